From an optimization exercise on the open Yosys and OpenROAD flow, aimed at small area; shortcuts taken in it are not production practice. In this exercise RTL edits were held to simulation tests only and were not proved equivalent to the original. Runs are listed by start time; runs that overlapped did not see each other's results, and the first one shown may already differ from the original design. The series may have gaps, and a smaller design here may also do less where the tests do not look. Power is estimated from default activity; no workload was simulated.

--- design/flow/design.v ---
`timescale 1ns / 1ps
module Controller (
    input [6:0] Opcode, 
    output reg ALUSrc, MemtoReg, RegWrite, MemRead, MemWrite,
    output reg [1:0] ALUOp
);
    always @ (*) begin      
        case (Opcode) 
            7'b0110011: begin        
                ALUSrc = 1'b0;
                MemtoReg = 1'b0;
                RegWrite = 1'b1;
                MemRead = 1'b0;
                MemWrite = 1'b0;
                ALUOp = 2'b10;
            end
            7'b0010011: begin        
                ALUSrc = 1'b1;
                MemtoReg = 1'b0;
                RegWrite = 1'b1;
                MemRead = 1'b0;
                MemWrite = 1'b0;
                ALUOp = 2'b10;
            end
            7'b0000011: begin        
                ALUSrc = 1'b1;
                MemtoReg = 1'b1;
                RegWrite = 1'b1;
                MemRead = 1'b1;
                MemWrite = 1'b0;
                ALUOp = 2'b00;
            end
            7'b0100011: begin        
                ALUSrc = 1'b1;
                MemtoReg = 1'b0;
                RegWrite = 1'b0;
                MemRead = 1'b0;
                MemWrite = 1'b1;
                ALUOp = 2'b01;
            end
            default: begin           
                ALUSrc = 1'b0;
                MemtoReg = 1'b0;
                RegWrite = 1'b0;
                MemRead = 1'b0;
                MemWrite = 1'b0;
                ALUOp = 2'b00;
            end
        endcase    
    end
endmodule    
`timescale 1ns / 1ps
module ALUController (
    input [1:0] ALUOp,
    input [6:0] Funct7,
    input [2:0] Funct3,
    output reg [3:0] Operation
);
    always @(*) begin
        case (ALUOp)
            2'b00: begin                                                                 
                case (Funct3)
                    3'b000: Operation = 4'b0010;                                         
                    3'b010: Operation = 4'b0010;                                         
                    3'b100: Operation = 4'b1100;                                         
                    3'b110: Operation = 4'b0001;                                         
                    3'b111: Operation = 4'b0000;                                         
                    default: Operation = 4'b0000;
                endcase
            end
            2'b01: Operation = 4'b0010;                                                  
            2'b10: begin                                                                 
                case (Funct3)
                    3'b000: Operation = (Funct7 == 7'b0100000) ? 4'b0110 : 4'b0010;      
                    3'b010: Operation = 4'b0111;                                         
                    3'b100: Operation = 4'b1100;                                         
                    3'b110: Operation = 4'b0001;                                         
                    3'b111: Operation = 4'b0000;                                         
                    default: Operation = 4'b0000;
                endcase
            end
            default: Operation = 4'b0000;
        endcase
    end
endmodule            
`timescale 1ns / 1ps
module alu_32(
    input wire [31:0] A_in, B_in,
    input wire [3:0] ALU_Sel,
    output reg [31:0] ALU_Out,
    output reg Carry_Out, Overflow,
    output wire Zero 
);
    reg [32:0] Temp;
    assign Zero = (ALU_Out == 32'h00000000);
    always @ (*)
    begin        
        ALU_Out = 32'b0;
        Temp = 33'b0;
        Carry_Out = 1'b0;
        Overflow = 1'b0;
        case(ALU_Sel)
            4'b0000:     
                begin
                    ALU_Out = A_in & B_in;
                end            
            4'b0001:     
                begin
                    ALU_Out = A_in | B_in;
                end
            4'b0010:     
                begin
                    ALU_Out = $signed(A_in) + $signed(B_in);
                    Temp = A_in + B_in;
                    Carry_Out = Temp[32];
                    Overflow = (~A_in[31] & ~B_in[31] & ALU_Out[31]) | (A_in[31] & B_in[31] & ~ALU_Out[31]);
                end
            4'b0110:     
                begin
                    ALU_Out = $signed(A_in) - $signed(B_in);
                    Overflow = (~A_in[31] & B_in[31] & ALU_Out[31]) | (A_in[31] & ~B_in[31] & ~ALU_Out[31]);
                end
            4'b0111:     
                begin
                    ALU_Out = ($signed(A_in) < $signed(B_in)) ? 32'h00000001 : 32'h00000000;
                end
            4'b1100:     
                begin
                    ALU_Out = ~(A_in | B_in);
                end
            4'b1111:     
                begin
                    ALU_Out = (A_in == B_in) ? 32'h00000001 : 32'h00000000;
                end
            default:     
                begin
                    ALU_Out = $signed(A_in) + $signed(B_in);
                    Temp = A_in + B_in;
                    Carry_Out = Temp[32];
                    Overflow = (~A_in[31] & ~B_in[31] & ALU_Out[31]) | (A_in[31] & B_in[31] & ~ALU_Out[31]);
                end
        endcase
    end
endmodule    
`timescale 1ns / 1ps
module RegFile(
    input clk, reset, rg_wrt_en,
    input [4:0] rg_rd_addr1, rg_rd_addr2, rg_wrt_addr,
    input [31:0] rg_wrt_data,
    output wire [31:0] rg_rd_data1, rg_rd_data2 
    );
    reg [31:0] register_file [31:0];
    integer i;
    always @ (posedge reset or posedge clk) begin
        if (reset) begin
            for (i = 0; i < 32; i = i + 1) begin
                register_file[i] <= 32'h00000000;
            end
        end
        else if (rg_wrt_en) begin
            register_file[rg_wrt_addr] <= rg_wrt_data;
        end
    end
    assign rg_rd_data1 = register_file[rg_rd_addr1];
    assign rg_rd_data2 = register_file[rg_rd_addr2];
endmodule  
`timescale 1ns / 1ps
module FlipFlop(input clk, reset, input [7:0] d, output reg [7:0] q);
    always @ (posedge clk)
        begin
            if (reset)
                q <= 8'b0000000;
            else 
                q <= d;
        end
endmodule    
`timescale 1ns / 1ps
module ImmGen(InstCode, ImmOut);
input [31:0] InstCode;
output reg [31:0] ImmOut;
always @ (InstCode)
    begin
        case (InstCode[6:0])
            7'b0000011:
                ImmOut = {InstCode[31] ? {20{1'b1}} : 20'b0, InstCode[31:20]};
            7'b0010011:
                ImmOut = {InstCode[31] ? {20{1'b1}} : 20'b0, InstCode[31:20]};
            7'b0100011:
                ImmOut = {InstCode[31] ? {20{1'b1}} : 20'b0, InstCode[31:25], InstCode[11:7]};
            7'b0010111:
                ImmOut = {InstCode[31:12], 12'b0};
            default:
                ImmOut = {32'b0};
        endcase
    end
endmodule
`timescale 1ns / 1ps
module MUX21 (
    input  S,
    input [31:0] D1, D2,
    output [31:0] Y
);
    assign Y = S ? D2 : D1;
endmodule 
`timescale 1ns / 1ps
module data_path #(
    parameter PC_W = 8,        
    parameter INS_W = 32,      
    parameter RF_ADDRESS = 5,  
    parameter DATA_W = 32,     
    parameter DM_ADDRESS = 9,  
    parameter ALU_CC_W = 4     
)(
    input                  clk ,         
    input                  reset,        
    input                  reg_write,    
    input                  mem2reg,      
    input                  alu_src,      
    input                  mem_write,    
    input                  mem_read,     
    input  [ALU_CC_W-1:0]  alu_cc,       
    output          [6:0]  opcode,       
    output          [6:0]  funct7,       
    output          [2:0]  funct3,       
    output   [DATA_W-1:0]  alu_result,   
    output     [PC_W-1:0]  pc_out,       
    input     [INS_W-1:0]  instruction,  
    output   [DATA_W-1:0]  dm_wdata,     
    input    [DATA_W-1:0]  dm_rdata      
);
    wire carry_out, overflow, zero;
    wire [RF_ADDRESS-1:0] rd_rg_wrt_wire, rd_rg_addr_wire1, rd_rg_addr_wire2;        
    wire [PC_W-1:0] pc, pc_plus4;                                                    
    wire [DATA_W-1:0] reg1, reg2, ext_imm, src_b;                                    
    wire [DATA_W-1:0] datamem_read, writeback_data;                                  
    assign opcode = instruction[6:0];
    assign funct3 = instruction[14:12];
    assign funct7 = instruction[31:25];
    assign rd_rg_wrt_wire = instruction[11:7];
    assign rd_rg_addr_wire1 = instruction[19:15];
    assign rd_rg_addr_wire2 = instruction[24:20];
    assign pc_plus4 = pc + 4;         
    FlipFlop PC_Reg (
        .clk(clk),           
        .reset(reset),       
        .d(pc_plus4),         
        .q(pc)               
    );    
    assign pc_out = pc;
    RegFile reg_file (
        .clk(clk),                               
        .reset(reset),                           
        .rg_wrt_en(reg_write),                   
        .rg_rd_addr1(rd_rg_addr_wire1),          
        .rg_rd_addr2(rd_rg_addr_wire2),          
        .rg_wrt_addr(rd_rg_wrt_wire),            
        .rg_wrt_data(writeback_data),            
        .rg_rd_data1(reg1),                      
        .rg_rd_data2(reg2)                       
    );
    ImmGen imm_gen (
        .InstCode(instruction),          
        .ImmOut(ext_imm)                  
    );
    MUX21 alu_src_mux (
        .S(alu_src),                 
        .D1(reg2),                   
        .D2(ext_imm),                 
        .Y(src_b)                     
    );
    alu_32 alu (
        .A_in(reg1),                 
        .B_in(src_b),                 
        .ALU_Sel(alu_cc),            
        .ALU_Out(alu_result),        
        .Carry_Out(carry_out),       
        .Overflow(overflow),         
        .Zero(zero)                  
    );
    assign dm_wdata = reg2;
    assign datamem_read = dm_rdata;
    MUX21 mem2reg_mux (
        .S(mem2reg),                         
        .D1(alu_result),                     
        .D2(datamem_read),                   
        .Y(writeback_data)                   
    );
endmodule
`timescale 1ns / 1ps
module processor (
    input clk, reset,
    output [31:0] Result,        
    output [7:0] pc,             
    input [31:0] instruction,    
    output mem_read,             
    output mem_write,            
    output [31:0] mem_wdata,     
    input [31:0] mem_rdata       
);
    wire alu_src, mem2reg, reg_write;       
    wire [6:0] funct7, opcode;                                   
    wire [2:0] funct3;                                           
    wire [3:0] operation;                                        
    wire [1:0] alu_op;                                           
    wire [31:0] datapath_result;                                 
    assign Result = datapath_result;
    Controller controller (
        .Opcode(opcode),                     
        .ALUSrc(alu_src),                    
        .MemtoReg(mem2reg),                  
        .RegWrite(reg_write),                
        .MemRead(mem_read),                  
        .MemWrite(mem_write),                
        .ALUOp(alu_op)                       
    );
    ALUController alu_controller (
        .ALUOp(alu_op),              
        .Funct7(funct7),             
        .Funct3(funct3),             
        .Operation(operation)        
    );
    data_path datapath (
        .clk(clk),                           
        .reset(reset),                       
        .reg_write(reg_write),               
        .mem2reg(mem2reg),                   
        .alu_src(alu_src),                   
        .mem_write(mem_write),               
        .mem_read(mem_read),                 
        .alu_cc(operation),                  
        .opcode(opcode),                     
        .funct7(funct7),                     
        .funct3(funct3),                     
        .alu_result(datapath_result),        
        .pc_out(pc),                         
        .instruction(instruction),           
        .dm_wdata(mem_wdata),                
        .dm_rdata(mem_rdata)                 
    );
endmodule    
--- design/flow/run.sh ---
#!/bin/bash
# synth_recipe.tcl (not shown) runs the flow's synth.tcl, then flattens the netlist and writes it again
# the make line also repeats each setting of config.mk as NAME=value (left out here)
make -C /OpenROAD-flow-scripts/flow DESIGN_CONFIG=/design/flow/config.mk WORK_HOME=/design/flow/orfs CLKGATE_MAP_FILE= SYNTH_SCRIPT=/design/flow/synth_recipe.tcl finish
--- design/flow/config.mk ---
export PLATFORM = sky130hd
export DESIGN_NAME = processor
export DESIGN_NICKNAME = processor
export VERILOG_FILES = /design/flow/design.v
export SDC_FILE = /design/flow/constraint.sdc
export NUM_CORES = 4
export LEC_CHECK = 0
export CAP_MARGIN = 20
export CORE_MARGIN = 2
export CORE_UTILIZATION = 40
export SLEW_MARGIN = 20
--- design/flow/constraint.sdc ---
create_clock -name core_clock -period 14.0 [get_ports {clk}]
set_input_delay 2.8000 -clock core_clock [delete_from_list [all_inputs] [get_ports {clk}]]
set_output_delay 2.8000 -clock core_clock [all_outputs]
set_load 0.01 [all_outputs]
==> metrics.cfg, run 1 <==
[global_routing]
antenna_found_initial=15
grt_pass1_wl_mm=431.6
grt_max_degree=167
overflow=0
grt_pass1_vias=55030
grt_use_total_pct=41.51

[finish]
final_layout_size_suffix_gt1_share_pct=14.76
final_nets=6497
final_cell_mix=nand2_1 (1212), dfrtp_1 (1024), a22oi_1 (795)
instances_no_fill=8354
layout_commonest_cell=nand2_1
syn_to_final_growth_pct=14.97

[logic_synthesis]
synth.yosys.seq_area_share_pct=44.82
synthesis.yosys.warnings=7
avgSynthCellArea_um2=8.986
synth_flop_cell=dfrtp_1
synth_top_cell_by_area=dfrtp_1
synth_edf_count=0
synth_seq_cells=1030
async_reset_ff_share_pct=99.42
netlist_area_um2=57440
synthCells=6392
synthTopCellsByArea=dfrtp_1 (45%), a22oi_1 (10%), nand2_1 (8.1%), mux2_2 (5.8%), o21ai_0 (5.7%)
yosysTopAreaCellShare_pct=44.61
synth_cell_type_count=111

[route]
via_per_inst=6.991
drt_iter0_drc=10580
routed_wl_mm=310.9
ant_nets=0
drc=0
drtPass1Iterations=11
routed-via-count=58410
wl_per_cell_um=37.21

[clock_tree]
cts_root_buffer=clkbuf_16
cts_num_sinks=1030
cts_resized=0
cts_made_buffers=113
cts_tree=built
cts_hold_buf=0
path_clk_slew_ns=0.05
cts_setup_buffers=0
htree_num_levels=3
clock_path_buffers=3
insertion_delay_ns=0.78

[worst_setup_path]
path_cells=clkdlybuf4s50_1, nand3_1, nor2_4, a22oi_1, nand2_1, nor4_1, a21oi_1, nor2b_1, o21ai_0, o221ai_1, fa_1, a21oi_1, nor4b_1, and3_1, nor4_1, o211ai_1, o211ai_2, a211oi_1, nor2_1, a2111o_1, or2_2, clkdlybuf4s50_1
critical_path.top_delay_family=simple AND/OR/NAND/NOR gates
arrival_ns=10.86
critPathCaptureType=primary output
slowest_stage=nor2_4
path_class=in2out
critPathMaxFanout=18
required_ns=11.20
crit_path_start_kind=primary input
cp_slowest_stage_delay_ns=1.18
worst-path-buf-inv=2

[placed_design]
dp.cells=8119
io_buffers=137
gp_congestion=1.024
dp.final_hpwl_mm=195.9

[die]
core_um2=143100
start_util_pct=40.13
dieArea_um2=146600
rows=139
fp.dieW_um=382.9
pin_count=140
die_h_um=382.9

[timing]
fmax_mhz=73.22
slew_violations=0
finClkSkew_ns=0.07529
tns_ns=0
setup_viol=0
layout_min_cycle_time_ns=13.66
finalHoldViolations=0
rsz0062_at_grt=false
min_period_over_period_pct=97.56
holdWs_ns=0.4618
worstMarginPinSlew_ns=1.352
relSlewSlack_pct=8.630

[flow_run]
max_cap_violations=0

[pwr]
powerDensity_nw_per_um2=104.7
ir_drop_mv=0.1077
leakage_nw=30.26

[status]
outcome=timing/DRC/antenna clean

[min_path]
hp-class=reg2reg

==> cells by family after synthesis <==
kind of cell / after synthesis / share of synthesized area (%)
other: 1 / 0.006529
adder cells (fa/ha/maj): 90 / 1.987
multiplexers: 345 / 6.692
AO/OA/AOI/OAI: 2156 / 25.05
flip-flops: 1030 / 44.82
buffers and inverters: 665 / 4.679
XOR/XNOR: 46 / 0.7014
AND/OR/NAND/NOR: 2059 / 16.06
==> worst register-to-register path, cell delays in order, from the launching register on <==
cell and delay (ns):
dfrtp_1 0.42, a22o_1 0.21, a221oi_1 0.22, nand3_1 0.12
nor4_1 0.99, buf_4 0.25, nor2_1 0.15, a21oi_1 0.45
ha_1 0.32, buf_4 0.19, inv_1 0.21, a21oi_1 0.11
nor2_1 0.09, nor2_1 0.05, o21ai_1 0.39, nor2_1 0.08
nor3_1 0.22, nor3_1 0.07, nor2_1 0.15, a31oi_1 0.12
a221oi_1 0.31, a31o_2 0.23, buf_4 0.42, o21ai_0 0.23
==> worst paths after layout <==
path	start	endpoint	slack, ns	cells past startpoint
min reg2reg	datapath.PC_Reg.q[2]	datapath.PC_Reg.q[2]	0.46	1
max in group asynchronous	reset	datapath.reg_file.register_file[31][26]	8.13	5
max reg2reg	datapath.reg_file.register_file[12][24]	datapath.reg_file.register_file[13][31]	7.89	23
max	instruction[20]	Result[16]	0.34	22
min in group asynchronous	reset	datapath.reg_file.register_file[14][16]	2.75	2
min	datapath.PC_Reg.q[2]	datapath.PC_Reg.q[2]	0.46	1
==> report_power, final <==
group	switching, mW	internal, mW
Clock	1.35	1.90
Sequential	0.0316	3.01
Combinational	0.471	0.157
Total	1.85	5.07
==> flip-flops by register name, summed over array words and instances (netlist names) <==
| name | count |
|---|---|
| datapath.PC_Reg.q | 6 |
| datapath.reg_file.register_file | 1024 |
==> cells in the mapped netlist, types with 9 or more instances <==
cell	count
a2111oi_0	22
a211oi_1	13
a21o_1	15
a21oi_1	177
a221oi_1	50
a22o_1	34
a22oi_1	795
a31o_2	10
a31oi_1	11
and3_1	84
buf_1	34
buf_2	56
buf_6	9
clkbuf_1	446
clkbuf_2	10
dfrtp_1	1024
ha_1	88
inv_1	99
mux2_2	298
mux2i_1	45
nand2_1	1240
nand2b_1	27
nand3_1	128
nand3b_1	22
nand4_1	44
nor2_1	206
nor2b_1	32
nor3_1	68
nor4_1	90
nor4b_1	10
o2111ai_1	9
o211ai_1	15
o21a_1	36
o21ai_0	650
o21ai_1	75
o21ai_2	12
o21bai_1	28
o22ai_1	14
o31ai_1	72
or2_2	19
or3_1	13
or4_1	15
xnor2_1	9
xor2_1	37
==> final cells by class <==
type | instances | area [um2]
Tap cell | 1903 | 2381
Sequential cell | 1030 | 25740
Clock inverter | 49 | 728.2
Multi-Input combinational cell | 4698 | 29900
Fill cell | 13690 | 77100
Antenna cell | 13 | 32.53
Clock buffer | 163 | 3267
Inverter | 101 | 382.9
Timing Repair Buffer | 397 | 3601
==> layer usage <==
layer	vias to the layer above	wire length, um	GRT usage (%)
met1	28440	114900	52.92
met5	-	372	1.455
li1	23300	-	-
met3	1542	47930	18.11
met2	5093	123600	57.74
met4	28	24090	24.49
==> per-stage QoR <==
step	utilization, %	area [um2]	setup WS [ns]	total power, mW
floorplan	-	57450	-2.914	3.408
global placement	43.14	61750	0.9030	3.687
detailed placement	43.15	61760	0.7627	3.687
CTS	45.94	65750	0.7400	6.877
global route	46.11	66000	0.1841	7.053
finish	46.14	66030	0.3417	6.917
==> run 2: changes to the inputs <==
==> design/flow/design.v (replaced) <==
`timescale 1ns / 1ps
module Controller (
    input [6:0] Opcode,
    output RegWrite, MemRead, MemWrite
);
    wire r_type = (Opcode == 7'b0110011);
    wire i_type = (Opcode == 7'b0010011);
    assign MemRead  = (Opcode == 7'b0000011);
    assign MemWrite = (Opcode == 7'b0100011);
    assign RegWrite = r_type | i_type | MemRead;
endmodule
`timescale 1ns / 1ps
`timescale 1ns / 1ps
module alu_32 (
    input  wire [31:0] ins,
    input  wire [31:0] A_in, B_reg,
    output wire [31:0] ALU_Out
);
    wire [2:0] f3 = ins[14:12];
    wire st   = ins[5] & ~ins[4];           
    wire ri   = ins[4];                     
    wire [31:0] immI = {{20{ins[31]}}, ins[31:20]};
    wire [31:0] immS = {{20{ins[31]}}, ins[31:25], ins[11:7]};
    wire [31:0] B = (ins[5] & ins[4]) ? B_reg : (st ? immS : immI);
    wire slt   = ri & (f3 == 3'b010);
    wire sub   = slt | (ri & (f3 == 3'b000) & (ins[31:25] == 7'b0100000));
    wire arith = st | (f3 == 3'b000) | (f3 == 3'b010);
    wire [31:0] sum = A_in + (B ^ {32{sub}}) + {31'b0, sub};
    wire lt = (A_in[31] ^ B[31]) ? A_in[31] : sum[31];
    reg [31:0] logic_out;
    always @(*) begin
        case (f3)
            3'b100:  logic_out = ~(A_in | B);
            3'b110:  logic_out = A_in | B;
            default: logic_out = A_in & B;
        endcase
    end
    assign ALU_Out = arith ? (slt ? {31'b0, lt} : sum) : logic_out;
endmodule
`timescale 1ns / 1ps
module RegFile(
    input clk, reset, rg_wrt_en,
    input [4:0] rg_rd_addr1, rg_rd_addr2, rg_wrt_addr,
    input [31:0] rg_wrt_data,
    output wire [31:0] rg_rd_data1, rg_rd_data2
    );
    wire [31:0] we, hold, valid;
    wire [31:0] sel1, sel2;
    wire [1023:0] q;
    WriteDec wdec (
        .clk(clk), .reset(reset), .en(rg_wrt_en), .addr(rg_wrt_addr),
        .we(we), .hold(hold), .valid(valid)
    );
    ReadDec rdec1 (.addr(rg_rd_addr1), .valid(valid), .sel(sel1));
    ReadDec rdec2 (.addr(rg_rd_addr2), .valid(valid), .sel(sel2));
    genvar k, j;
    generate
        for (k = 0; k < 32; k = k + 1) begin : row
            for (j = 0; j < 32; j = j + 1) begin : b
                RegBit r (
                    .clk(clk), .we(we[k]), .hold(hold[k]),
                    .d(rg_wrt_data[j]), .q(q[32*k + j])
                );
            end
        end
    endgenerate
    ReadMux rmux1 (.sel(sel1), .q(q), .y(rg_rd_data1));
    ReadMux rmux2 (.sel(sel2), .q(q), .y(rg_rd_data2));
endmodule
module WriteDec (
    input clk, reset, en,
    input [4:0] addr,
    output [31:0] we, hold,
    output reg [31:0] valid
);
    genvar k;
    generate
        for (k = 0; k < 32; k = k + 1) begin : dec
            assign we[k]   = en & (addr == k);
            assign hold[k] = ~(en & (addr == k));
        end
    endgenerate
    always @ (posedge reset or posedge clk)
        if (reset) valid <= 32'h0;
        else       valid <= valid | we;
endmodule
module ReadDec (
    input [4:0] addr,
    input [31:0] valid,
    output [31:0] sel
);
    genvar k;
    generate
        for (k = 0; k < 32; k = k + 1) begin : dec
            assign sel[k] = valid[k] & (addr == k);
        end
    endgenerate
endmodule
module RegBit (
    input clk, we, hold, d,
    output reg q
);
    always @ (posedge clk)
        q <= (d & we) | (q & hold);
endmodule
module ReadMux (
    input [31:0] sel,
    input [1023:0] q,
    output [31:0] y
);
    genvar j;
    generate
        for (j = 0; j < 32; j = j + 1) begin : bs
            wire [31:0] col;
            genvar k;
            for (k = 0; k < 32; k = k + 1) begin : c
                assign col[k] = q[32*k + j];
            end
            ReadSlice s (.sel(sel), .d(col), .y(y[j]));
        end
    endgenerate
endmodule
module ReadSlice (
    input [31:0] sel,
    input [31:0] d,
    output y
);
    wire [10:0] n;
    wire [2:0] o;
    genvar g;
    generate
        for (g = 0; g < 10; g = g + 1) begin : grp
            AOI222 u (.a1(sel[3*g]), .a2(d[3*g]), .b1(sel[3*g+1]), .b2(d[3*g+1]),
                      .c1(sel[3*g+2]), .c2(d[3*g+2]), .y(n[g]));
        end
    endgenerate
    AOI22 u10 (.a1(sel[30]), .a2(d[30]), .b1(sel[31]), .b2(d[31]), .y(n[10]));
    NAND4 u11 (.a(n[0]), .b(n[1]), .c(n[2]), .d(n[3]), .y(o[0]));
    NAND4 u12 (.a(n[4]), .b(n[5]), .c(n[6]), .d(n[7]), .y(o[1]));
    NAND3 u13 (.a(n[8]), .b(n[9]), .c(n[10]), .y(o[2]));
    assign y = o[0] | o[1] | o[2];
endmodule
module AOI222 (input a1, a2, b1, b2, c1, c2, output y);
    assign y = ~((a1 & a2) | (b1 & b2) | (c1 & c2));
endmodule
module AOI22 (input a1, a2, b1, b2, output y);
    assign y = ~((a1 & a2) | (b1 & b2));
endmodule
module NAND4 (input a, b, c, d, output y);
    assign y = ~(a & b & c & d);
endmodule
module NAND3 (input a, b, c, output y);
    assign y = ~(a & b & c);
endmodule
`timescale 1ns / 1ps
module PCReg (input clk, reset, output [7:0] pc);
    reg [5:0] q;
    always @ (posedge clk)
        if (reset) q <= 6'd0;
        else       q <= q + 6'd1;
    assign pc = {q, 2'b00};
endmodule
`timescale 1ns / 1ps
`timescale 1ns / 1ps
module MUX21 (
    input  S,
    input [31:0] D1, D2,
    output [31:0] Y
);
    assign Y = S ? D2 : D1;
endmodule
`timescale 1ns / 1ps
`timescale 1ns / 1ps
module processor (
    input clk, reset,
    output [31:0] Result,        
    output [7:0] pc,             
    input [31:0] instruction,    
    output mem_read,             
    output mem_write,            
    output [31:0] mem_wdata,     
    input [31:0] mem_rdata       
);
    wire        reg_write;
    wire [31:0] reg1, reg2, wb_data;
    Controller controller (
        .Opcode(instruction[6:0]),
        .RegWrite(reg_write),
        .MemRead(mem_read),
        .MemWrite(mem_write)
    );
    PCReg pc_reg (
        .clk(clk),
        .reset(reset),
        .pc(pc)
    );
    RegFile reg_file (
        .clk(clk),
        .reset(reset),
        .rg_wrt_en(reg_write),
        .rg_rd_addr1(instruction[19:15]),
        .rg_rd_addr2(instruction[24:20]),
        .rg_wrt_addr(instruction[11:7]),
        .rg_wrt_data(wb_data),
        .rg_rd_data1(reg1),
        .rg_rd_data2(reg2)
    );
    alu_32 alu (
        .ins(instruction),
        .A_in(reg1),
        .B_reg(reg2),
        .ALU_Out(Result)
    );
    assign mem_wdata = reg2;
    MUX21 wb_mux (
        .S(instruction[4]),
        .D1(mem_rdata),
        .D2(Result),
        .Y(wb_data)
    );
endmodule
--- a/design/flow/config.mk
+++ b/design/flow/config.mk
@@ -11 +11,2 @@
 export SLEW_MARGIN = 20
+export SYNTH_HIERARCHICAL = 1
==> metrics.cfg, run 2 <==
[status]
outcome=timing/DRC/antenna clean

[worst_setup_path]
path_class=in2out
slowest_stage=o221ai_1
cp_slowest_stage_delay_ns=0.78
regToRegSetupSlack_ns=6.36
r2r-end=reg_file.row[7].b[31].r.q
critPathCaptureType=primary output
required_ns=11.20
rr_worst_depth=18
timing.rr.start=reg_file.wdec.valid[21]
worst-path-buf-inv=3
crit_path_start_kind=primary input
critical_path.top_delay_family=compound AO/OA/AOI/OAI gates
critPathMaxFanout=18
path_cells=clkdlybuf4s50_1, and3b_2, and3_1, buf_4, a222oi_1, nand4_1, or3_1, a21oi_1, xnor2_1, ha_1, a21oi_1, a21oi_1, a21oi_1, nand3_1, a31oi_1, o21a_1, xnor2_1, o221ai_1, clkdlybuf4s50_1
path_common_cell=a21oi_1
arrival_ns=10.39

[timing]
min_period_over_period_pct=94.24
worstMarginPinSlew_ns=1.291
layout_min_cycle_time_ns=13.19
finClkSkew_ns=0.05049
holdWs_ns=0.4668
relSlewSlack_pct=13.70
rsz0062_at_grt=false
setup_viol=0
slew_violations=0
finalHoldViolations=0
fmax_mhz=75.79
tns_ns=0

[finish]
final_layout_size_suffix_gt1_share_pct=12.06
final_cell_mix=dfxtp_1 (1030), a22o_1 (1025), a222oi_1 (640)
largestRegisters=reg_file.row.b.r.q: 1024 flops, reg_file.wdec.valid: 32 flops, pc_reg.q: 6 flops
nFillCells=10140
regMostFlops=reg_file.row.b.r.q
layout_commonest_cell=dfxtp_1
instances_no_fill=5784
final_nets=4294
largest_reg_flops=1024
syn_to_final_growth_pct=18.08

[pwr]
power.switching_mw=1.659
ir_drop_mv=0.1233
swShare_pct=24.90
seq_power_share_pct=47.0
p_int_mw=5.004
powerDensity_nw_per_um2=125.6
leakage_nw=19.72
p_clk_share_pct=46.8
power_frac_comb_pct=6.2

[placed_design]
dp.cells=5559
dp.final_hpwl_mm=133.5
io_buffers=137
gp_congestion=0.9977

[clock_tree]
cts_resized=0
cts_made_buffers=112
cts_hold_buf=0
cts_setup_buffers=0
clock_path_buffers=3
cts_root_buffer=clkbuf_16
cts_num_sinks=1062
htree_num_levels=3
path_clk_slew_ns=0.07
insertion_delay_ns=0.75
cts_tree=built

[logic_synthesis]
synthTopCellsByArea=dfxtp_1 (46%), a22o_1 (20%), a222oi_1 (14%), nand4_1 (1.9%), a22oi_2 (1.8%)
synth.yosys.seq_area_share_pct=47.68
synth_seq_cells=1062
yosysMostFrequentCell=dfxtp_1
avgSynthCellArea_um2=11.52
synthCells=3900
yosysTopAreaCellShare_pct=45.90
synthesis.yosys.warnings=10
synthTopCellsByCount=dfxtp_1 (1030), a22o_1 (1025), a222oi_1 (640)
synth_cell_type_count=82
synth_edf_count=0
synth_flop_cell=dfxtp_1
synth_top_cell_by_area=dfxtp_1
netlist_area_um2=44920
async_reset_ff_share_pct=3.013

[die]
core_um2=111000
die_h_um=339.1
fp.dieW_um=339.1
start_util_pct=40.48
pin_count=140
dieArea_um2=115000
rows=122

[min_path]
hp-class=reg2reg
min_from=reg_file.wdec.valid[25]
worstHoldPathCells=1
whs_endpoint=reg_file.wdec.valid[25]

[route]
routed_wl_mm=219.5
ant_nets=0
routed-via-count=44910
drt_iter0_drc=10070
via_per_inst=7.765
wl_per_cell_um=37.94
drc=0
drtPass1Iterations=14

[global_routing]
grt_pass1_wl_mm=307.2
overflow=0
grt_pass1_vias=41580
antenna_found_initial=27
grt_max_degree=38
grt_use_total_pct=36.14

[flow_run]
max_cap_violations=0

## run 2: worst max path at each step
stage / startpoint / to / slack (ns) / depth (start not counted)
2_1_floorplan: instruction[20] / Result[22] / 3.78 / 18
5_1_grt: instruction[21] / Result[0] / 0.82 / 19
3_3_place_gp: instruction[21] / Result[0] / 1.47 / 20
6_report: instruction[21] / Result[0] / 0.81 / 19
3_5_place_dp: instruction[21] / Result[0] / 1.41 / 20
4_1_cts: instruction[20] / Result[0] / 1.38 / 20
## run 2: Yosys stat by module (local to each module, per instance), a selection
| module | area, um2 | flip-flops and latches | times used |
|---|---|---|---|
| NAND3 | 5.005 | 0 | 64 |
| MUX21 | 544.3 | 0 | 1 |
| PCReg | 247.7 | 6 | 1 |
| AOI222 | 10.01 | 0 | 640 |
| Controller | 41.29 | 0 | 1 |
| WriteDec | 1608 | 32 | 1 |
| ReadSlice | 6.256 | 0 | 64 |
| AOI22 | 12.51 | 0 | 64 |
| RegBit | 28.78 | 1 | 1024 |
| ReadDec | 325.3 | 0 | 2 |
| NAND4 | 6.256 | 0 | 128 |
## run 2: routing by layer
| layer | global-route usage (%) | wire length [um] |
|---|---|---|
| met1 | 47.11 | 82310 |
| met2 | 48.99 | 85860 |
| met3 | 15.43 | 36190 |
| met4 | 21.56 | 14990 |
| met5 | 1.144 | 126 |
## run 2: kinds of logic (layout without fill, tap and decap cells)
group           Yosys count  after routing  synth area share, %
other cells               1             11             0.008347
compound gates         1995           1995                39.86
mux                      46             46                1.381
buf+inv                  80            466               0.8801
simple gates            610            610                7.818
xor+xnor                 71             71                1.384
flops                  1062           1062                47.68
fa+ha+maj                35             35               0.9915
## run 2: area by class of cell
class                   count  area (um2)  area share (%)
clock inverters            46       545.5           1.028
inverters                  13       48.80         0.09199
diodes                      9       22.52         0.04246
multi-input cells        2759       23470           44.24
clock buffers             162        3306           6.232
flip-flops and latches   1062       21420           40.38
well taps                1488        1862           3.510
repair buffers            245        2375           4.477
## run 2: per-stage QoR
| stage | setup WS (ns) | instance area [um2] | util [%] | power [mW] |
|---|---|---|---|---|
| 2_1_floorplan | 3.780 | 44930 | - | 3.405 |
| 3_3_place_gp | 1.466 | 48870 | 44.03 | 3.589 |
| 3_5_place_dp | 1.408 | 48970 | 44.12 | 3.593 |
| 4_1_cts | 1.380 | 52820 | 47.59 | 6.658 |
| 5_1_grt | 0.8241 | 53030 | 47.79 | 6.822 |
| 6_report | 0.8064 | 53040 | 47.80 | 6.662 |
## run 2: power by group through the flow
stage                     combinational [mW]  clock (mW)  sequential (mW)
after detailed placement               0.400           0             3.19
after floorplan                        0.224           0             3.18
after global placement                 0.395           0             3.19
final                                  0.416        3.11             3.13
after global routing                   0.431        3.26             3.14
after CTS                              0.401        3.13             3.13
==> run 3: changes to the inputs <==
--- a/design/flow/design.v
+++ b/design/flow/design.v
@@ -19,21 +19,298 @@
     wire [2:0] f3 = ins[14:12];
-    wire st   = ins[5] & ~ins[4];           
-    wire ri   = ins[4];                     
-    wire [31:0] immI = {{20{ins[31]}}, ins[31:20]};
-    wire [31:0] immS = {{20{ins[31]}}, ins[31:25], ins[11:7]};
-    wire [31:0] B = (ins[5] & ins[4]) ? B_reg : (st ? immS : immI);
-    wire slt   = ri & (f3 == 3'b010);
-    wire sub   = slt | (ri & (f3 == 3'b000) & (ins[31:25] == 7'b0100000));
-    wire arith = st | (f3 == 3'b000) | (f3 == 3'b010);
-    wire [31:0] sum = A_in + (B ^ {32{sub}}) + {31'b0, sub};
-    wire lt = (A_in[31] ^ B[31]) ? A_in[31] : sum[31];
-    reg [31:0] logic_out;
-    always @(*) begin
-        case (f3)
-            3'b100:  logic_out = ~(A_in | B);
-            3'b110:  logic_out = A_in | B;
-            default: logic_out = A_in & B;
-        endcase
-    end
-    assign ALU_Out = arith ? (slt ? {31'b0, lt} : sum) : logic_out;
+    wire st    = ins[5] & ~ins[4];          
+    wire ri    = ins[4];                    
+    wire selB  = ins[5] & ins[4];           
+    wire [11:0] imm = {ins[31:25], st ? ins[11:7] : ins[24:20]};
+    wire hi_k  = ~selB & ins[31];           
+    wire slt    = ri & (f3 == 3'b010);
+    wire sub    = slt | (ri & (f3 == 3'b000) & (ins[31:25] == 7'b0100000));
+    wire arith  = st | (f3 == 3'b000) | (f3 == 3'b010);
+    wire nor_m  = ~arith & (f3 == 3'b100);
+    wire or_m   = ~arith & (f3 == 3'b110);
+    wire and_m  = ~arith & ~nor_m & ~or_m;
+    wire k_g = or_m | and_m;
+    wire k_p = or_m;
+    wire k_n = nor_m;
+    wire add_m = arith & ~slt;
+    wire cinn = ~sub;
+    wire [31:0] op2n, b, p, g, gn, tn, sn, ln;
+    wire g0c;
+    genvar i;
+    generate
+        for (i = 0; i < 32; i = i + 1) begin : sl
+            if (i < 12) begin : lo
+                CellMux2i m (.a0(imm[i]), .a1(B_reg[i]), .s(selB), .y(op2n[i]));
+            end else begin : hi
+                CellA21oi m (.a1(selB), .a2(B_reg[i]), .b1(hi_k), .y(op2n[i]));
+            end
+            CellXnor2 x (.a(op2n[i]), .b(sub), .y(b[i]));
+            CellHa h (.a(A_in[i]), .b(b[i]), .s(p[i]), .c(g[i]));
+            CellNand2 gg (.a(A_in[i]), .b(b[i]), .y(gn[i]));
+            CellNor2 tt (.a(A_in[i]), .b(b[i]), .y(tn[i]));
+            CellA222oi l (.a1(g[i]), .a2(k_g), .b1(p[i]), .b2(k_p), .c1(tn[i]), .c2(k_n), .y(ln[i]));
+        end
+    endgenerate
+    CellO21ai c0 (.a1(tn[0]), .a2(cinn), .b1(gn[0]), .y(g0c));
+    wire i_g0c;
+    wire G_1_0;
+    wire G_3_2;
+    wire T_3_2;
+    wire G_5_4;
+    wire T_5_4;
+    wire G_7_6;
+    wire T_7_6;
+    wire G_9_8;
+    wire T_9_8;
+    wire G_11_10;
+    wire T_11_10;
+    wire G_13_12;
+    wire T_13_12;
+    wire G_15_14;
+    wire T_15_14;
+    wire G_17_16;
+    wire T_17_16;
+    wire G_19_18;
+    wire T_19_18;
+    wire G_21_20;
+    wire T_21_20;
+    wire G_23_22;
+    wire T_23_22;
+    wire G_25_24;
+    wire T_25_24;
+    wire G_27_26;
+    wire T_27_26;
+    wire G_29_28;
+    wire T_29_28;
+    wire G_31_30;
+    wire T_31_30;
+    wire G_3_0;
+    wire G_7_4;
+    wire T_7_4;
+    wire G_11_8;
+    wire T_11_8;
+    wire G_15_12;
+    wire T_15_12;
+    wire G_19_16;
+    wire T_19_16;
+    wire G_23_20;
+    wire T_23_20;
+    wire G_27_24;
+    wire T_27_24;
+    wire G_31_28;
+    wire T_31_28;
+    wire G_7_0;
+    wire G_15_8;
+    wire T_15_8;
+    wire G_23_16;
+    wire T_23_16;
+    wire G_31_24;
+    wire T_31_24;
+    wire G_15_0;
+    wire G_31_16;
+    wire T_31_16;
+    wire G_31_0;
+    wire i_G_15_0;
+    wire G_23_0;
+    wire i_G_7_0;
+    wire G_11_0;
+    wire G_19_0;
+    wire G_27_0;
+    wire i_G_3_0;
+    wire G_5_0;
+    wire G_9_0;
+    wire G_13_0;
+    wire G_17_0;
+    wire G_21_0;
+    wire i_G_23_0;
+    wire G_25_0;
+    wire G_29_0;
+    wire i_G_1_0;
+    wire G_2_0;
+    wire G_4_0;
+    wire G_6_0;
+    wire G_8_0;
+    wire G_10_0;
+    wire i_G_11_0;
+    wire G_12_0;
+    wire G_14_0;
+    wire G_16_0;
+    wire G_18_0;
+    wire i_G_19_0;
+    wire G_20_0;
+    wire G_22_0;
+    wire G_24_0;
+    wire G_26_0;
+    wire i_G_27_0;
+    wire G_28_0;
+    wire G_30_0;
+    CellInv u1 (.a(g0c), .y(i_g0c));
+    CellO21ai u2 (.a1(tn[1]), .a2(i_g0c), .b1(gn[1]), .y(G_1_0));
+    CellO21ai u3 (.a1(tn[3]), .a2(gn[2]), .b1(gn[3]), .y(G_3_2));
+    CellNor2 u4 (.a(tn[3]), .b(tn[2]), .y(T_3_2));
+    CellO21ai u5 (.a1(tn[5]), .a2(gn[4]), .b1(gn[5]), .y(G_5_4));
+    CellNor2 u6 (.a(tn[5]), .b(tn[4]), .y(T_5_4));
+    CellO21ai u7 (.a1(tn[7]), .a2(gn[6]), .b1(gn[7]), .y(G_7_6));
+    CellNor2 u8 (.a(tn[7]), .b(tn[6]), .y(T_7_6));
+    CellO21ai u9 (.a1(tn[9]), .a2(gn[8]), .b1(gn[9]), .y(G_9_8));
+    CellNor2 u10 (.a(tn[9]), .b(tn[8]), .y(T_9_8));
+    CellO21ai u11 (.a1(tn[11]), .a2(gn[10]), .b1(gn[11]), .y(G_11_10));
+    CellNor2 u12 (.a(tn[11]), .b(tn[10]), .y(T_11_10));
+    CellO21ai u13 (.a1(tn[13]), .a2(gn[12]), .b1(gn[13]), .y(G_13_12));
+    CellNor2 u14 (.a(tn[13]), .b(tn[12]), .y(T_13_12));
+    CellO21ai u15 (.a1(tn[15]), .a2(gn[14]), .b1(gn[15]), .y(G_15_14));
+    CellNor2 u16 (.a(tn[15]), .b(tn[14]), .y(T_15_14));
+    CellO21ai u17 (.a1(tn[17]), .a2(gn[16]), .b1(gn[17]), .y(G_17_16));
+    CellNor2 u18 (.a(tn[17]), .b(tn[16]), .y(T_17_16));
+    CellO21ai u19 (.a1(tn[19]), .a2(gn[18]), .b1(gn[19]), .y(G_19_18));
+    CellNor2 u20 (.a(tn[19]), .b(tn[18]), .y(T_19_18));
+    CellO21ai u21 (.a1(tn[21]), .a2(gn[20]), .b1(gn[21]), .y(G_21_20));
+    CellNor2 u22 (.a(tn[21]), .b(tn[20]), .y(T_21_20));
+    CellO21ai u23 (.a1(tn[23]), .a2(gn[22]), .b1(gn[23]), .y(G_23_22));
+    CellNor2 u24 (.a(tn[23]), .b(tn[22]), .y(T_23_22));
+    CellO21ai u25 (.a1(tn[25]), .a2(gn[24]), .b1(gn[25]), .y(G_25_24));
+    CellNor2 u26 (.a(tn[25]), .b(tn[24]), .y(T_25_24));
+    CellO21ai u27 (.a1(tn[27]), .a2(gn[26]), .b1(gn[27]), .y(G_27_26));
+    CellNor2 u28 (.a(tn[27]), .b(tn[26]), .y(T_27_26));
+    CellO21ai u29 (.a1(tn[29]), .a2(gn[28]), .b1(gn[29]), .y(G_29_28));
+    CellNor2 u30 (.a(tn[29]), .b(tn[28]), .y(T_29_28));
+    CellO21ai u31 (.a1(tn[31]), .a2(gn[30]), .b1(gn[31]), .y(G_31_30));
+    CellNor2 u32 (.a(tn[31]), .b(tn[30]), .y(T_31_30));
+    CellA21oi u33 (.a1(T_3_2), .a2(G_1_0), .b1(G_3_2), .y(G_3_0));
+    CellA21oi u34 (.a1(T_7_6), .a2(G_5_4), .b1(G_7_6), .y(G_7_4));
+    CellNand2 u35 (.a(T_7_6), .b(T_5_4), .y(T_7_4));
+    CellA21oi u36 (.a1(T_11_10), .a2(G_9_8), .b1(G_11_10), .y(G_11_8));
+    CellNand2 u37 (.a(T_11_10), .b(T_9_8), .y(T_11_8));
+    CellA21oi u38 (.a1(T_15_14), .a2(G_13_12), .b1(G_15_14), .y(G_15_12));
+    CellNand2 u39 (.a(T_15_14), .b(T_13_12), .y(T_15_12));
+    CellA21oi u40 (.a1(T_19_18), .a2(G_17_16), .b1(G_19_18), .y(G_19_16));
+    CellNand2 u41 (.a(T_19_18), .b(T_17_16), .y(T_19_16));
+    CellA21oi u42 (.a1(T_23_22), .a2(G_21_20), .b1(G_23_22), .y(G_23_20));
+    CellNand2 u43 (.a(T_23_22), .b(T_21_20), .y(T_23_20));
+    CellA21oi u44 (.a1(T_27_26), .a2(G_25_24), .b1(G_27_26), .y(G_27_24));
+    CellNand2 u45 (.a(T_27_26), .b(T_25_24), .y(T_27_24));
+    CellA21oi u46 (.a1(T_31_30), .a2(G_29_28), .b1(G_31_30), .y(G_31_28));
+    CellNand2 u47 (.a(T_31_30), .b(T_29_28), .y(T_31_28));
+    CellO21ai u48 (.a1(T_7_4), .a2(G_3_0), .b1(G_7_4), .y(G_7_0));
+    CellO21ai u49 (.a1(T_15_12), .a2(G_11_8), .b1(G_15_12), .y(G_15_8));
+    CellNor2 u50 (.a(T_15_12), .b(T_11_8), .y(T_15_8));
+    CellO21ai u51 (.a1(T_23_20), .a2(G_19_16), .b1(G_23_20), .y(G_23_16));
+    CellNor2 u52 (.a(T_23_20), .b(T_19_16), .y(T_23_16));
+    CellO21ai u53 (.a1(T_31_28), .a2(G_27_24), .b1(G_31_28), .y(G_31_24));
+    CellNor2 u54 (.a(T_31_28), .b(T_27_24), .y(T_31_24));
+    CellA21oi u55 (.a1(T_15_8), .a2(G_7_0), .b1(G_15_8), .y(G_15_0));
+    CellA21oi u56 (.a1(T_31_24), .a2(G_23_16), .b1(G_31_24), .y(G_31_16));
+    CellNand2 u57 (.a(T_31_24), .b(T_23_16), .y(T_31_16));
+    CellO21ai u58 (.a1(T_31_16), .a2(G_15_0), .b1(G_31_16), .y(G_31_0));
+    CellInv u59 (.a(G_15_0), .y(i_G_15_0));
+    CellA21oi u60 (.a1(T_23_16), .a2(i_G_15_0), .b1(G_23_16), .y(G_23_0));
+    CellInv u61 (.a(G_7_0), .y(i_G_7_0));
+    CellO21ai u62 (.a1(T_11_8), .a2(i_G_7_0), .b1(G_11_8), .y(G_11_0));
+    CellO21ai u63 (.a1(T_19_16), .a2(G_15_0), .b1(G_19_16), .y(G_19_0));
+    CellO21ai u64 (.a1(T_27_24), .a2(G_23_0), .b1(G_27_24), .y(G_27_0));
+    CellInv u65 (.a(G_3_0), .y(i_G_3_0));
+    CellA21oi u66 (.a1(T_5_4), .a2(i_G_3_0), .b1(G_5_4), .y(G_5_0));
+    CellA21oi u67 (.a1(T_9_8), .a2(G_7_0), .b1(G_9_8), .y(G_9_0));
+    CellA21oi u68 (.a1(T_13_12), .a2(G_11_0), .b1(G_13_12), .y(G_13_0));
+    CellA21oi u69 (.a1(T_17_16), .a2(i_G_15_0), .b1(G_17_16), .y(G_17_0));
+    CellA21oi u70 (.a1(T_21_20), .a2(G_19_0), .b1(G_21_20), .y(G_21_0));
+    CellInv u71 (.a(G_23_0), .y(i_G_23_0));
+    CellA21oi u72 (.a1(T_25_24), .a2(i_G_23_0), .b1(G_25_24), .y(G_25_0));
+    CellA21oi u73 (.a1(T_29_28), .a2(G_27_0), .b1(G_29_28), .y(G_29_0));
+    CellInv u74 (.a(G_1_0), .y(i_G_1_0));
+    CellO21ai u75 (.a1(tn[2]), .a2(i_G_1_0), .b1(gn[2]), .y(G_2_0));
+    CellO21ai u76 (.a1(tn[4]), .a2(G_3_0), .b1(gn[4]), .y(G_4_0));
+    CellO21ai u77 (.a1(tn[6]), .a2(G_5_0), .b1(gn[6]), .y(G_6_0));
+    CellO21ai u78 (.a1(tn[8]), .a2(i_G_7_0), .b1(gn[8]), .y(G_8_0));
+    CellO21ai u79 (.a1(tn[10]), .a2(G_9_0), .b1(gn[10]), .y(G_10_0));
+    CellInv u80 (.a(G_11_0), .y(i_G_11_0));
+    CellO21ai u81 (.a1(tn[12]), .a2(i_G_11_0), .b1(gn[12]), .y(G_12_0));
+    CellO21ai u82 (.a1(tn[14]), .a2(G_13_0), .b1(gn[14]), .y(G_14_0));
+    CellO21ai u83 (.a1(tn[16]), .a2(G_15_0), .b1(gn[16]), .y(G_16_0));
+    CellO21ai u84 (.a1(tn[18]), .a2(G_17_0), .b1(gn[18]), .y(G_18_0));
+    CellInv u85 (.a(G_19_0), .y(i_G_19_0));
+    CellO21ai u86 (.a1(tn[20]), .a2(i_G_19_0), .b1(gn[20]), .y(G_20_0));
+    CellO21ai u87 (.a1(tn[22]), .a2(G_21_0), .b1(gn[22]), .y(G_22_0));
+    CellO21ai u88 (.a1(tn[24]), .a2(G_23_0), .b1(gn[24]), .y(G_24_0));
+    CellO21ai u89 (.a1(tn[26]), .a2(G_25_0), .b1(gn[26]), .y(G_26_0));
+    CellInv u90 (.a(G_27_0), .y(i_G_27_0));
+    CellO21ai u91 (.a1(tn[28]), .a2(i_G_27_0), .b1(gn[28]), .y(G_28_0));
+    CellO21ai u92 (.a1(tn[30]), .a2(G_29_0), .b1(gn[30]), .y(G_30_0));
+    CellXnor2 s1 (.a(p[1]), .b(g0c), .y(sn[1]));
+    CellMux2i r1 (.a0(ln[1]), .a1(sn[1]), .s(add_m), .y(ALU_Out[1]));
+    CellXnor2 s2 (.a(p[2]), .b(G_1_0), .y(sn[2]));
+    CellMux2i r2 (.a0(ln[2]), .a1(sn[2]), .s(add_m), .y(ALU_Out[2]));
+    CellXnor2 s3 (.a(p[3]), .b(G_2_0), .y(sn[3]));
+    CellMux2i r3 (.a0(ln[3]), .a1(sn[3]), .s(add_m), .y(ALU_Out[3]));
+    CellXor2 s4 (.a(p[4]), .b(G_3_0), .y(sn[4]));
+    CellMux2i r4 (.a0(ln[4]), .a1(sn[4]), .s(add_m), .y(ALU_Out[4]));
+    CellXnor2 s5 (.a(p[5]), .b(G_4_0), .y(sn[5]));
+    CellMux2i r5 (.a0(ln[5]), .a1(sn[5]), .s(add_m), .y(ALU_Out[5]));
+    CellXor2 s6 (.a(p[6]), .b(G_5_0), .y(sn[6]));
+    CellMux2i r6 (.a0(ln[6]), .a1(sn[6]), .s(add_m), .y(ALU_Out[6]));
+    CellXnor2 s7 (.a(p[7]), .b(G_6_0), .y(sn[7]));
+    CellMux2i r7 (.a0(ln[7]), .a1(sn[7]), .s(add_m), .y(ALU_Out[7]));
+    CellXnor2 s8 (.a(p[8]), .b(G_7_0), .y(sn[8]));
+    CellMux2i r8 (.a0(ln[8]), .a1(sn[8]), .s(add_m), .y(ALU_Out[8]));
+    CellXnor2 s9 (.a(p[9]), .b(G_8_0), .y(sn[9]));
+    CellMux2i r9 (.a0(ln[9]), .a1(sn[9]), .s(add_m), .y(ALU_Out[9]));
+    CellXor2 s10 (.a(p[10]), .b(G_9_0), .y(sn[10]));
+    CellMux2i r10 (.a0(ln[10]), .a1(sn[10]), .s(add_m), .y(ALU_Out[10]));
+    CellXnor2 s11 (.a(p[11]), .b(G_10_0), .y(sn[11]));
+    CellMux2i r11 (.a0(ln[11]), .a1(sn[11]), .s(add_m), .y(ALU_Out[11]));
+    CellXnor2 s12 (.a(p[12]), .b(G_11_0), .y(sn[12]));
+    CellMux2i r12 (.a0(ln[12]), .a1(sn[12]), .s(add_m), .y(ALU_Out[12]));
+    CellXnor2 s13 (.a(p[13]), .b(G_12_0), .y(sn[13]));
+    CellMux2i r13 (.a0(ln[13]), .a1(sn[13]), .s(add_m), .y(ALU_Out[13]));
+    CellXor2 s14 (.a(p[14]), .b(G_13_0), .y(sn[14]));
+    CellMux2i r14 (.a0(ln[14]), .a1(sn[14]), .s(add_m), .y(ALU_Out[14]));
+    CellXnor2 s15 (.a(p[15]), .b(G_14_0), .y(sn[15]));
+    CellMux2i r15 (.a0(ln[15]), .a1(sn[15]), .s(add_m), .y(ALU_Out[15]));
+    CellXor2 s16 (.a(p[16]), .b(G_15_0), .y(sn[16]));
+    CellMux2i r16 (.a0(ln[16]), .a1(sn[16]), .s(add_m), .y(ALU_Out[16]));
+    CellXnor2 s17 (.a(p[17]), .b(G_16_0), .y(sn[17]));
+    CellMux2i r17 (.a0(ln[17]), .a1(sn[17]), .s(add_m), .y(ALU_Out[17]));
+    CellXor2 s18 (.a(p[18]), .b(G_17_0), .y(sn[18]));
+    CellMux2i r18 (.a0(ln[18]), .a1(sn[18]), .s(add_m), .y(ALU_Out[18]));
+    CellXnor2 s19 (.a(p[19]), .b(G_18_0), .y(sn[19]));
+    CellMux2i r19 (.a0(ln[19]), .a1(sn[19]), .s(add_m), .y(ALU_Out[19]));
+    CellXnor2 s20 (.a(p[20]), .b(G_19_0), .y(sn[20]));
+    CellMux2i r20 (.a0(ln[20]), .a1(sn[20]), .s(add_m), .y(ALU_Out[20]));
+    CellXnor2 s21 (.a(p[21]), .b(G_20_0), .y(sn[21]));
+    CellMux2i r21 (.a0(ln[21]), .a1(sn[21]), .s(add_m), .y(ALU_Out[21]));
+    CellXor2 s22 (.a(p[22]), .b(G_21_0), .y(sn[22]));
+    CellMux2i r22 (.a0(ln[22]), .a1(sn[22]), .s(add_m), .y(ALU_Out[22]));
+    CellXnor2 s23 (.a(p[23]), .b(G_22_0), .y(sn[23]));
+    CellMux2i r23 (.a0(ln[23]), .a1(sn[23]), .s(add_m), .y(ALU_Out[23]));
+    CellXor2 s24 (.a(p[24]), .b(G_23_0), .y(sn[24]));
+    CellMux2i r24 (.a0(ln[24]), .a1(sn[24]), .s(add_m), .y(ALU_Out[24]));
+    CellXnor2 s25 (.a(p[25]), .b(G_24_0), .y(sn[25]));
+    CellMux2i r25 (.a0(ln[25]), .a1(sn[25]), .s(add_m), .y(ALU_Out[25]));
+    CellXor2 s26 (.a(p[26]), .b(G_25_0), .y(sn[26]));
+    CellMux2i r26 (.a0(ln[26]), .a1(sn[26]), .s(add_m), .y(ALU_Out[26]));
+    CellXnor2 s27 (.a(p[27]), .b(G_26_0), .y(sn[27]));
+    CellMux2i r27 (.a0(ln[27]), .a1(sn[27]), .s(add_m), .y(ALU_Out[27]));
+    CellXnor2 s28 (.a(p[28]), .b(G_27_0), .y(sn[28]));
+    CellMux2i r28 (.a0(ln[28]), .a1(sn[28]), .s(add_m), .y(ALU_Out[28]));
+    CellXnor2 s29 (.a(p[29]), .b(G_28_0), .y(sn[29]));
+    CellMux2i r29 (.a0(ln[29]), .a1(sn[29]), .s(add_m), .y(ALU_Out[29]));
+    CellXor2 s30 (.a(p[30]), .b(G_29_0), .y(sn[30]));
+    CellMux2i r30 (.a0(ln[30]), .a1(sn[30]), .s(add_m), .y(ALU_Out[30]));
+    CellXnor2 s31 (.a(p[31]), .b(G_30_0), .y(sn[31]));
+    CellMux2i r31 (.a0(ln[31]), .a1(sn[31]), .s(add_m), .y(ALU_Out[31]));
+    wire c32 = G_31_0;
+    wire lt = p[31] ^ c32;
+    wire l0 = ~ln[0] | (lt & slt);
+    assign ALU_Out[0] = add_m ? (p[0] ^ sub) : l0;
+endmodule
+module CellInv (input a, output y);            assign y = ~a;                 endmodule
+module CellNand2 (input a, b, output y);       assign y = ~(a & b);           endmodule
+module CellNor2 (input a, b, output y);        assign y = ~(a | b);           endmodule
+module CellXor2 (input a, b, output y);        assign y = a ^ b;              endmodule
+module CellXnor2 (input a, b, output y);       assign y = ~(a ^ b);           endmodule
+module CellHa (input a, b, output s, c);       assign s = a ^ b; assign c = a & b; endmodule
+module CellMux2i (input a0, a1, s, output y);  assign y = ~(s ? a1 : a0);     endmodule
+module CellA21oi (input a1, a2, b1, output y); assign y = ~((a1 & a2) | b1);  endmodule
+module CellO21ai (input a1, a2, b1, output y); assign y = ~((a1 | a2) & b1);  endmodule
+module CellA222oi (input a1, a2, b1, b2, c1, c2, output y);
+    assign y = ~((a1 & a2) | (b1 & b2) | (c1 & c2));
 endmodule
@@ -128,3 +405,3 @@
     wire [10:0] n;
-    wire [2:0] o;
+    wire [1:0] o;
     genvar g;
@@ -136,7 +413,6 @@
     endgenerate
-    AOI22 u10 (.a1(sel[30]), .a2(d[30]), .b1(sel[31]), .b2(d[31]), .y(n[10]));
     NAND4 u11 (.a(n[0]), .b(n[1]), .c(n[2]), .d(n[3]), .y(o[0]));
     NAND4 u12 (.a(n[4]), .b(n[5]), .c(n[6]), .d(n[7]), .y(o[1]));
-    NAND3 u13 (.a(n[8]), .b(n[9]), .c(n[10]), .y(o[2]));
-    assign y = o[0] | o[1] | o[2];
+    ReadTail u13 (.o0(o[0]), .o1(o[1]), .n8(n[8]), .n9(n[9]),
+                  .s30(sel[30]), .d30(d[30]), .s31(sel[31]), .d31(d[31]), .y(y));
 endmodule
@@ -145,4 +421,4 @@
 endmodule
-module AOI22 (input a1, a2, b1, b2, output y);
-    assign y = ~((a1 & a2) | (b1 & b2));
+module ReadTail (input o0, o1, n8, n9, s30, d30, s31, d31, output y);
+    assign y = o0 | o1 | ~n8 | ~n9 | (s30 & d30) | (s31 & d31);
 endmodule
@@ -151,5 +427,2 @@
 endmodule
-module NAND3 (input a, b, c, output y);
-    assign y = ~(a & b & c);
-endmodule
 `timescale 1ns / 1ps
==> design/flow/flow/run.sh (new file) <==
#!/bin/bash
set -euo pipefail
export BUFFER_PORTS_ARGS="-buffer_cell sky130_fd_sc_hd__buf_1"
bash standard.sh > standard.log 2>&1
==> design/flow/standard.sh (new file) <==
#!/bin/bash
# synth_recipe.tcl (not shown) runs the flow's synth.tcl, then flattens the netlist and writes it again
# the make line also repeats each setting of config.mk as NAME=value (left out here)
make -C /OpenROAD-flow-scripts/flow DESIGN_CONFIG=/design/flow/config.mk WORK_HOME=/design/flow/orfs CLKGATE_MAP_FILE= SYNTH_SCRIPT=/design/flow/synth_recipe.tcl "${@:-finish}"
--- a/design/flow/config.mk
+++ b/design/flow/config.mk
@@ -9,3 +9,5 @@
 export CORE_MARGIN = 2
-export CORE_UTILIZATION = 40
+export CORE_UTILIZATION = 50
+export CTS_CLUSTER_DIAMETER = 100
+export CTS_CLUSTER_SIZE = 24
 export SLEW_MARGIN = 20
removed: design/flow/run.sh
==> metrics.cfg, run 3 <==
[timing]
rsz0062_at_grt=false
worstMarginPinSlew_ns=1.278
finalHoldViolations=0
min_period_over_period_pct=87.74
setup_viol=0
tns_ns=0
finClkSkew_ns=0.06611
layout_min_cycle_time_ns=12.28
relSlewSlack_pct=14.62
holdWs_ns=0.4749
fmax_mhz=81.41
slew_violations=0

[route]
routed-via-count=44940
drt_iter0_drc=12170
wl_per_cell_um=41.93
routed_wl_mm=217.9
via_per_inst=8.645
ant_nets=0
drtPass1Iterations=15
drc=0

[flow_run]
max_cap_violations=0

[clock_tree]
clock_path_buffers=3
cts_num_sinks=1062
htree_num_levels=2
path_clk_slew_ns=0.10
cts_tree=built
cts_hold_buf=0
cts_resized=0
cts_root_buffer=clkbuf_16
insertion_delay_ns=0.72
cts_setup_buffers=0
cts_made_buffers=51

[finish]
syn_to_final_growth_pct=10.79
final_util_pct=55.88
largest_reg_flops=1024
layout_commonest_cell=dfxtp_1
final_nets=4126
final_layout_size_suffix_gt1_share_pct=8.938
regMostFlops=reg_file.row.b.r.q
final_cell_mix=dfxtp_1 (1030), a22o_1 (1024), a222oi_1 (672)
largestRegisters=reg_file.row.b.r.q: 1024 flops, reg_file.wdec.valid: 32 flops, pc_reg.q: 6 flops
instances_no_fill=5198

[worst_setup_path]
timing.rr.start=reg_file.wdec.valid[11]
crit_end=Result[31]
required_ns=11.20
arrival_ns=9.48
r2r-end=reg_file.row[18].b[31].r.q
crit_path_start_kind=primary input
regToRegSetupSlack_ns=6.52
crit_start=instruction[21]
critPathMaxFanout=19
path_class=in2out
critPathCaptureType=primary output
rr_worst_depth=24

[pwr]
powerDensity_nw_per_um2=108.0
ir_drop_mv=0.1229
seq_power_share_pct=59.8
power_frac_comb_pct=7.2
power.switching_mw=1.361
p_total_mw=5.235
p_int_mw=3.873
swShare_pct=26.01
p_clk_share_pct=32.9
leakage_nw=17.50

[die]
die_h_um=299.8
core_um2=86750
pin_count=140
rows=108
start_util_pct=50.44
fp.dieW_um=299.8
dieArea_um2=89900

[logic_synthesis]
synthCells=3733
synth_top_cell_by_area=dfxtp_1
synthesis.yosys.warnings=9
yosysTopAreaCellShare_pct=47.12
netlist_area_um2=43760
synth_cell_type_count=56
synthTopCellsByCount=dfxtp_1 (1030), a22o_1 (1024), a222oi_1 (672)
synth_flop_cell=dfxtp_1
avgSynthCellArea_um2=11.72
yosysMostFrequentCell=dfxtp_1
async_reset_ff_share_pct=3.013
synthTopCellsByArea=dfxtp_1 (47%), a22o_1 (20%), a222oi_1 (15%), nand4_1 (2.8%), dfrtp_1 (1.8%)
synth.yosys.seq_area_share_pct=48.95
synth_seq_cells=1062
synth_edf_count=0

[placed_design]
gp_congestion=0.9945
dp.final_hpwl_mm=132.7
dp.cells=5121
io_buffers=137

[global_routing]
grt_use_total_pct=46.11
antenna_found_initial=10
overflow=0
grt_max_degree=33
grt_pass1_wl_mm=305.8
grt_pass1_vias=42290

[status]
outcome=timing/DRC/antenna clean

[min_path]
min_from=reg_file.wdec.valid[24]
hp-class=reg2reg

[run 3: kinds of logic after synthesis]
logic type | synth area share, %
other | 0.008570
DFF | 48.95
muxes | 2.087
buffers and inverters | 0.5347
xor gates and xnor gates | 1.361
and+or+nand+nor | 7.277
AOI/OAI and AO/OA | 38.84
adders and majority gates | 0.9436
[run 3: how the worst min path moves through the flow]
| stage | endpoint | slack [ns] | cells past startpoint |
|---|---|---|---|
| 3_3_place_gp | pc_reg.q[0] | 0.46 | 1 |
| 2_1_floorplan | reg_file.wdec.valid[11] | 0.43 | 1 |
| 5_1_grt | reg_file.wdec.valid[10] | 0.51 | 1 |
| 4_1_cts | reg_file.wdec.valid[24] | 0.48 | 1 |
| 6_report | reg_file.wdec.valid[24] | 0.47 | 1 |
| 3_5_place_dp | reg_file.wdec.valid[10] | 0.46 | 1 |
[run 3: worst max-delay path, cell delays in order]
cell,delay (ns)
buf_1,0.43
nor2b_1,0.24
and3_2,0.42
buf_4,0.30
a222oi_1,0.53
nand4_1,0.27
nor2_1,0.44
nand4_1,0.21
mux2i_1,0.22
xnor2_1,0.19
nor2_1,0.10
o21ai_1,0.22
inv_1,0.08
o21ai_1,0.38
a21oi_2,0.21
o21ai_1,0.56
a21oi_2,0.26
inv_1,0.17
a21oi_2,0.10
o21ai_1,0.52
a21oi_2,0.14
o21ai_1,0.19
xnor2_1,0.09
mux2i_1,0.23
buf_1,0.18
[run 3: layout make-up]
class                   instances  area, um2
fillers                      7386      38270
clock inverters                 7      96.34
repair buffers                268       1697
multi-input cells            2634      22440
inverters                      10      37.54
diodes                          4      10.01
clock buffers                  58       1334
flip-flops and latches       1062      21420
well taps                    1155       1445
[run 3: power by group through the flow]
stage / clock network [mW] / logic, mW / registers [mW]
2_1_floorplan: 0 / 0.221 / 3.18
3_3_place_gp: 0 / 0.349 / 3.20
3_5_place_dp: 0 / 0.360 / 3.20
4_1_cts: 1.72 / 0.361 / 3.13
5_1_grt: 1.83 / 0.389 / 3.14
6_report: 1.72 / 0.379 / 3.13
[run 3: metal layers]
metal	global-route usage [%]	vias to the layer above	part of all wire [%]
met5	0	-	0.033
met4	31.12	12	8.2
met3	17.79	965	17
met2	64.97	4584	40
met1	58.19	21890	35
li1	-	17480	-
[run 3: metrics by stage]
step                instance area, um2  setup slack (ns)
floorplan                        43760             4.409
global placement                 46750             2.302
detailed placement               46820             2.163
CTS                              48260             2.114
global route                     48470             1.778
finish                           48480             1.717
[run 3: Yosys stat by module (local to each module, per instance), a selection]
| module | times used | cell area, um2 | cells | flops+latches |
|---|---|---|---|---|
| CellXnor2 | 53 | 8.758 | 1 | 0 |
| RegBit | 1024 | 28.78 | 2 | 1 |
| ReadDec | 2 | 325.3 | 48 | 0 |
| CellA21oi | 38 | 8.758 | 1 | 0 |
| alu_32 | 1 | 264.0 | 41 | 0 |
| WriteDec | 1 | 1608 | 174 | 32 |
| CellA222oi | 32 | 10.01 | 1 | 0 |
| CellHa | 32 | 12.51 | 1 | 0 |
| ReadTail | 64 | 17.52 | 3 | 0 |
| CellNor2 | 50 | 3.754 | 1 | 0 |
| PCReg | 1 | 247.7 | 25 | 6 |
==> run 4: changes to the inputs <==
--- a/design/flow/design.v
+++ b/design/flow/design.v
@@ -323,3 +323,3 @@
     );
-    wire [31:0] we, hold, valid;
+    wire [31:0] we, hold;
     wire [31:0] sel1, sel2;
@@ -327,7 +327,7 @@
     WriteDec wdec (
-        .clk(clk), .reset(reset), .en(rg_wrt_en), .addr(rg_wrt_addr),
-        .we(we), .hold(hold), .valid(valid)
+        .reset(reset), .en(rg_wrt_en), .addr(rg_wrt_addr),
+        .we(we), .hold(hold)
     );
-    ReadDec rdec1 (.addr(rg_rd_addr1), .valid(valid), .sel(sel1));
-    ReadDec rdec2 (.addr(rg_rd_addr2), .valid(valid), .sel(sel2));
+    ReadDec rdec1 (.addr(rg_rd_addr1), .sel(sel1));
+    ReadDec rdec2 (.addr(rg_rd_addr2), .sel(sel2));
     genvar k, j;
@@ -347,7 +347,7 @@
 module WriteDec (
-    input clk, reset, en,
+    input reset, en,
     input [4:0] addr,
-    output [31:0] we, hold,
-    output reg [31:0] valid
+    output [31:0] we, hold
 );
+    wire wen = en & ~reset;
     genvar k;
@@ -355,9 +355,6 @@
         for (k = 0; k < 32; k = k + 1) begin : dec
-            assign we[k]   = en & (addr == k);
-            assign hold[k] = ~(en & (addr == k));
+            assign we[k]   = wen & (addr == k);
+            assign hold[k] = ~(wen & (addr == k)) & ~reset;
         end
     endgenerate
-    always @ (posedge reset or posedge clk)
-        if (reset) valid <= 32'h0;
-        else       valid <= valid | we;
 endmodule
@@ -365,3 +362,2 @@
     input [4:0] addr,
-    input [31:0] valid,
     output [31:0] sel
@@ -371,3 +367,3 @@
         for (k = 0; k < 32; k = k + 1) begin : dec
-            assign sel[k] = valid[k] & (addr == k);
+            assign sel[k] = (addr == k);
         end
==> metrics.cfg, run 4 <==
[pwr]
ir_drop_mv=0.1013
powerDensity_nw_per_um2=105.9
p_total_mw=5.069
leakage_nw=16.39

[die]
start_util_pct=50.66
rows=106
fp.dieW_um=295.6
core_um2=83950
die_h_um=295.6
dieArea_um2=87400
pin_count=140

[clock_tree]
clock_path_buffers=3
insertion_delay_ns=0.69
cts_hold_buf=0
cts_made_buffers=49
cts_setup_buffers=0
htree_num_levels=2
cts_resized=0
cts_num_sinks=1030
cts_root_buffer=clkbuf_16
path_clk_slew_ns=0.10
cts_tree=built

[logic_synthesis]
synthTopCellsByArea=dfxtp_1 (48%), a22o_1 (21%), a222oi_1 (16%), nand4_1 (2.8%), nor2_1 (1.7%)
synth_edf_count=0
synthesis.yosys.warnings=8
avgSynthCellArea_um2=11.65
synth_flop_cell=dfxtp_1
synth_seq_cells=1030
synthCells=3649
yosysTopAreaCellShare_pct=48.49
synth_cell_type_count=51
netlist_area_um2=42530
synth.yosys.seq_area_share_pct=48.49
synth_top_cell_by_area=dfxtp_1
synthTopCellsByCount=dfxtp_1 (1030), a22o_1 (1024), a222oi_1 (672)
async_reset_ff_share_pct=0
yosysMostFrequentCell=dfxtp_1

[finish]
syn_to_final_growth_pct=12.53
nFillCells=7006
regMostFlops=reg_file.row.b.r.q
largestRegisters=reg_file.row.b.r.q: 1024 flops, pc_reg.q: 6 flops
final_layout_size_suffix_gt1_share_pct=9.896
final_cell_mix=dfxtp_1 (1030), a22o_1 (1024), a222oi_1 (672)
final_nets=4035
layout_commonest_cell=dfxtp_1
register_area_um2=20620
multi_input_area_um2=22630
largest_reg_flops=1024

[global_routing]
overflow=0
grt_pass1_wl_mm=293.1
antenna_found_initial=13
grt_pass1_vias=41720
grt_use_total_pct=45.57
grt_max_degree=40

[placed_design]
dp_slack_ns=2.767
io_buffers=137
dp.final_hpwl_mm=120.5
gp_congestion=0.9734

[timing]
worstMarginPinSlew_ns=1.326
holdWs_ns=0.4806
finClkSkew_ns=0.03727
min_period_over_period_pct=82.96
rsz0062_at_grt=false
layout_min_cycle_time_ns=11.61
setup_viol=0
final.setup.worst_slack_ns=2.386
slew_violations=0
fmax_mhz=86.10
finalHoldViolations=0
relSlewSlack_pct=11.40
tns_ns=0

[min_path]
min_from=pc_reg.q[0]
worstHoldPathCells=1
whs_endpoint=pc_reg.q[0]
hp-class=reg2reg

[flow_run]
max_cap_violations=0

[worst_setup_path]
path_class=in2out
critPathCaptureType=primary output
timing.rr.start=reg_file.row[6].b[0].r.q
critPathMaxFanout=32
r2r-end=reg_file.row[19].b[31].r.q
arrival_ns=8.81
regToRegSetupSlack_ns=8.17
required_ns=11.20
rr_worst_depth=22
crit_path_start_kind=primary input

[route]
routed_wl_mm=209.3
drtPass1Iterations=14
via_per_inst=8.619
wl_per_cell_um=41.21
drt_iter0_drc=11510
routed-via-count=43780
ant_nets=0
drc=0

[status]
outcome=timing/DRC/antenna clean

==> run 4: cell types whose count changed in the layout (fill, tap and decap cells not counted), moves of 9 or more <==
cell,before,now
nand2_2,10,1
nand2_1,82,60
and3_2,26,9
dfrtp_1,32,0
nor2b_1,11,2
buf_4,120,111
a31oi_4,0,32
nor2_4,26,57
a21o_1,32,0
and3_1,40,23
==> run 4: kinds of logic (layout without fill, tap and decap cells) <==
kind of cell	Yosys count	after routing	synth area share, %
DFF	1030	1030	48.49
other	1	6	0.008818
xor gates and xnor gates	68	68	1.400
buffers and inverters	40	331	0.6061
and+or+nand+nor	525	525	6.511
AOI/OAI and AO/OA	1876	1876	39.87
muxes	76	76	2.148
adders and majority gates	33	33	0.9709
==> run 4: metal layers <==
metal  global-route usage, %  part of all wire [%]
met1                   55.49                    34
met2                   65.69                    41
met3                   18.75                    17
met4                   30.57                   7.6
met5                  0.2772                 0.052
==> run 4: layout make-up <==
cell class                 count  area share (%)
multi-input combinational   2580           47.29
sequential                  1030           43.09
timing repair buffer         266           3.799
tap                         1134           2.965
clock buffer                  50           2.570
clock inverter                 6          0.1987
inverter                       9         0.07059
antenna                        4         0.02092
==> run 4: stage by stage <==
step	instances	utilization (%)	instance area [um2]
global route	5076	56.99	47850
CTS	5060	56.54	47460
finish	5079	57.00	47860
floorplan	3650	-	42530
detailed placement	5004	54.96	46140
global placement	5001	54.86	46060
==> run 4: critical path, cell delays in order <==
cell and delay, ns:
buf_1 0.19, nand2b_1 0.71, nor2_4 0.41, a222oi_1 0.46
nand4_1 0.55, nor2_1 0.70, nand4_1 0.34, a21oi_2 0.22
xnor2_1 0.21, nor2_1 0.13, nor2_1 0.34, nand2_1 0.12
nor2_1 0.33, nand2_1 0.10, o21ai_1 0.33, xor2_1 0.23
o22ai_1 0.11, a221oi_2 0.33, buf_1 0.19
==> run 4: power breakdown <==
group	switching (mW)	internal, mW	total (mW)
registers	0.00183	2.93	2.93
clock network	0.999	0.658	1.66
logic	0.393	0.0879	0.481
total	1.39	3.68	5.07
==> run 4: Yosys stat by module (local to each module, per instance), excerpt <==
module / cell area (um2) / flip-flops and latches
CellA222oi: 10.01 / 0
CellInv: 3.754 / 0
CellA21oi: 8.758 / 0
AOI222: 10.01 / 0
alu_32: 264.0 / 0
WriteDec: 583.1 / 0
CellNor2: 3.754 / 0
==> run 4: worst max-delay path by stage <==
stage | endpoint | slack (ns) | cells past startpoint | from
2_1_floorplan | Result[31] | 3.82 | 23 | instruction[24]
3_3_place_gp | Result[31] | 2.85 | 24 | instruction[24]
3_5_place_dp | Result[31] | 2.77 | 24 | instruction[20]
4_1_cts | Result[31] | 2.75 | 24 | instruction[24]
5_1_grt | Result[0] | 2.31 | 19 | instruction[24]
6_report | Result[0] | 2.39 | 19 | instruction[24]
==> run 5: changes to the inputs <==
--- a/design/flow/config.mk
+++ b/design/flow/config.mk
@@ -7,3 +7,3 @@
 export LEC_CHECK = 0
-export CAP_MARGIN = 20
+export CAP_MARGIN = 5
 export CORE_MARGIN = 2
@@ -12,3 +12,3 @@
 export CTS_CLUSTER_SIZE = 24
-export SLEW_MARGIN = 20
+export SLEW_MARGIN = 5
 export SYNTH_HIERARCHICAL = 1
==> metrics.cfg, run 5 <==
[status]
outcome=timing/DRC/antenna clean

[clock_tree]
cts_resized=0
htree_num_levels=2
cts_made_buffers=49
cts_root_buffer=clkbuf_16
cts_setup_buffers=0
cts_tree=built
cts_hold_buf=0
clock_path_buffers=3
cts_num_sinks=1030
path_clk_slew_ns=0.09
insertion_delay_ns=0.66

[placed_design]
io_buffers=137
gp_congestion=0.9734
dp.final_hpwl_mm=119.8
placed_area_um2=46060

[timing]
finClkSkew_ns=0.03792
min_period_over_period_pct=83.48
setup_viol=0
finalHoldViolations=0
fmax_mhz=85.56
relSlewSlack_pct=3.495
holdWs_ns=0.4863
worstMarginPinSlew_ns=1.444
layout_min_cycle_time_ns=11.69
slew_violations=0
tns_ns=0
rsz0062_at_grt=false

[finish]
largest_reg_flops=1024
regMostFlops=reg_file.row.b.r.q
multi_input_area_um2=22630
layout_commonest_cell=dfxtp_1
syn_to_final_growth_pct=11.56
largestRegisters=reg_file.row.b.r.q: 1024 flops, pc_reg.q: 6 flops
nFillCells=7103
final_nets=4017
final_cell_mix=dfxtp_1 (1030), a22o_1 (1024), a222oi_1 (672)
register_area_um2=20620
stdcell_area_um2=47440
final_layout_size_suffix_gt1_share_pct=9.501

[pwr]
powerDensity_nw_per_um2=107.1
ir_drop_mv=0.1027
leakage_nw=16.22
p_total_mw=5.080

[die]
core_um2=83950
die_h_um=295.6
dieArea_um2=87400
start_util_pct=50.66
pin_count=140
fp.dieW_um=295.6
rows=106

[logic_synthesis]
synth_top_family_by_area=compound AO/OA/AOI/OAI gates
async_reset_ff_share_pct=0
synth.yosys.seq_area_share_pct=48.49
yosys.area_share.xor_xnor_pct=1.400
synth_top_cell_by_area=dfxtp_1
synthMuxAreaShare_pct=2.148
synth_cell_type_count=51
synthesis.yosys.warnings=8
synthTopCellsByArea=dfxtp_1 (48%), a22o_1 (21%), a222oi_1 (16%), nand4_1 (2.8%), nor2_1 (1.7%)
avgSynthCellArea_um2=11.65
netlist_area_um2=42530
synth_flop_cell=dfxtp_1
synthTopCellsByCount=dfxtp_1 (1030), a22o_1 (1024), a222oi_1 (672)
yosysMostFrequentCell=dfxtp_1
synth_compound_area_share_pct=39.87
synth_edf_count=0
synth_seq_cells=1030
yosys.area_share.simple_pct=6.511
synth_adder_area_share_pct=0.9709
synthCells=3649
yosysTopAreaCellShare_pct=48.49

[global_routing]
grt_use_total_pct=45.38
antenna_found_initial=11
grt_pass1_wl_mm=291.9
grt_pass1_vias=41730
grt_max_degree=40
overflow=0

[min_path]
worstHoldPathCells=1
hp-class=reg2reg
whs_endpoint=pc_reg.q[0]
min_from=pc_reg.q[0]

[worst_setup_path]
arrival_ns=8.89
r2r-end=reg_file.row[14].b[31].r.q
critPathCaptureType=primary output
crit_path_start_kind=primary input
required_ns=11.20
critPathMaxFanout=32
regToRegSetupSlack_ns=8.10
rr_worst_depth=22
path_class=in2out
timing.rr.start=reg_file.row[6].b[0].r.q

[flow_run]
max_cap_violations=0

[route]
ant_nets=0
wl_per_cell_um=41.29
drc=0
routed-via-count=43610
via_per_inst=8.611
routed_wl_mm=209.1
drt_iter0_drc=10620
drtPass1Iterations=17

-- run 5: power breakdown --
part	switching [mW]	leakage, nW	internal, mW	total [mW]
clock	0.977	0.671	0.696	1.67
combinational	0.392	7.25	0.0837	0.476
sequential	0.00184	8.29	2.93	2.93
-- run 5: worst max-delay path by stage --
stage	startpoint	end	slack, ns	cells after the start
floorplan	instruction[24]	Result[31]	3.82	23
global placement	instruction[24]	Result[31]	2.85	24
detailed placement	instruction[24]	Result[31]	2.70	24
CTS	instruction[24]	Result[31]	2.70	24
global route	instruction[21]	Result[31]	2.21	24
finish	instruction[20]	Result[31]	2.31	24
-- run 5: final cells by class --
class                           instances  share of cell area (%)
Antenna cell                            5                 0.02637
Clock buffer                           54                   2.714
Clock inverter                          5                  0.1846
Timing Repair Buffer                  248                   2.851
Inverter                                9                 0.07121
Tap cell                             1134                   2.991
Sequential cell                      1030                   43.46
Multi-Input combinational cell       2580                   47.70
-- run 5: Yosys stat by module (local to each module, per instance), excerpt --
| module | cells | flip-flops and latches |
|---|---|---|
| CellNor2 | 1 | 0 |
| CellNand2 | 1 | 0 |
| CellHa | 1 | 0 |
| ReadTail | 3 | 0 |
| alu_32 | 41 | 0 |
| CellA21oi | 1 | 0 |
| RegBit | 2 | 1 |
| CellXor2 | 1 | 0 |
| ReadDec | 47 | 0 |
| CellA222oi | 1 | 0 |
| CellMux2i | 1 | 0 |
| WriteDec | 92 | 0 |
| CellO21ai | 1 | 0 |
-- run 5: metrics by stage --
stage	util (%)	worst slack, ns	std cells
finish	56.51	2.313	5065
global route	56.50	2.207	5060
CTS	56.50	2.698	5060
detailed placement	54.86	2.700	5001
global placement	54.86	2.845	5001
floorplan	-	3.824	3650
-- run 5: logic make-up after synthesis --
family	after synthesis
compound gates	1876
xor+xnor	68
fa+ha+maj	33
buf+inv	40
flops	1030
mux	76
other cells	1
simple gates	525
-- run 5: per-layer routing --
| metal | global-route usage (%) | share of wire [%] |
|---|---|---|
| met1 | 54.79 | 34 |
| met2 | 65.11 | 41 |
| met3 | 19.10 | 17 |
| met4 | 31.66 | 8.2 |
| met5 | 0.05543 | 0.15 |
-- run 5: worst max-delay path, cell delays in order --
cell      delay [ns]
buf_1           0.26
or3b_4          0.51
nor2_4          1.11
a222oi_1        0.31
nand4_1         0.24
nor2_1          0.07
nand4_1         0.12
mux2i_1         0.11
xnor2_1         0.28
nor2_1          0.10
o21ai_1         0.22
inv_1           0.08
o21ai_1         0.29
a21oi_2         0.15
o21ai_1         0.56
a21oi_2         0.23
inv_1           0.16
a21oi_2         0.13
o21ai_1         0.36
a21oi_2         0.12
o21ai_1         0.20
xnor2_1         0.09
mux2i_1         0.18
buf_1           0.17
==> run 6: changes to the inputs <==
--- a/design/flow/design.v
+++ b/design/flow/design.v
@@ -352,7 +352,16 @@
     wire wen = en & ~reset;
+    wire resetn = ~reset;
+    wire [3:0] ph = {wen & addr[4] & addr[3], wen & addr[4] & ~addr[3],
+                     wen & ~addr[4] & addr[3], wen & ~addr[4] & ~addr[3]};
+    wire [7:0] pl;
     genvar k;
     generate
+        for (k = 0; k < 8; k = k + 1) begin : lo
+            assign pl[k] = (addr[2:0] == k);
+        end
         for (k = 0; k < 32; k = k + 1) begin : dec
-            assign we[k]   = wen & (addr == k);
-            assign hold[k] = ~(wen & (addr == k)) & ~reset;
+            wire nwe;
+            AND2 w (.a(ph[k / 8]), .b(pl[k % 8]), .y(we[k]));
+            NAND2 n (.a(ph[k / 8]), .b(pl[k % 8]), .y(nwe));
+            AND2 h (.a(nwe), .b(resetn), .y(hold[k]));
         end
@@ -364,6 +373,14 @@
 );
+    wire [3:0] ph;
+    wire [7:0] pl;
     genvar k;
     generate
+        for (k = 0; k < 4; k = k + 1) begin : hi
+            assign ph[k] = (addr[4:3] == k);
+        end
+        for (k = 0; k < 8; k = k + 1) begin : lo
+            assign pl[k] = (addr[2:0] == k);
+        end
         for (k = 0; k < 32; k = k + 1) begin : dec
-            assign sel[k] = (addr == k);
+            AND2 a (.a(ph[k / 8]), .b(pl[k % 8]), .y(sel[k]));
         end
@@ -371,2 +388,8 @@
 endmodule
+module AND2 (input a, b, output y);
+    assign y = a & b;
+endmodule
+module NAND2 (input a, b, output y);
+    assign y = ~(a & b);
+endmodule
 module RegBit (
--- a/design/flow/config.mk
+++ b/design/flow/config.mk
@@ -11,3 +11,3 @@
 export CTS_CLUSTER_DIAMETER = 100
-export CTS_CLUSTER_SIZE = 24
+export CTS_CLUSTER_SIZE = 26
 export SLEW_MARGIN = 5
==> metrics.cfg, run 6 <==
[route]
ant_nets=0
drtPass1Iterations=17
wl_per_cell_um=41.74
via_per_inst=8.624
routed-via-count=44030
drt_iter0_drc=10860
drc=0
routed_wl_mm=213.1

[placed_design]
io_buffers=137
dp.cells=5048
dp.final_hpwl_mm=121.3
dp_slack_ns=2.774
gp_congestion=0.9743

[timing]
layout_min_cycle_time_ns=11.55
finClkSkew_ns=0.03713
tns_ns=0
setup_viol=0
fmax_mhz=86.56
rsz0062_at_grt=false
relSlewSlack_pct=-4.878
min_period_over_period_pct=82.52
finalHoldViolations=0
worstMarginPinSlew_ns=1.573
final.setup.worst_slack_ns=2.447
slew_violations=20

[pwr]
powerDensity_nw_per_um2=106.6
p_total_mw=4.983
leakage_nw=16.22
ir_drop_mv=0.1166

[status]
outcome=finished with violations
so_faults=capacitance limit, slew limit

[clock_tree]
htree_num_levels=2
cts_hold_buf=0
path_clk_slew_ns=0.09
insertion_delay_ns=0.67
cts_root_buffer=clkbuf_16
cts_num_sinks=1030
cts_tree=built
cts_made_buffers=46
cts_resized=0
cts_setup_buffers=0
clock_path_buffers=3

[logic_synthesis]
synth_seq_cells=1030
yosysMostFrequentCell=dfxtp_1
async_reset_ff_share_pct=0
yosysTopAreaCellShare_pct=48.27
synthTopCellsByCount=dfxtp_1 (1030), a22o_1 (1024), a222oi_1 (672)
avgSynthCellArea_um2=11.67
synth_edf_count=0
netlist_area_um2=42720
synth_top_cell_by_area=dfxtp_1
synthCells=3660
synth.yosys.seq_area_share_pct=48.27
synthesis.yosys.warnings=8
synthTopCellsByArea=dfxtp_1 (48%), a22o_1 (21%), a222oi_1 (16%), nand4_1 (2.8%), and2_1 (1.9%)
synth_flop_cell=dfxtp_1
synth_cell_type_count=47

[min_path]
hp-class=reg2reg
worstHoldPathCells=1
min_from=pc_reg.q[0]
whs_endpoint=pc_reg.q[0]

[global_routing]
overflow=0
grt_pass1_wl_mm=296.6
grt_pass1_vias=42200
grt_use_total_pct=46.17
grt_max_degree=34
antenna_found_initial=13

[worst_setup_path]
required_ns=11.20
timing.rr.start=reg_file.row[3].b[3].r.q
path_class=in2out
critical_path.top_delay_family=simple AND/OR/NAND/NOR gates
rr_worst_depth=20
cp_slowest_stage_delay_ns=1.27
arrival_ns=8.75
critPathCaptureType=primary output
regToRegSetupSlack_ns=8.20
r2r-end=reg_file.row[1].b[31].r.q
worst-path-buf-inv=5
crit_path_start_kind=primary input
critPathMaxFanout=19
slowest_stage=and2_1
path_cells=buf_1, nor3b_1, and2_1, a222oi_1, nand4_1, nor2_1, nand4_1, mux2i_1, xnor2_1, nor2_1, o21ai_1, inv_1, o21ai_1, a21oi_2, o21ai_1, a21oi_2, inv_1, a21oi_2, inv_1, a21oi_2, o21ai_1, xnor2_1, mux2i_1, buf_1

[finish]
final_cell_mix=dfxtp_1 (1030), a22o_1 (1024), a222oi_1 (672)
register_area_um2=20620
largestRegisters=reg_file.row.b.r.q: 1024 flops, pc_reg.q: 6 flops
nFillCells=7360
final_nets=4051
final_layout_size_suffix_gt1_share_pct=7.399
largest_reg_flops=1024
final_util_pct=55.06
instances_no_fill=5106
syn_to_final_growth_pct=9.402
regMostFlops=reg_file.row.b.r.q
multi_input_area_um2=22030
layout_commonest_cell=dfxtp_1

[die]
fp.dieW_um=296.3
start_util_pct=50.33
dieArea_um2=87780
core_um2=84880
rows=107
pin_count=140
die_h_um=296.3

[flow_run]
max_cap_violations=1

[run 6: cell count changes after synthesis, sizes merged, moves of 9 or more]
| cell | before | now |
|---|---|---|
| nor2 | 189 | 125 |
| and2 | 4 | 132 |
| and3 | 32 | 3 |
| nand2 | 61 | 91 |
| clkbuf | 9 | 0 |
| buf | 22 | 7 |
| a31oi | 32 | 0 |
[run 6: final cells by class]
class	count	area share [%]
tap	1144	3.063
multi-input combinational	2614	47.14
sequential	1030	44.12
antenna	2	0.01071
clock buffer	48	2.501
timing repair buffer	250	2.918
clock inverter	8	0.1687
inverter	10	0.08032
[run 6: stage by stage]
step / hold slack [ns] / cell area (um2)
floorplan: 0.4621 / 42720
global placement: 0.4519 / 45480
detailed placement: 0.4782 / 45480
CTS: 0.5074 / 46730
global route: 0.5230 / 46730
finish: 0.5024 / 46730
[run 6: logic make-up after synthesis]
family          share of synthesized area [%]
xor+xnor                                1.394
compound gates                          39.22
buf+inv                                0.3017
fa+ha+maj                              0.9666
other cells                          0.008779
flops                                   48.27
mux                                     2.138
simple gates                            7.695
[run 6: layer usage]
metal	part of all wire, %	up-vias	routed length, um	global-route usage, %
li1	-	17160	-	-
met1	35	21570	73820	56.33
met2	41	4314	86720	65.19
met3	17	973	35370	19.13
met4	8.0	16	17150	33.36
met5	0.042	-	89	0.1109
[run 6: how the worst max path moves through the flow]
stage	to	startpoint	depth (start not counted)	slack, ns
2_1_floorplan	Result[31]	instruction[31]	19	4.41
3_3_place_gp	Result[31]	instruction[21]	24	2.95
3_5_place_dp	Result[27]	instruction[22]	23	2.77
4_1_cts	Result[27]	instruction[22]	23	2.75
5_1_grt	Result[31]	instruction[21]	24	2.32
6_report	Result[27]	instruction[21]	24	2.45
[run 6: where the power goes]
part           internal [mW]  switching, mW  leakage (nW)
clock                  0.610          0.990         0.607
sequential              2.93        0.00196          8.29
combinational         0.0768          0.374          7.32
[run 6: per-module statistics from Yosys (local to each module, per instance), a selection]
module	area, um2	copies in the design
CellNor2	3.754	50
RegBit	28.78	1024
CellNand2	3.754	40
CellHa	12.51	32
CellO21ai	5.005	40
MUX21	544.3	1
CellXnor2	8.758	53
CellMux2i	10.01	43
CellA21oi	8.758	38
alu_32	264.0	1
==> run 7: changes to the inputs <==
--- a/design/flow/config.mk
+++ b/design/flow/config.mk
@@ -7,8 +7,8 @@
 export LEC_CHECK = 0
-export CAP_MARGIN = 5
+export CAP_MARGIN = 10
 export CORE_MARGIN = 2
-export CORE_UTILIZATION = 50
+export CORE_UTILIZATION = 45
 export CTS_CLUSTER_DIAMETER = 100
 export CTS_CLUSTER_SIZE = 26
-export SLEW_MARGIN = 5
+export SLEW_MARGIN = 10
 export SYNTH_HIERARCHICAL = 1
==> metrics.cfg, run 7 <==
[min_path]
hp-class=reg2reg

[finish]
layout_commonest_cell=dfxtp_1
syn_to_final_growth_pct=9.063
multi_input_area_um2=22100
nFillCells=8545
largest_reg_flops=1024
register_area_um2=20620
largestRegisters=reg_file.row.b.r.q: 1024 flops, pc_reg.q: 6 flops
final_util_pct=49.25
regMostFlops=reg_file.row.b.r.q
final_cell_mix=dfxtp_1 (1030), a22o_1 (1024), a222oi_1 (672)
instances_no_fill=5175
final_nets=4000
final_layout_size_suffix_gt1_share_pct=7.501
stdcell_area_um2=46590

[timing]
fmax_mhz=89.81
relSlewSlack_pct=14.56
finalHoldViolations=0
min_period_over_period_pct=79.53
setup_viol=0
worstMarginPinSlew_ns=1.279
rsz0062_at_grt=false
layout_min_cycle_time_ns=11.13
finClkSkew_ns=0.04380
tns_ns=0
slew_violations=0

[logic_synthesis]
synth_cell_type_count=47
yosysMostFrequentCell=dfxtp_1
synth_flop_cell=dfxtp_1
synth_seq_cells=1030
synthTopCellsByCount=dfxtp_1 (1030), a22o_1 (1024), a222oi_1 (672)
synth.yosys.seq_area_share_pct=48.27
synthCells=3660
async_reset_ff_share_pct=0
synth_edf_count=0
avgSynthCellArea_um2=11.67
yosysTopAreaCellShare_pct=48.27
netlist_area_um2=42720
synthTopCellsByArea=dfxtp_1 (48%), a22o_1 (21%), a222oi_1 (16%), nand4_1 (2.8%), and2_1 (1.9%)
synthesis.yosys.warnings=8
synth_top_cell_by_area=dfxtp_1

[pwr]
power_frac_comb_pct=8.7
seq_power_share_pct=58.9
p_int_mw=3.634
p_total_mw=4.980
p_clk_share_pct=32.4
powerDensity_nw_per_um2=106.9
swShare_pct=27.02
ir_drop_mv=0.08997
leakage_nw=16.01
power.switching_mw=1.346

[clock_tree]
cts_setup_buffers=0
cts_resized=0
insertion_delay_ns=0.68
cts_num_sinks=1030
cts_tree=built
path_clk_slew_ns=0.10
cts_root_buffer=clkbuf_16
htree_num_levels=2
cts_hold_buf=0
cts_made_buffers=46
clock_path_buffers=3

[route]
drt_iter0_drc=10760
wl_per_cell_um=38.55
ant_nets=0
drc=0
routed-via-count=42130
drtPass1Iterations=11
via_per_inst=8.141
routed_wl_mm=199.5

[placed_design]
io_buffers=137
dp.cells=5118
gp_congestion=0.9563
placed_area_um2=45320
dp.final_hpwl_mm=112.3

[global_routing]
grt_pass1_wl_mm=278.9
grt_pass1_vias=38440
grt_max_degree=42
grt_use_total_pct=38.50
overflow=0
antenna_found_initial=13

[flow_run]
max_cap_violations=0

[worst_setup_path]
critPathMaxFanout=32
required_ns=11.20
path_class=in2out
arrival_ns=8.33
crit_path_start_kind=primary input
critPathCaptureType=primary output

[die]
dieArea_um2=97400
die_h_um=312.1
start_util_pct=45.16
rows=113
fp.dieW_um=312.1
core_um2=94590
pin_count=140

[status]
outcome=timing/DRC/antenna clean

## run 7: power by group through the flow
stage          Combinational, mW  Sequential, mW  Clock [mW]
6_report                   0.436            2.93        1.61
5_1_grt                    0.440            2.93        1.71
4_1_cts                    0.414            2.93        1.62
3_5_place_dp               0.414            3.00           0
3_3_place_gp               0.414            3.00           0
2_1_floorplan              0.220            3.00           0
## run 7: routing by layer
metal / GRT usage, % / up-vias / share of wire, %
li1: - / 17060 / -
met1: 49.88 / 20480 / 36
met2: 54.58 / 3804 / 40
met3: 13.50 / 768 / 16
met4: 24.03 / 14 / 7.5
met5: 0 / - / 0.051
## run 7: layout make-up
type	instances	area share [%]
antenna	4	0.02149
sequential	1030	44.26
inverter	10	0.08057
timing repair buffer	199	2.106
tap	1265	3.397
clock buffer	47	2.525
multi-input combinational	2614	47.44
clock inverter	6	0.1746
## run 7: metrics by stage
step,setup WS [ns],hold WS [ns]
floorplan,4.409,0.4621
global placement,3.127,0.4633
detailed placement,3.066,0.4785
CTS,3.041,0.5002
global route,2.579,0.5231
finish,2.865,0.5020
## run 7: worst max-delay path, stage by stage
cell and delay [ns]:
buf_1 0.24, nor3b_1 0.52, and2_2 0.96, a222oi_1 0.25
nand4_1 0.27, nor2_1 0.19, nand4_1 0.16, mux2i_1 0.12
xnor2_1 0.20, nor2_1 0.22, nor2_1 0.08, a21oi_2 0.27
o21ai_1 0.25, a21oi_2 0.40, inv_1 0.14, a21oi_2 0.25
o21ai_1 0.19, a21oi_2 0.19, o21ai_1 0.10, xnor2_1 0.13
mux2i_1 0.18, buf_1 0.18
## run 7: path summary, 6_finish.rpt
kind | start | end | slack [ns] | cells after the start
min | pc_reg.q[0] | pc_reg.q[0] | 0.50 | 1
max | instruction[22] | Result[31] | 2.87 | 22
min reg2reg | pc_reg.q[0] | pc_reg.q[0] | 0.50 | 1
max reg2reg | reg_file.row[18].b[3].r.q | reg_file.row[19].b[31].r.q | 8.14 | 20
## run 7: cell families after synthesis
logic type      after synthesis  share of synthesized area [%]
buf+inv                      17                         0.3017
other cells                   1                       0.008779
mux                          76                          2.138
fa+ha+maj                    33                         0.9666
xor+xnor                     68                          1.394
flops                      1030                          48.27
simple gates                591                          7.695
compound gates             1844                          39.22
## run 7: modules after synthesis (local to each module, per instance), a selection
module	cell area, um2	flops+latches
CellXor2	8.758	0
AND2	6.256	0
CellHa	12.51	0
ReadTail	17.52	0
CellMux2i	10.01	0
NAND2	3.754	0
WriteDec	118.9	0
==> run 8: changes to the inputs <==
--- a/design/flow/design.v
+++ b/design/flow/design.v
@@ -35,3 +35,4 @@
     wire cinn = ~sub;
-    wire [31:0] op2n, b, p, g, gn, tn, sn, ln;
+    wire hi_ks = hi_k ^ sub;                
+    wire [31:0] op2n, b, p, g, gn, tn, sm, sn, ln;
     wire g0c;
@@ -42,6 +43,7 @@
                 CellMux2i m (.a0(imm[i]), .a1(B_reg[i]), .s(selB), .y(op2n[i]));
+                CellXnor2 x (.a(op2n[i]), .b(sub), .y(b[i]));
             end else begin : hi
-                CellA21oi m (.a1(selB), .a2(B_reg[i]), .b1(hi_k), .y(op2n[i]));
+                CellNand2 m (.a(selB), .b(B_reg[i]), .y(op2n[i]));
+                CellXnor2 x (.a(op2n[i]), .b(hi_ks), .y(b[i]));
             end
-            CellXnor2 x (.a(op2n[i]), .b(sub), .y(b[i]));
             CellHa h (.a(A_in[i]), .b(b[i]), .s(p[i]), .c(g[i]));
@@ -237,64 +239,95 @@
     CellO21ai u92 (.a1(tn[30]), .a2(G_29_0), .b1(gn[30]), .y(G_30_0));
-    CellXnor2 s1 (.a(p[1]), .b(g0c), .y(sn[1]));
-    CellMux2i r1 (.a0(ln[1]), .a1(sn[1]), .s(add_m), .y(ALU_Out[1]));
-    CellXnor2 s2 (.a(p[2]), .b(G_1_0), .y(sn[2]));
-    CellMux2i r2 (.a0(ln[2]), .a1(sn[2]), .s(add_m), .y(ALU_Out[2]));
-    CellXnor2 s3 (.a(p[3]), .b(G_2_0), .y(sn[3]));
-    CellMux2i r3 (.a0(ln[3]), .a1(sn[3]), .s(add_m), .y(ALU_Out[3]));
-    CellXor2 s4 (.a(p[4]), .b(G_3_0), .y(sn[4]));
-    CellMux2i r4 (.a0(ln[4]), .a1(sn[4]), .s(add_m), .y(ALU_Out[4]));
-    CellXnor2 s5 (.a(p[5]), .b(G_4_0), .y(sn[5]));
-    CellMux2i r5 (.a0(ln[5]), .a1(sn[5]), .s(add_m), .y(ALU_Out[5]));
-    CellXor2 s6 (.a(p[6]), .b(G_5_0), .y(sn[6]));
-    CellMux2i r6 (.a0(ln[6]), .a1(sn[6]), .s(add_m), .y(ALU_Out[6]));
-    CellXnor2 s7 (.a(p[7]), .b(G_6_0), .y(sn[7]));
-    CellMux2i r7 (.a0(ln[7]), .a1(sn[7]), .s(add_m), .y(ALU_Out[7]));
-    CellXnor2 s8 (.a(p[8]), .b(G_7_0), .y(sn[8]));
-    CellMux2i r8 (.a0(ln[8]), .a1(sn[8]), .s(add_m), .y(ALU_Out[8]));
-    CellXnor2 s9 (.a(p[9]), .b(G_8_0), .y(sn[9]));
-    CellMux2i r9 (.a0(ln[9]), .a1(sn[9]), .s(add_m), .y(ALU_Out[9]));
-    CellXor2 s10 (.a(p[10]), .b(G_9_0), .y(sn[10]));
-    CellMux2i r10 (.a0(ln[10]), .a1(sn[10]), .s(add_m), .y(ALU_Out[10]));
-    CellXnor2 s11 (.a(p[11]), .b(G_10_0), .y(sn[11]));
-    CellMux2i r11 (.a0(ln[11]), .a1(sn[11]), .s(add_m), .y(ALU_Out[11]));
-    CellXnor2 s12 (.a(p[12]), .b(G_11_0), .y(sn[12]));
-    CellMux2i r12 (.a0(ln[12]), .a1(sn[12]), .s(add_m), .y(ALU_Out[12]));
-    CellXnor2 s13 (.a(p[13]), .b(G_12_0), .y(sn[13]));
-    CellMux2i r13 (.a0(ln[13]), .a1(sn[13]), .s(add_m), .y(ALU_Out[13]));
-    CellXor2 s14 (.a(p[14]), .b(G_13_0), .y(sn[14]));
-    CellMux2i r14 (.a0(ln[14]), .a1(sn[14]), .s(add_m), .y(ALU_Out[14]));
-    CellXnor2 s15 (.a(p[15]), .b(G_14_0), .y(sn[15]));
-    CellMux2i r15 (.a0(ln[15]), .a1(sn[15]), .s(add_m), .y(ALU_Out[15]));
-    CellXor2 s16 (.a(p[16]), .b(G_15_0), .y(sn[16]));
-    CellMux2i r16 (.a0(ln[16]), .a1(sn[16]), .s(add_m), .y(ALU_Out[16]));
-    CellXnor2 s17 (.a(p[17]), .b(G_16_0), .y(sn[17]));
-    CellMux2i r17 (.a0(ln[17]), .a1(sn[17]), .s(add_m), .y(ALU_Out[17]));
-    CellXor2 s18 (.a(p[18]), .b(G_17_0), .y(sn[18]));
-    CellMux2i r18 (.a0(ln[18]), .a1(sn[18]), .s(add_m), .y(ALU_Out[18]));
-    CellXnor2 s19 (.a(p[19]), .b(G_18_0), .y(sn[19]));
-    CellMux2i r19 (.a0(ln[19]), .a1(sn[19]), .s(add_m), .y(ALU_Out[19]));
-    CellXnor2 s20 (.a(p[20]), .b(G_19_0), .y(sn[20]));
-    CellMux2i r20 (.a0(ln[20]), .a1(sn[20]), .s(add_m), .y(ALU_Out[20]));
-    CellXnor2 s21 (.a(p[21]), .b(G_20_0), .y(sn[21]));
-    CellMux2i r21 (.a0(ln[21]), .a1(sn[21]), .s(add_m), .y(ALU_Out[21]));
-    CellXor2 s22 (.a(p[22]), .b(G_21_0), .y(sn[22]));
-    CellMux2i r22 (.a0(ln[22]), .a1(sn[22]), .s(add_m), .y(ALU_Out[22]));
-    CellXnor2 s23 (.a(p[23]), .b(G_22_0), .y(sn[23]));
-    CellMux2i r23 (.a0(ln[23]), .a1(sn[23]), .s(add_m), .y(ALU_Out[23]));
-    CellXor2 s24 (.a(p[24]), .b(G_23_0), .y(sn[24]));
-    CellMux2i r24 (.a0(ln[24]), .a1(sn[24]), .s(add_m), .y(ALU_Out[24]));
-    CellXnor2 s25 (.a(p[25]), .b(G_24_0), .y(sn[25]));
-    CellMux2i r25 (.a0(ln[25]), .a1(sn[25]), .s(add_m), .y(ALU_Out[25]));
-    CellXor2 s26 (.a(p[26]), .b(G_25_0), .y(sn[26]));
-    CellMux2i r26 (.a0(ln[26]), .a1(sn[26]), .s(add_m), .y(ALU_Out[26]));
-    CellXnor2 s27 (.a(p[27]), .b(G_26_0), .y(sn[27]));
-    CellMux2i r27 (.a0(ln[27]), .a1(sn[27]), .s(add_m), .y(ALU_Out[27]));
-    CellXnor2 s28 (.a(p[28]), .b(G_27_0), .y(sn[28]));
-    CellMux2i r28 (.a0(ln[28]), .a1(sn[28]), .s(add_m), .y(ALU_Out[28]));
-    CellXnor2 s29 (.a(p[29]), .b(G_28_0), .y(sn[29]));
-    CellMux2i r29 (.a0(ln[29]), .a1(sn[29]), .s(add_m), .y(ALU_Out[29]));
-    CellXor2 s30 (.a(p[30]), .b(G_29_0), .y(sn[30]));
-    CellMux2i r30 (.a0(ln[30]), .a1(sn[30]), .s(add_m), .y(ALU_Out[30]));
-    CellXnor2 s31 (.a(p[31]), .b(G_30_0), .y(sn[31]));
-    CellMux2i r31 (.a0(ln[31]), .a1(sn[31]), .s(add_m), .y(ALU_Out[31]));
+    CellXor2 s1 (.a(p[1]), .b(g0c), .y(sm[1]));
+    CellNand2 q1 (.a(sm[1]), .b(add_m), .y(sn[1]));
+    CellNand2 r1 (.a(ln[1]), .b(sn[1]), .y(ALU_Out[1]));
+    CellXor2 s2 (.a(p[2]), .b(G_1_0), .y(sm[2]));
+    CellNand2 q2 (.a(sm[2]), .b(add_m), .y(sn[2]));
+    CellNand2 r2 (.a(ln[2]), .b(sn[2]), .y(ALU_Out[2]));
+    CellXor2 s3 (.a(p[3]), .b(G_2_0), .y(sm[3]));
+    CellNand2 q3 (.a(sm[3]), .b(add_m), .y(sn[3]));
+    CellNand2 r3 (.a(ln[3]), .b(sn[3]), .y(ALU_Out[3]));
+    CellXnor2 s4 (.a(p[4]), .b(G_3_0), .y(sm[4]));
+    CellNand2 q4 (.a(sm[4]), .b(add_m), .y(sn[4]));
+    CellNand2 r4 (.a(ln[4]), .b(sn[4]), .y(ALU_Out[4]));
+    CellXor2 s5 (.a(p[5]), .b(G_4_0), .y(sm[5]));
+    CellNand2 q5 (.a(sm[5]), .b(add_m), .y(sn[5]));
+    CellNand2 r5 (.a(ln[5]), .b(sn[5]), .y(ALU_Out[5]));
+    CellXnor2 s6 (.a(p[6]), .b(G_5_0), .y(sm[6]));
+    CellNand2 q6 (.a(sm[6]), .b(add_m), .y(sn[6]));
+    CellNand2 r6 (.a(ln[6]), .b(sn[6]), .y(ALU_Out[6]));
+    CellXor2 s7 (.a(p[7]), .b(G_6_0), .y(sm[7]));
+    CellNand2 q7 (.a(sm[7]), .b(add_m), .y(sn[7]));
+    CellNand2 r7 (.a(ln[7]), .b(sn[7]), .y(ALU_Out[7]));
+    CellXor2 s8 (.a(p[8]), .b(G_7_0), .y(sm[8]));
+    CellNand2 q8 (.a(sm[8]), .b(add_m), .y(sn[8]));
+    CellNand2 r8 (.a(ln[8]), .b(sn[8]), .y(ALU_Out[8]));
+    CellXor2 s9 (.a(p[9]), .b(G_8_0), .y(sm[9]));
+    CellNand2 q9 (.a(sm[9]), .b(add_m), .y(sn[9]));
+    CellNand2 r9 (.a(ln[9]), .b(sn[9]), .y(ALU_Out[9]));
+    CellXnor2 s10 (.a(p[10]), .b(G_9_0), .y(sm[10]));
+    CellNand2 q10 (.a(sm[10]), .b(add_m), .y(sn[10]));
+    CellNand2 r10 (.a(ln[10]), .b(sn[10]), .y(ALU_Out[10]));
+    CellXor2 s11 (.a(p[11]), .b(G_10_0), .y(sm[11]));
+    CellNand2 q11 (.a(sm[11]), .b(add_m), .y(sn[11]));
+    CellNand2 r11 (.a(ln[11]), .b(sn[11]), .y(ALU_Out[11]));
+    CellXor2 s12 (.a(p[12]), .b(G_11_0), .y(sm[12]));
+    CellNand2 q12 (.a(sm[12]), .b(add_m), .y(sn[12]));
+    CellNand2 r12 (.a(ln[12]), .b(sn[12]), .y(ALU_Out[12]));
+    CellXor2 s13 (.a(p[13]), .b(G_12_0), .y(sm[13]));
+    CellNand2 q13 (.a(sm[13]), .b(add_m), .y(sn[13]));
+    CellNand2 r13 (.a(ln[13]), .b(sn[13]), .y(ALU_Out[13]));
+    CellXnor2 s14 (.a(p[14]), .b(G_13_0), .y(sm[14]));
+    CellNand2 q14 (.a(sm[14]), .b(add_m), .y(sn[14]));
+    CellNand2 r14 (.a(ln[14]), .b(sn[14]), .y(ALU_Out[14]));
+    CellXor2 s15 (.a(p[15]), .b(G_14_0), .y(sm[15]));
+    CellNand2 q15 (.a(sm[15]), .b(add_m), .y(sn[15]));
+    CellNand2 r15 (.a(ln[15]), .b(sn[15]), .y(ALU_Out[15]));
+    CellXnor2 s16 (.a(p[16]), .b(G_15_0), .y(sm[16]));
+    CellNand2 q16 (.a(sm[16]), .b(add_m), .y(sn[16]));
+    CellNand2 r16 (.a(ln[16]), .b(sn[16]), .y(ALU_Out[16]));
+    CellXor2 s17 (.a(p[17]), .b(G_16_0), .y(sm[17]));
+    CellNand2 q17 (.a(sm[17]), .b(add_m), .y(sn[17]));
+    CellNand2 r17 (.a(ln[17]), .b(sn[17]), .y(ALU_Out[17]));
+    CellXnor2 s18 (.a(p[18]), .b(G_17_0), .y(sm[18]));
+    CellNand2 q18 (.a(sm[18]), .b(add_m), .y(sn[18]));
+    CellNand2 r18 (.a(ln[18]), .b(sn[18]), .y(ALU_Out[18]));
+    CellXor2 s19 (.a(p[19]), .b(G_18_0), .y(sm[19]));
+    CellNand2 q19 (.a(sm[19]), .b(add_m), .y(sn[19]));
+    CellNand2 r19 (.a(ln[19]), .b(sn[19]), .y(ALU_Out[19]));
+    CellXor2 s20 (.a(p[20]), .b(G_19_0), .y(sm[20]));
+    CellNand2 q20 (.a(sm[20]), .b(add_m), .y(sn[20]));
+    CellNand2 r20 (.a(ln[20]), .b(sn[20]), .y(ALU_Out[20]));
+    CellXor2 s21 (.a(p[21]), .b(G_20_0), .y(sm[21]));
+    CellNand2 q21 (.a(sm[21]), .b(add_m), .y(sn[21]));
+    CellNand2 r21 (.a(ln[21]), .b(sn[21]), .y(ALU_Out[21]));
+    CellXnor2 s22 (.a(p[22]), .b(G_21_0), .y(sm[22]));
+    CellNand2 q22 (.a(sm[22]), .b(add_m), .y(sn[22]));
+    CellNand2 r22 (.a(ln[22]), .b(sn[22]), .y(ALU_Out[22]));
+    CellXor2 s23 (.a(p[23]), .b(G_22_0), .y(sm[23]));
+    CellNand2 q23 (.a(sm[23]), .b(add_m), .y(sn[23]));
+    CellNand2 r23 (.a(ln[23]), .b(sn[23]), .y(ALU_Out[23]));
+    CellXnor2 s24 (.a(p[24]), .b(G_23_0), .y(sm[24]));
+    CellNand2 q24 (.a(sm[24]), .b(add_m), .y(sn[24]));
+    CellNand2 r24 (.a(ln[24]), .b(sn[24]), .y(ALU_Out[24]));
+    CellXor2 s25 (.a(p[25]), .b(G_24_0), .y(sm[25]));
+    CellNand2 q25 (.a(sm[25]), .b(add_m), .y(sn[25]));
+    CellNand2 r25 (.a(ln[25]), .b(sn[25]), .y(ALU_Out[25]));
+    CellXnor2 s26 (.a(p[26]), .b(G_25_0), .y(sm[26]));
+    CellNand2 q26 (.a(sm[26]), .b(add_m), .y(sn[26]));
+    CellNand2 r26 (.a(ln[26]), .b(sn[26]), .y(ALU_Out[26]));
+    CellXor2 s27 (.a(p[27]), .b(G_26_0), .y(sm[27]));
+    CellNand2 q27 (.a(sm[27]), .b(add_m), .y(sn[27]));
+    CellNand2 r27 (.a(ln[27]), .b(sn[27]), .y(ALU_Out[27]));
+    CellXor2 s28 (.a(p[28]), .b(G_27_0), .y(sm[28]));
+    CellNand2 q28 (.a(sm[28]), .b(add_m), .y(sn[28]));
+    CellNand2 r28 (.a(ln[28]), .b(sn[28]), .y(ALU_Out[28]));
+    CellXor2 s29 (.a(p[29]), .b(G_28_0), .y(sm[29]));
+    CellNand2 q29 (.a(sm[29]), .b(add_m), .y(sn[29]));
+    CellNand2 r29 (.a(ln[29]), .b(sn[29]), .y(ALU_Out[29]));
+    CellXnor2 s30 (.a(p[30]), .b(G_29_0), .y(sm[30]));
+    CellNand2 q30 (.a(sm[30]), .b(add_m), .y(sn[30]));
+    CellNand2 r30 (.a(ln[30]), .b(sn[30]), .y(ALU_Out[30]));
+    CellXor2 s31 (.a(p[31]), .b(G_30_0), .y(sm[31]));
+    CellNand2 q31 (.a(sm[31]), .b(add_m), .y(sn[31]));
+    CellNand2 r31 (.a(ln[31]), .b(sn[31]), .y(ALU_Out[31]));
     wire c32 = G_31_0;
--- a/design/flow/config.mk
+++ b/design/flow/config.mk
@@ -7,3 +7,3 @@
 export LEC_CHECK = 0
-export CAP_MARGIN = 10
+export CAP_MARGIN = 5
 export CORE_MARGIN = 2
@@ -12,3 +12,3 @@
 export CTS_CLUSTER_SIZE = 26
-export SLEW_MARGIN = 10
+export SLEW_MARGIN = 5
 export SYNTH_HIERARCHICAL = 1
==> metrics.cfg, run 8 <==
[clock_tree]
cts_num_sinks=1030
cts_resized=0
insertion_delay_ns=0.66
cts_tree=built
cts_root_buffer=clkbuf_16
clock_path_buffers=3
cts_hold_buf=0
cts_setup_buffers=0
cts_made_buffers=46
path_clk_slew_ns=0.11
htree_num_levels=2

[route]
drc=0
routed_wl_mm=198.2
ant_nets=0
via_per_inst=8.082
drtPass1Iterations=14
wl_per_cell_um=38.14
drt_iter0_drc=10550
routed-via-count=42000

[global_routing]
grt_use_met3_pct=15.42
grt_max_degree=40
grtUsageMet2_pct=54.83
grt_pass1_wl_mm=279.0
grtUsageMet1_pct=48.96
grt_busiest_layer=met2
grt_use_total_pct=38.50
overflow=0
grt_pass1_vias=38780
antenna_found_initial=16

[logic_synthesis]
netlist_area_um2=42520
async_reset_ff_share_pct=0
synth_seq_cells=1030
yosysTopAreaCellShare_pct=48.49
synthTopCellsByCount=dfxtp_1 (1030), a22o_1 (1024), a222oi_1 (672)
synthCells=3682
synthTopCellsByArea=dfxtp_1 (48%), a22o_1 (21%), a222oi_1 (16%), nand4_1 (2.8%), and2_1 (1.9%)
synth.yosys.seq_area_share_pct=48.49
synthesis.yosys.warnings=8
yosysMostFrequentCell=dfxtp_1
synth_top_cell_by_area=dfxtp_1
synth_edf_count=0
avgSynthCellArea_um2=11.55
synth_flop_cell=dfxtp_1
synth_cell_type_count=46

[die]
pin_count=140
rows=112
fp.dieW_um=311.4
die_h_um=311.4
core_um2=93470
dieArea_um2=96970
start_util_pct=45.50

[worst_setup_path]
critPathCaptureType=primary output
cp_slowest_stage_delay_ns=0.74
critical_path.top_delay_family=compound AO/OA/AOI/OAI gates
arrival_ns=8.57
worst-path-buf-inv=5
slowest_stage=and2_1
crit_path_start_kind=primary input
regToRegSetupSlack_ns=8.23
rr_worst_depth=23
r2r-end=reg_file.row[11].b[31].r.q
path_common_cell=o21ai_1
path_class=in2out
cp.depth=26
critPathMaxFanout=18
required_ns=11.20
timing.rr.start=reg_file.row[0].b[0].r.q

[timing]
holdWs_ns=0.4972
min_period_over_period_pct=81.20
slew_violations=0
final.setup.worst_slack_ns=2.633
worstMarginPinSlew_ns=1.236
finalHoldViolations=0
fmax_mhz=87.97
setup_viol=0
tns_ns=0
layout_min_cycle_time_ns=11.37
finClkSkew_ns=0.02591
relSlewSlack_pct=17.61
rsz0062_at_grt=false

[finish]
syn_to_final_growth_pct=9.230
largest_reg_flops=1024
final_layout_size_suffix_gt1_share_pct=6.963
largestRegisters=reg_file.row.b.r.q: 1024 flops, pc_reg.q: 6 flops
layout_commonest_cell=dfxtp_1
final_nets=4028
stdcell_area_um2=46450
final_cell_mix=dfxtp_1 (1030), a22o_1 (1024), a222oi_1 (672)
regMostFlops=reg_file.row.b.r.q

[min_path]
min_from=pc_reg.q[0]
hp-class=reg2reg
whs_endpoint=pc_reg.q[0]
worstHoldPathCells=1

[placed_design]
dp_slack_ns=2.840
placed_area_um2=45160
dp.final_hpwl_mm=112.6
io_buffers=137
gp_congestion=0.9344

[pwr]
leakage_nw=16.20
ir_drop_mv=0.1098
powerDensity_nw_per_um2=107.1

[status]
outcome=timing/DRC/antenna clean

[flow_run]
max_cap_violations=0

[run 8: area by class of cell]
cell class	instances	area [um2]
Sequential cell	1030	20620
Inverter	12	45.04
Tap cell	1254	1569
Multi-Input combinational cell	2634	21900
Clock inverter	6	77.57
Fill cell	8409	47020
Timing Repair Buffer	205	1026
Clock buffer	48	1190
Antenna cell	8	20.02
[run 8: worst reg2reg max path, cell delays in order (launching register included)]
cell and delay, ns:
dfxtp_1 0.34, a222oi_1 0.38, nand4_1 0.34, nor2_1 0.25, nand4_1 0.16, mux2i_1 0.21
xnor2_1 0.19, nor2_1 0.10, o21ai_1 0.21, inv_1 0.08, o21ai_1 0.28, a21oi_2 0.16
o21ai_1 0.44, a21oi_2 0.23, inv_1 0.16, a21oi_2 0.10, o21ai_1 0.35, a21oi_2 0.12
o21ai_1 0.17, xor2_1 0.16, nand2_1 0.08, nand2_1 0.10, mux2_2 0.83, a22o_1 0.29
[run 8: power breakdown]
group	switching, mW	total (mW)	internal (mW)
Combinational	0.361	0.430	0.0697
Sequential	0.00188	2.93	2.93
Clock	0.973	1.61	0.637
Total	1.34	4.97	3.64
[run 8: per-stage QoR]
| step | power (mW) | cells | util (%) |
|---|---|---|---|
| after floorplan | 3.212 | 3683 | - |
| after global placement | 3.407 | 5135 | 48.32 |
| after detailed placement | 3.407 | 5135 | 48.32 |
| after CTS | 4.959 | 5189 | 49.67 |
| after global routing | 5.088 | 5192 | 49.68 |
| final | 4.973 | 5197 | 49.69 |
[run 8: per-module statistics from Yosys (local to each module, per instance), excerpt]
module      area, um2  flip-flops and latches  times used
Controller      41.29                       0           1
CellNor2        3.754                       0          50
CellXor2        8.758                       0          21
WriteDec        118.9                       0           1
CellInv         3.754                       0           9
AND2            6.256                       0         128
PCReg           247.7                       6           1
CellXnor2       8.758                       0          42
CellO21ai       5.005                       0          40
CellHa          12.51                       0          32
[run 8: kinds of logic (layout without fill, tap and decap cells)]
family / Yosys count / count (layout) / synth area share, %
AO/OA/AOI/OAI: 1823 / 1823 / 38.97
multiplexers: 50 / 50 / 1.551
other: 1 / 10 / 0.008818
adder cells (fa/ha/maj): 33 / 33 / 0.9710
flip-flops: 1030 / 1030 / 48.49
buffers and inverters: 19 / 271 / 0.3207
AND/OR/NAND/NOR: 657 / 657 / 8.268
XOR/XNOR: 69 / 69 / 1.421
[run 8: worst max-delay path by stage]
| stage | to | start | slack [ns] |
|---|---|---|---|
| 2_1_floorplan | Result[31] | instruction[5] | 4.02 |
| 3_3_place_gp | Result[23] | instruction[20] | 3.01 |
| 3_5_place_dp | Result[31] | instruction[23] | 2.84 |
| 4_1_cts | Result[31] | instruction[20] | 2.81 |
| 5_1_grt | Result[31] | instruction[20] | 2.24 |
| 6_report | Result[31] | instruction[20] | 2.63 |
[run 8: routing by layer]
layer	up-vias	wire length (um)
li1	17090	-
met1	20540	72690
met2	3658	80830
met3	687	31440
met4	20	12680
met5	-	558
==> run 9: changes to the inputs <==
--- a/design/flow/config.mk
+++ b/design/flow/config.mk
@@ -7,3 +7,3 @@
 export LEC_CHECK = 0
-export CAP_MARGIN = 5
+export CAP_MARGIN = 10
 export CORE_MARGIN = 2
@@ -12,3 +12,3 @@
 export CTS_CLUSTER_SIZE = 26
-export SLEW_MARGIN = 5
+export SLEW_MARGIN = 10
 export SYNTH_HIERARCHICAL = 1
==> metrics.cfg, run 9 <==
[clock_tree]
cts_root_buffer=clkbuf_16
insertion_delay_ns=0.66
clock_path_buffers=3
cts_resized=0
cts_made_buffers=46
path_clk_slew_ns=0.11
cts_setup_buffers=0
cts_num_sinks=1030
cts_tree=built
cts_hold_buf=0
htree_num_levels=2

[worst_setup_path]
crit_path_start_kind=primary input
regToRegSetupSlack_ns=8.23
arrival_ns=8.57
path_common_cell=o21ai_1
critPathCaptureType=primary output
slowest_stage=and2_1
critPathMaxFanout=18
cp_slowest_stage_delay_ns=0.74
required_ns=11.20
path_class=in2out

[timing]
setup_viol=0
fmax_mhz=87.97
relSlewSlack_pct=17.61
slew_violations=0
tns_ns=0
min_period_over_period_pct=81.20
finalHoldViolations=0
rsz0062_at_grt=false
finClkSkew_ns=0.02591
layout_min_cycle_time_ns=11.37
worstMarginPinSlew_ns=1.236

[finish]
syn_to_final_growth_pct=9.230
largestRegisters=reg_file.row.b.r.q: 1024 flops, pc_reg.q: 6 flops
final_layout_size_suffix_gt1_share_pct=6.963
regMostFlops=reg_file.row.b.r.q
layout_commonest_cell=dfxtp_1
largest_reg_flops=1024
final_nets=4028
nFillCells=8409
final_cell_mix=dfxtp_1 (1030), a22o_1 (1024), a222oi_1 (672)
instances_no_fill=5197

[logic_synthesis]
synth_adder_area_share_pct=0.9710
yosysMostFrequentCell=dfxtp_1
synth_top_cell_by_area=dfxtp_1
yosys.area_share.xor_xnor_pct=1.421
netlist_area_um2=42520
avgSynthCellArea_um2=11.55
synthMuxAreaShare_pct=1.551
synthTopCellsByArea=dfxtp_1 (48%), a22o_1 (21%), a222oi_1 (16%), nand4_1 (2.8%), and2_1 (1.9%)
synth_flop_cell=dfxtp_1
synthesis.yosys.warnings=8
synth_compound_area_share_pct=38.97
synth_cell_type_count=46
synth_seq_cells=1030
synthCells=3682
synth_top_family_by_area=compound AO/OA/AOI/OAI gates
async_reset_ff_share_pct=0
synth.yosys.seq_area_share_pct=48.49
yosysTopAreaCellShare_pct=48.49
yosys.area_share.simple_pct=8.268
synth_edf_count=0
synthTopCellsByCount=dfxtp_1 (1030), a22o_1 (1024), a222oi_1 (672)

[die]
rows=112
dieArea_um2=96970
die_h_um=311.4
start_util_pct=45.50
core_um2=93470
fp.dieW_um=311.4
pin_count=140

[route]
routed_wl_mm=198.2
via_per_inst=8.082
drt_iter0_drc=10550
drtPass1Iterations=14
routed-via-count=42000
wl_per_cell_um=38.14
ant_nets=0
drc=0

[global_routing]
grt_use_total_pct=38.50
grt_pass1_vias=38780
antenna_found_initial=16
overflow=0
grt_pass1_wl_mm=279.0
grt_max_degree=40

[flow_run]
max_cap_violations=0

[status]
outcome=timing/DRC/antenna clean

[pwr]
p_int_mw=3.637
p_clk_share_pct=32.4
seq_power_share_pct=59.0
power.switching_mw=1.336
power_frac_comb_pct=8.7
leakage_nw=16.20
swShare_pct=26.87
ir_drop_mv=0.1098
powerDensity_nw_per_um2=107.1

[placed_design]
gp_congestion=0.9344
io_buffers=137
dp.cells=5135
dp.final_hpwl_mm=112.6

[min_path]
hp-class=reg2reg

## run 9: worst paths after layout
check                                         startpoint                    endpoint  cells past startpoint
worst min-delay path                         pc_reg.q[0]                 pc_reg.q[0]                      1
worst max-delay path                     instruction[20]                  Result[31]                     26
worst min register to register               pc_reg.q[0]                 pc_reg.q[0]                      1
worst max register to register  reg_file.row[0].b[0].r.q  reg_file.row[11].b[31].r.q                     23
## run 9: cells by family after synthesis
group	Yosys count
AOI/OAI and AO/OA	1823
xor gates and xnor gates	69
adders and majority gates	33
buffers and inverters	19
DFF	1030
muxes	50
other	1
and+or+nand+nor	657
## run 9: layer usage
| layer | routed length (um) | global-route usage [%] | up-vias |
|---|---|---|---|
| li1 | - | - | 17090 |
| met4 | 12680 | 21.86 | 20 |
| met1 | 72690 | 48.96 | 20540 |
| met2 | 80830 | 54.83 | 3658 |
| met3 | 31440 | 15.42 | 687 |
| met5 | 558 | 2.174 | - |
## run 9: critical path, delay by kind of cell
family,cells,cell delay (ns)
AND/OR/NAND/NOR,8,1.92
buffers and inverters,5,1.08
AO/OA/AOI/OAI,10,2.23
multiplexers,1,0.10
XOR/XNOR,2,0.42
## run 9: layout make-up
class | instances | area, um2 | area share [%]
Antenna cell | 8 | 20.02 | 0.04310
Clock inverter | 6 | 77.57 | 0.1670
Tap cell | 1254 | 1569 | 3.378
Multi-Input combinational cell | 2634 | 21900 | 47.15
Timing Repair Buffer | 205 | 1026 | 2.209
Sequential cell | 1030 | 20620 | 44.39
Clock buffer | 48 | 1190 | 2.562
Inverter | 12 | 45.04 | 0.09697
## run 9: modules after synthesis (local to each module, per instance), excerpt
| module | cells | flip-flops and latches |
|---|---|---|
| WriteDec | 13 | 0 |
| PCReg | 25 | 6 |
| Controller | 6 | 0 |
| CellNand2 | 1 | 0 |
| CellXor2 | 1 | 0 |
| CellXnor2 | 1 | 0 |
| CellA21oi | 1 | 0 |
| NAND2 | 1 | 0 |
| alu_32 | 32 | 0 |
| CellNor2 | 1 | 0 |
| CellInv | 1 | 0 |
| AND2 | 1 | 0 |
## run 9: through the flow
stage | util, % | hold slack, ns | cell area (um2) | power (mW) | setup WS, ns
finish | 49.69 | 0.4972 | 46450 | 4.973 | 2.633
global route | 49.68 | 0.5125 | 46440 | 5.088 | 2.240
detailed placement | 48.32 | 0.4776 | 45160 | 3.407 | 2.840
floorplan | - | 0.4621 | 42530 | 3.212 | 4.020
CTS | 49.67 | 0.5017 | 46430 | 4.959 | 2.814
global placement | 48.32 | 0.4535 | 45160 | 3.407 | 3.015
## run 9: power groups by stage
stage | Clock, mW | Sequential [mW] | Combinational [mW]
global route | 1.72 | 2.93 | 0.434
floorplan | 0 | 3.00 | 0.213
global placement | 0 | 3.00 | 0.408
detailed placement | 0 | 3.00 | 0.408
CTS | 1.62 | 2.93 | 0.409
finish | 1.61 | 2.93 | 0.430
==> run 10: changes to the inputs <==
==> design/flow/flow/run.sh (replaced) <==
#!/bin/bash
set -euo pipefail
export BUFFER_PORTS_ARGS="-buffer_cell sky130_fd_sc_hd__buf_1"
export CTS_ARGS="-sink_clustering_enable -repair_clock_nets -sink_clustering_size 26 -sink_clustering_max_diameter 100 -dont_use_dummy_load"
bash standard.sh > standard.log 2>&1
==> metrics.cfg, run 10 <==
[timing]
slew_violations=0
min_period_over_period_pct=81.53
tns_ns=0
final.setup.worst_slack_ns=2.586
layout_min_cycle_time_ns=11.41
fmax_mhz=87.61
finalHoldViolations=0
finClkSkew_ns=0.04928
rsz0062_at_grt=false
relSlewSlack_pct=19.87
worstMarginPinSlew_ns=1.202
setup_viol=0

[clock_tree]
path_clk_slew_ns=0.11
cts_hold_buf=0
clock_path_buffers=3
cts_resized=0
insertion_delay_ns=0.66
cts_tree=built
cts_root_buffer=clkbuf_16
cts_made_buffers=46
cts_setup_buffers=0
htree_num_levels=2
cts_num_sinks=1030

[logic_synthesis]
synth_edf_count=0
synth.yosys.seq_area_share_pct=48.49
avgSynthCellArea_um2=11.55
yosysMostFrequentCell=dfxtp_1
netlist_area_um2=42520
synthCells=3682
async_reset_ff_share_pct=0
yosysTopAreaCellShare_pct=48.49
synthesis.yosys.warnings=8
synth_seq_cells=1030
synthTopCellsByArea=dfxtp_1 (48%), a22o_1 (21%), a222oi_1 (16%), nand4_1 (2.8%), and2_1 (1.9%)
synth_cell_type_count=46
synth_flop_cell=dfxtp_1
synth_top_cell_by_area=dfxtp_1
synthTopCellsByCount=dfxtp_1 (1030), a22o_1 (1024), a222oi_1 (672)

[die]
dieArea_um2=96970
fp.dieW_um=311.4
rows=112
die_h_um=311.4
start_util_pct=45.50
core_um2=93470
pin_count=140

[worst_setup_path]
path_common_cell=o21ai_1
arrival_ns=8.61
crit_path_start_kind=primary input
critPathMaxFanout=18
slowest_stage=and2_1
cp_slowest_stage_delay_ns=0.73
critPathCaptureType=primary output
path_class=in2out
required_ns=11.20

[route]
drc=0
ant_nets=0
drt_iter0_drc=10120
drtPass1Iterations=13
via_per_inst=8.079
wl_per_cell_um=38.15
routed_wl_mm=198.1
routed-via-count=41960

[finish]
final_cell_mix=dfxtp_1 (1030), a22o_1 (1024), a222oi_1 (672)
final_nets=4028
register_area_um2=20620
final_util_pct=49.58
largestRegisters=reg_file.row.b.r.q: 1024 flops, pc_reg.q: 6 flops
regMostFlops=reg_file.row.b.r.q
syn_to_final_growth_pct=8.986
layout_commonest_cell=dfxtp_1
largest_reg_flops=1024
multi_input_area_um2=21900
nFillCells=8414
instances_no_fill=5194
final_layout_size_suffix_gt1_share_pct=6.774

[pwr]
ir_drop_mv=0.1109
powerDensity_nw_per_um2=105.8
leakage_nw=16.14

[placed_design]
gp_congestion=0.9344
io_buffers=137
dp_slack_ns=2.840
dp.final_hpwl_mm=112.6
dp.cells=5135

[global_routing]
antenna_found_initial=14
overflow=0
grt_use_total_pct=38.44
grt_pass1_wl_mm=278.8
grt_pass1_vias=38770
grt_max_degree=40

[status]
outcome=timing/DRC/antenna clean

[flow_run]
max_cap_violations=0

[min_path]
hp-class=reg2reg

run 10: cell count changes in the layout (fill, tap and decap cells not counted):
cell | before | now
inv_16 | 1 | 0
clkbuf_8 | 1 | 0
inv_6 | 2 | 0
bufinv_16 | 1 | 0
clkbuf_16 | 47 | 46
diode_2 | 8 | 13
clkinv_2 | 2 | 0
run 10: final timing paths:
path	slack, ns	from	depth (start not counted)	to
min	0.50	pc_reg.q[0]	1	pc_reg.q[0]
min reg2reg	0.50	pc_reg.q[0]	1	pc_reg.q[0]
max reg2reg	8.10	reg_file.row[21].b[1].r.q	21	reg_file.row[27].b[31].r.q
max	2.59	instruction[20]	26	Result[31]
run 10: Yosys stat by module, one instance, submodules excluded, excerpt:
| module | cells | area (um2) |
|---|---|---|
| CellXnor2 | 1 | 8.758 |
| CellA21oi | 1 | 8.758 |
| CellO21ai | 1 | 5.005 |
| NAND4 | 1 | 6.256 |
| AOI222 | 1 | 10.01 |
| Controller | 6 | 41.29 |
| CellInv | 1 | 3.754 |
| CellNor2 | 1 | 3.754 |
run 10: final cells by class:
type	count	share of cell area, %
Tap cell	1254	3.385
Inverter	12	0.09719
Timing Repair Buffer	205	2.214
Clock buffer	46	2.484
Multi-Input combinational cell	2634	47.26
Antenna cell	13	0.07019
Sequential cell	1030	44.49
run 10: layer usage:
| layer | GRT usage, % | wire length, um | vias up |
|---|---|---|---|
| met1 | 48.56 | 72090 | 20550 |
| met4 | 21.56 | 12430 | 10 |
| met2 | 54.91 | 81330 | 3634 |
| li1 | - | - | 17090 |
| met3 | 15.85 | 31960 | 684 |
| met5 | 2.174 | 334 | - |
run 10: critical path: cells and delay by family:
kind            cells  cell delay, ns
mux                 1            0.10
xor+xnor            2            0.42
simple gates        8            1.89
buf+inv             5            1.11
compound gates     10            2.28
run 10: logic make-up (layout without fill, tap and decap cells):
| group | count (synthesis) | after routing | synth area share, % |
|---|---|---|---|
| XOR/XNOR | 69 | 69 | 1.421 |
| multiplexers | 50 | 50 | 1.551 |
| AO/OA/AOI/OAI | 1823 | 1823 | 38.97 |
| buffers and inverters | 19 | 263 | 0.3207 |
| flip-flops | 1030 | 1030 | 48.49 |
| AND/OR/NAND/NOR | 657 | 657 | 8.268 |
| other | 1 | 15 | 0.008818 |
| adder cells (fa/ha/maj) | 33 | 33 | 0.9710 |
run 10: metrics by stage:
stage | area, um2 | hold slack, ns | power [mW]
final | 46350 | 0.4981 | 4.902
after global routing | 46320 | 0.5125 | 5.017
after CTS | 46310 | 0.5017 | 4.888
after detailed placement | 45160 | 0.4776 | 3.407
after global placement | 45160 | 0.4535 | 3.407
after floorplan | 42530 | 0.4621 | 3.212
run 10: power by group:
part           switching [mW]  internal [mW]  total, mW
Sequential            0.00189           2.93       2.93
Combinational           0.360         0.0697      0.430
Clock                   0.949          0.592       1.54
Total                    1.31           3.59       4.90
==> run 11: changes to the inputs <==
--- a/design/flow/config.mk
+++ b/design/flow/config.mk
@@ -7,3 +7,3 @@
 export LEC_CHECK = 0
-export CAP_MARGIN = 10
+export CAP_MARGIN = 5
 export CORE_MARGIN = 2
@@ -12,3 +12,3 @@
 export CTS_CLUSTER_SIZE = 26
-export SLEW_MARGIN = 10
+export SLEW_MARGIN = 5
 export SYNTH_HIERARCHICAL = 1
==> metrics.cfg, run 11 <==
[finish]
final_util_pct=49.58
final_nets=4028
layout_commonest_cell=dfxtp_1
largest_reg_flops=1024
syn_to_final_growth_pct=8.986
nFillCells=8414
final_cell_mix=dfxtp_1 (1030), a22o_1 (1024), a222oi_1 (672)
final_layout_size_suffix_gt1_share_pct=6.774
regMostFlops=reg_file.row.b.r.q
largestRegisters=reg_file.row.b.r.q: 1024 flops, pc_reg.q: 6 flops
stdcell_area_um2=46350

[timing]
finalHoldViolations=0
layout_min_cycle_time_ns=11.41
tns_ns=0
holdWs_ns=0.4981
rsz0062_at_grt=false
worstMarginPinSlew_ns=1.202
finClkSkew_ns=0.04928
min_period_over_period_pct=81.53
relSlewSlack_pct=19.87
fmax_mhz=87.61
setup_viol=0
slew_violations=0

[pwr]
leakage_nw=16.14
p_total_mw=4.902
powerDensity_nw_per_um2=105.8
ir_drop_mv=0.1109

[worst_setup_path]
arrival_ns=8.61
crit_path_start_kind=primary input
path_class=in2out
critPathCaptureType=primary output
regToRegSetupSlack_ns=8.10
timing.rr.start=reg_file.row[21].b[1].r.q
critPathMaxFanout=18
required_ns=11.20
r2r-end=reg_file.row[27].b[31].r.q
crit_end=Result[31]
rr_worst_depth=21
crit_start=instruction[20]

[clock_tree]
insertion_delay_ns=0.66
cts_made_buffers=46
cts_tree=built
path_clk_slew_ns=0.11
cts_num_sinks=1030
cts_hold_buf=0
cts_resized=0
htree_num_levels=2
cts_setup_buffers=0
cts_root_buffer=clkbuf_16
clock_path_buffers=3

[placed_design]
io_buffers=137
gp_congestion=0.9344
placed_area_um2=45160
dp.final_hpwl_mm=112.6

[global_routing]
overflow=0
grt_max_degree=40
grt_pass1_vias=38770
grt_use_total_pct=38.44
grt_pass1_wl_mm=278.8
antenna_found_initial=14

[die]
pin_count=140
die_h_um=311.4
start_util_pct=45.50
fp.dieW_um=311.4
core_um2=93470
dieArea_um2=96970
rows=112

[route]
drt_iter0_drc=10120
wl_per_cell_um=38.15
drtPass1Iterations=13
drc=0
routed_wl_mm=198.1
routed-via-count=41960
ant_nets=0
via_per_inst=8.079

[logic_synthesis]
synthCells=3682
synth_edf_count=0
synth_cell_type_count=46
avgSynthCellArea_um2=11.55
synth_top_cell_by_area=dfxtp_1
synth_flop_cell=dfxtp_1
synthTopCellsByCount=dfxtp_1 (1030), a22o_1 (1024), a222oi_1 (672)
netlist_area_um2=42520
yosysTopAreaCellShare_pct=48.49
synth_seq_cells=1030
synthesis.yosys.warnings=8
synth.yosys.seq_area_share_pct=48.49
yosysMostFrequentCell=dfxtp_1
async_reset_ff_share_pct=0
synthTopCellsByArea=dfxtp_1 (48%), a22o_1 (21%), a222oi_1 (16%), nand4_1 (2.8%), and2_1 (1.9%)

[min_path]
hp-class=reg2reg
min_from=pc_reg.q[0]

[flow_run]
max_cap_violations=0

[status]
outcome=timing/DRC/antenna clean

run 11: critical path: stages:
cell and delay (ns):
buf_1 0.26, nor3b_1 0.39, and2_1 0.73, buf_4 0.45
a222oi_1 0.17, nand4_1 0.26, nor2_1 0.10, nand4_1 0.13
mux2i_1 0.10, xnor2_1 0.26, nor2_1 0.10, o21ai_1 0.22
inv_1 0.08, o21ai_1 0.28, a21oi_2 0.17, o21ai_1 0.45
a21oi_2 0.24, inv_1 0.16, a21oi_2 0.10, o21ai_1 0.36
a21oi_2 0.12, o21ai_1 0.17, xor2_1 0.16, nand2_1 0.08
nand2_1 0.10, buf_1 0.16
run 11: routing by layer:
metal	wire length, um	up-vias	global-route usage (%)
li1	-	17090	-
met1	72090	20550	48.56
met2	81330	3634	54.91
met3	31960	684	15.85
met4	12430	10	21.56
met5	334	-	2.174
run 11: power by group:
part           leakage, nW  total (mW)  switching [mW]  internal (mW)
registers             8.29        2.93         0.00189           2.93
clock network        0.567        1.54           0.949          0.592
logic                 7.28       0.430           0.360         0.0697
total                 16.1        4.90            1.31           3.59
run 11: cells by family (layout without fill, tap and decap cells):
family / count (synthesis) / after routing / synth area share [%]
compound gates: 1823 / 1823 / 38.97
xor+xnor: 69 / 69 / 1.421
fa+ha+maj: 33 / 33 / 0.9710
buf+inv: 19 / 263 / 0.3207
flops: 1030 / 1030 / 48.49
mux: 50 / 50 / 1.551
other cells: 1 / 15 / 0.008818
simple gates: 657 / 657 / 8.268
run 11: final cells by class:
cell class	count	area, um2	share of cell area (%)
Multi-Input combinational cell	2634	21900	47.26
Sequential cell	1030	20620	44.49
Tap cell	1254	1569	3.385
Clock buffer	46	1151	2.484
Timing Repair Buffer	205	1026	2.214
Inverter	12	45.04	0.09719
Antenna cell	13	32.53	0.07019
run 11: how the worst min path moves through the flow:
stage / end / cells past startpoint
after floorplan: reg_file.row[0].b[0].r.q / 1
after global placement: pc_reg.q[0] / 1
after detailed placement: pc_reg.q[0] / 1
after CTS: pc_reg.q[0] / 1
after global routing: pc_reg.q[0] / 1
final: pc_reg.q[0] / 1
run 11: modules after synthesis (local to each module, per instance), a selection:
module      cell area (um2)  copies in the design  cells inside  flip-flops and latches
CellNor2              3.754                    50             1                       0
CellInv               3.754                     9             1                       0
CellHa                12.51                    32             1                       0
MUX21                 544.3                     1            36                       0
CellA21oi             8.758                    18             1                       0
CellA222oi            10.01                    32             1                       0
Controller            41.29                     1             6                       0
CellO21ai             5.005                    40             1                       0
WriteDec              118.9                     1            13                       0
ReadTail              17.52                    64             3                       0
run 11: metrics by stage:
| stage | cells | setup WS, ns |
|---|---|---|
| final | 5194 | 2.586 |
| after global routing | 5184 | 2.240 |
| after CTS | 5181 | 2.814 |
| after detailed placement | 5135 | 2.840 |
| after global placement | 5135 | 3.015 |
| after floorplan | 3683 | 4.020 |

[separate check: timing with driven ports]
No port has a modelled driver above. Below, the same layouts with a new extraction and two added sets of constraints. Step 1, drivers: a clkbuf_16 drives clk and a buf_2 each remaining input, both assumed. Step 2 times the ports against the registers' clock, not the clock port: input delays grow and output delays shrink by t, the midpoint of the rising clock arrivals with the driver on. a / b / c = ideal / step 1 / step 2; a / b = the first two.
run | t, ns | setup WS [ns] | clock arrival spread, ns | pins driven straight from the clock port
run 1 | 0.818 | 0.342 / 0.313 / 0.313 | 0.075 / 0.076 | 1
run 2 | 0.799 | 0.806 / 0.682 / 0.682 | 0.050 / 0.051 | 1
run 3 | 0.756 | 1.717 / 1.684 / 1.684 | 0.066 / 0.066 | 1
run 4 | 0.740 | 2.386 / 2.274 / 2.274 | 0.037 / 0.037 | 1
run 5 | 0.711 | 2.313 / 2.200 / 2.200 | 0.038 / 0.038 | 1
run 6 | 0.732 | 2.447 / 2.311 / 2.311 | 0.037 / 0.037 | 1
run 7 | 0.733 | 2.865 / 2.739 / 2.739 | 0.044 / 0.044 | 1
run 8 | 0.722 | 2.633 / 2.513 / 2.513 | 0.026 / 0.026 | 1
run 9 | 0.722 | 2.633 / 2.513 / 2.513 | 0.026 / 0.026 | 1
run 10 | 0.708 | 2.586 / 2.476 / 2.476 | 0.050 / 0.049 | 1
run 11 | 0.708 | 2.586 / 2.476 / 2.476 | 0.050 / 0.049 | 1
The setup slack of run 6, which loses most, moves by -0.136 ns with the drivers and by -0.136 ns with both steps.
